Context: an optimization exercise on an open-source flow, tuned for a short achievable clock period and few clock cycles. The choices shown serve that exercise and are no tape-out recipe.
RTL that was checked went through simulation tests only; none was proved equivalent to the original.
Runs are listed by start time; runs that overlapped did not see each other's results, and the first one shown may already differ from the original design.
Some runs may be left out. An edit can pass the tests and still lose a function that they never use.
The RTL of run 2 was laid out without a check of its function.
Power figures rest on the tool's default switching activity, not on a simulated workload.

[design.v]
module ALU (Control,Src1,Src2,Result,Zero);
	input[2:0] Control;
	input[31:0] Src1, Src2;
	output[31:0] Result;
		reg[31:0] Result;
	output Zero;
		wire Zero;
	assign Zero = ~|Result;
	always @(Control or Src1 or Src2)
	begin
		case(Control)
		3'b000:	Result = 32'd0;
		3'b010:	Result = Src1 + Src2;
		3'b011:	Result = Src1 - Src2;
		3'b100:	Result = Src1 & Src2;
		3'b101:		Result = Src1 | Src2;
		3'b110:	Result = Src1 < Src2;
		default:		Result = 32'd0;
		endcase
	end
endmodule
module ALUControl (ALU_Op,Function,Control);
	input[2:0] ALU_Op;
	input[5:0] Function;
	output[2:0] Control;
		reg[2:0] Control;
	always @(ALU_Op or Function)
	begin
		if(ALU_Op == 3'b001)
		begin
			case(Function)
			6'b100000:		Control = 3'b010;
			6'b100010:		Control = 3'b011;
			6'b100100:		Control = 3'b100;
			6'b100101:		Control = 3'b101;
			6'b101010:		Control = 3'b110;
			default: Control = 3'b000;
			endcase
		end
		else
			Control = ALU_Op;
	end
endmodule
module ControlUnit (Op,WriteReg,MemToReg,Branch,ReadMem,WriteMem,DstReg,ALUSrc,ALU_Op);
	input[5:0] Op;
	output WriteReg, MemToReg;
	output Branch, ReadMem, WriteMem;
	output DstReg, ALUSrc;
	output[2:0] ALU_Op;
		reg WriteReg, MemToReg;
		reg Branch, ReadMem, WriteMem;
		reg DstReg, ALUSrc;
		reg[2:0] ALU_Op;
	always @(Op)
	begin
		case(Op)
		6'b000000:	{WriteReg,MemToReg,Branch,ReadMem,WriteMem,DstReg,ALUSrc,ALU_Op} = {7'b1000010,3'b001};
		6'b000100:			{WriteReg,MemToReg,Branch,ReadMem,WriteMem,DstReg,ALUSrc,ALU_Op} = {7'b0010010,3'b011};
		6'b001000:		{WriteReg,MemToReg,Branch,ReadMem,WriteMem,DstReg,ALUSrc,ALU_Op} = {7'b1000001,3'b010};
		6'b100011:			{WriteReg,MemToReg,Branch,ReadMem,WriteMem,DstReg,ALUSrc,ALU_Op} = {7'b1101001,3'b010};
		6'b101011:			{WriteReg,MemToReg,Branch,ReadMem,WriteMem,DstReg,ALUSrc,ALU_Op} = {7'b0000101,3'b010};
		default: 	{WriteReg,MemToReg,Branch,ReadMem,WriteMem,DstReg,ALUSrc,ALU_Op} = {7'b0000000,3'b000};
		endcase
	end
endmodule
module EX_Ctrl (clk,rst,En,Clr,WriteReg_i,MemToReg_i,Branch_i,ReadMem_i,WriteMem_i,WriteReg,MemToReg,Branch,ReadMem,WriteMem);
	input clk, rst;
	input En, Clr;
	input WriteReg_i, MemToReg_i;
	input Branch_i, ReadMem_i, WriteMem_i;
	output WriteReg, MemToReg;
	output Branch, ReadMem, WriteMem;
		reg WriteReg, MemToReg;
		reg Branch, ReadMem, WriteMem;
	always @(posedge clk or negedge rst)
	begin
		if(!rst)
		begin
			{WriteReg,MemToReg} <= 2'b00;
			{Branch,ReadMem,WriteMem} <= 3'b00;
		end
		else
		begin
			if(Clr)
			begin
				{WriteReg,MemToReg} <= 2'b00;
				{Branch,ReadMem,WriteMem} <= 3'b00;
			end
			else if(En)
			begin
				{WriteReg,MemToReg} <= {WriteReg_i,MemToReg_i};
				{Branch,ReadMem,WriteMem} <= {Branch_i,ReadMem_i,WriteMem_i};
			end
		end
	end
endmodule
module EX_Register (clk,rst,En,Clr,JumpAddr_i,Result_i,Zero_i,rData2_i,wAddr_i,JumpAddr,Result,Zero,rData2,wAddr);
	input clk, rst;
	input En, Clr;
	input[31:0] JumpAddr_i,Result_i;
	input Zero_i;
	input[31:0] rData2_i;
	input[4:0] wAddr_i;
	output[31:0] JumpAddr,Result;
	output Zero;
	output[31:0] rData2;
	output[4:0] wAddr;
		reg[31:0] JumpAddr,Result;
		reg Zero;
		reg[31:0] rData2;
		reg[4:0] wAddr;
	always @(posedge clk or negedge rst)
	begin
		if(!rst)
			{JumpAddr,Result,Zero,rData2,wAddr} <= {32'd0,32'd0,1'b0,32'd0,5'd0};
		else
			if(Clr)
				{JumpAddr,Result,Zero,rData2,wAddr} <= {32'd0,32'd0,1'b0,32'd0,5'd0};
			else if(En)
				{JumpAddr,Result,Zero,rData2,wAddr} <= {JumpAddr_i,Result_i,Zero_i,rData2_i,wAddr_i};
	end
endmodule
module EX_Stage (clk,rst,En,Clr,RefAddr,rData1,rData2_i,Offset,RtAddr,RdAddr,DstReg,ALUSrc,ALU_Op,JumpAddr,Result,Zero,rData2,wAddr);
	input clk, rst;
	input En, Clr;
	input[31:0] RefAddr;
	input[31:0] rData1, rData2_i;
	input[31:0] Offset;
	input[4:0] RtAddr, RdAddr;
	input DstReg, ALUSrc;
	input[2:0] ALU_Op;
	output[31:0] JumpAddr;
	output[31:0] Result;
	output Zero;
	output[31:0] rData2;
	output[4:0] wAddr;
		wire[31:0] JumpAddr;
		wire[31:0] Result;
		wire Zero;
		wire[31:0] rData2;
		wire[4:0] wAddr;
	wire[31:0] Src2;
	wire[2:0] Control;
	wire[31:0] JumpAddr_a;
	wire[31:0] Result_a;
	wire Zero_a;
	wire[4:0] wAddr_a;
	JumpAddressAdder JumpAddressAdder (
		.RefAddr(RefAddr),
		.Offset(Offset[29:0]),
		.JumpAddr(JumpAddr_a)
	);
	Mux32_2to1 SrcMux (
		.Sel(ALUSrc),
		.In0(rData2_i),
		.In1(Offset),
		.Out(Src2)
	);
	ALU ALU (
		.Control(Control),
		.Src1(rData1),
		.Src2(Src2),
		.Result(Result_a),
		.Zero(Zero_a)
	);
	ALUControl ALUControl (
		.ALU_Op(ALU_Op),
		.Function(Offset[5:0]),
		.Control(Control)
	);
	Mux5_1to2 Mux5_1to2 (
		.Sel(DstReg),
		.In0(RtAddr),
		.In1(RdAddr),
		.Out(wAddr_a)
	);
	EX_Register EX_Register (
		.clk(clk),
		.rst(rst),
		.En(En),
		.Clr(Clr),
		.JumpAddr_i(JumpAddr_a),
		.Result_i(Result_a),
		.Zero_i(Zero_a),
		.rData2_i(rData2_i),
		.wAddr_i(wAddr_a),
		.JumpAddr(JumpAddr),
		.Result(Result),
		.Zero(Zero),
		.rData2(rData2),
		.wAddr(wAddr)
	);
endmodule
module ForwardingUnit (ID_RsAddr,ID_RtAddr,EX_wAddr,MEM_wAddr,EX_WriteReg,MEM_WriteReg,Fwd1,Fwd2);
	input[4:0] ID_RsAddr, ID_RtAddr;
	input[4:0] EX_wAddr, MEM_wAddr;
	input EX_WriteReg, MEM_WriteReg;
	output[1:0] Fwd1, Fwd2;
		reg[1:0] Fwd1, Fwd2;
	always @(ID_RsAddr or EX_wAddr or MEM_wAddr or EX_WriteReg or MEM_WriteReg)
	begin
		if(EX_WriteReg & (|EX_wAddr) & (EX_wAddr==ID_RsAddr))
			Fwd1 = 2'b01;
		else if(MEM_WriteReg & (|MEM_wAddr) & (MEM_wAddr==ID_RsAddr))
			Fwd1 = 2'b10;
		else
			Fwd1 = 2'b00;
	end
	always @(ID_RtAddr or EX_wAddr or MEM_wAddr or EX_WriteReg or MEM_WriteReg)
	begin
		if(EX_WriteReg & (|EX_wAddr) & (EX_wAddr==ID_RtAddr))
			Fwd2 = 2'b01;
		else if(MEM_WriteReg & (|MEM_wAddr) & (MEM_wAddr==ID_RtAddr))
			Fwd2 = 2'b10;
		else
			Fwd2 = 2'b00;
	end
endmodule
module HazardControlUnit (Enable,LoadStall,SetBranch,nStall,Flush);
	input Enable, LoadStall, SetBranch;
	output[3:0] nStall, Flush;
		reg[3:0] nStall, Flush;
	always @(Enable or LoadStall or SetBranch)
	begin
		if(!Enable)
			{nStall,Flush} = {4'b0000,4'b0000};
		else if(LoadStall)
			{nStall,Flush} = {4'b0011,4'b0010};
		else if(SetBranch)
			{nStall,Flush} = {4'b1111,4'b0110};
		else
			{nStall,Flush} = {4'b1111,4'b0000};
	end
endmodule
module ID_Ctrl (clk,rst,En,Clr,WriteReg_i,MemToReg_i,Branch_i,ReadMem_i,WriteMem_i,DstReg_i,ALUSrc_i,ALU_Op_i,WriteReg,MemToReg,Branch,ReadMem,WriteMem,DstReg,ALUSrc,ALU_Op);
	input clk, rst;
	input En, Clr;
	input WriteReg_i, MemToReg_i;
	input Branch_i, ReadMem_i, WriteMem_i;
	input DstReg_i, ALUSrc_i;
	input[2:0] ALU_Op_i;
	output WriteReg, MemToReg;
	output Branch, ReadMem, WriteMem;
	output DstReg, ALUSrc;
	output[2:0] ALU_Op;
		reg WriteReg, MemToReg;
		reg Branch, ReadMem, WriteMem;
		reg DstReg, ALUSrc;
		reg[2:0] ALU_Op;
	always @(posedge clk or negedge rst)
	begin
		if(!rst)
		begin
			{WriteReg,MemToReg} <= 2'b00;
			{Branch,ReadMem,WriteMem} <= 3'b00;
			{DstReg,ALUSrc,ALU_Op} <= {2'b00,3'b000};
		end
		else
		begin
			if(Clr)
			begin
				{WriteReg,MemToReg} <= 2'b00;
				{Branch,ReadMem,WriteMem} <= 3'b00;
				{DstReg,ALUSrc,ALU_Op} <= {2'b00,3'b000};
			end
			else if(En)
			begin
				{WriteReg,MemToReg} <= {WriteReg_i,MemToReg_i};
				{Branch,ReadMem,WriteMem} <= {Branch_i,ReadMem_i,WriteMem_i};
				{DstReg,ALUSrc,ALU_Op} <= {DstReg_i,ALUSrc_i,ALU_Op_i};
			end
		end
	end
endmodule
module ID_Register (clk,rst,En,Clr,Upd,fData1,fData2,RefAddr_i,rData1_i,rData2_i,Offset_i,RsAddr_i,RtAddr_i,RdAddr_i,RefAddr,rData1,rData2,Offset,RsAddr,RtAddr,RdAddr);
	input clk, rst;
	input En,Clr;
	input Upd;
	input[31:0] fData1, fData2;
	input[31:0] RefAddr_i;
	input[31:0] rData1_i, rData2_i;
	input[31:0] Offset_i;
	input[4:0] RsAddr_i, RtAddr_i, RdAddr_i;
	output[31:0] RefAddr;
	output[31:0] rData1, rData2;
	output[31:0] Offset;
	output[4:0] RsAddr, RtAddr, RdAddr;
		reg[31:0] RefAddr;
		reg[31:0] rData1, rData2;
		reg[31:0] Offset;
		reg[4:0] RsAddr, RtAddr, RdAddr;
	always @(posedge clk or negedge rst)
	begin
		if(!rst)
			{RefAddr,rData1,rData2,Offset,RsAddr,RtAddr,RdAddr} <= {32'd0,32'd0,32'd0,32'd0,5'd0,5'd0,5'd0};
		else
			if(Clr)
				{RefAddr,rData1,rData2,Offset,RsAddr,RtAddr,RdAddr} <= {32'd0,32'd0,32'd0,32'd0,5'd0,5'd0,5'd0};
			else if(En)
				{RefAddr,rData1,rData2,Offset,RsAddr,RtAddr,RdAddr} <= {RefAddr_i,rData1_i,rData2_i,Offset_i,RsAddr_i,RtAddr_i,RdAddr_i};
			else if(Upd)
				{rData1,rData2} <= {fData1,fData2};
	end
endmodule
module ID_Stage (clk,rst,En,Clr,Upd,fData1,fData2,RefAddr_i,Instr,WriteReg,wAddr,wData,RefAddr,rData1,rData2,Offset,RsAddr,RtAddr,RdAddr);
	input clk, rst;
	input En, Clr;
	input Upd;
	input[31:0] fData1, fData2;
	input[31:0] RefAddr_i;
	input[25:0] Instr;
	input WriteReg;
	input[4:0] wAddr;
	input[31:0] wData;
	output[31:0] RefAddr;
	output[31:0] rData1, rData2;
	output[31:0] Offset;
	output[4:0] RsAddr, RtAddr, RdAddr;
		wire[31:0] RefAddr;
		wire[31:0] rData1, rData2;
		wire[31:0] Offset;
		wire[4:0] RsAddr, RtAddr, RdAddr;
	wire[31:0] rData1_a, rData2_a;
	wire[31:0] Offset_a;
	RegisterFile RegisterFile (
		.clk(clk),
		.rst(rst),
		.WriteReg(WriteReg),
		.rAddr1(Instr[25:21]),
		.rAddr2(Instr[20:16]),
		.wAddr(wAddr),
		.wData(wData),
		.rData1(rData1_a),
		.rData2(rData2_a)
	);
	SignExtension SignExtension (
		.In(Instr[15:0]),
		.Out(Offset_a)
	);
	ID_Register ID_Register (
		.clk(clk),
		.rst(rst),
		.En(En),
		.Clr(Clr),
		.Upd(Upd),
		.fData1(fData1),
		.fData2(fData2),
		.RefAddr_i(RefAddr_i),
		.rData1_i(rData1_a),
		.rData2_i(rData2_a),
		.Offset_i(Offset_a),
		.RsAddr_i(Instr[25:21]),
		.RtAddr_i(Instr[20:16]),
		.RdAddr_i(Instr[15:11]),
		.RefAddr(RefAddr),
		.rData1(rData1),
		.rData2(rData2),
		.Offset(Offset),
		.RsAddr(RsAddr),
		.RtAddr(RtAddr),
		.RdAddr(RdAddr)
	);
endmodule
module IF_Register (clk,rst,En,Clr,RefAddr_i,Instr_i,RefAddr,Instr);
	input clk, rst;
	input En, Clr;
	input[31:0] RefAddr_i, Instr_i;
	output[31:0] RefAddr, Instr;
		reg[31:0] RefAddr, Instr;
	always @(posedge clk or negedge rst)
	begin
		if(!rst)
			{RefAddr,Instr} <= {32'd0,32'd0};
		else
			if(Clr)
				{RefAddr,Instr} <= {32'd0,32'd0};
			else if(En)
				{RefAddr,Instr} <= {RefAddr_i,Instr_i};
	end
endmodule
module IF_Stage (clk,rst,En,Clr,PCSrc,JumpAddr,Instr_i,iAddr,RefAddr,Instr);
	input clk, rst;
	input En, Clr;
	input PCSrc;
	input[31:0] JumpAddr, Instr_i;
	output[31:0] iAddr;
	output[31:0] RefAddr, Instr;
		wire[31:0] iAddr;
		wire[31:0] RefAddr, Instr;
	wire[31:0] PC, RefAddr_a;
	PC_Register PC_Register (
		.clk(clk),
		.rst(rst),
		.En(En),
		.Clr(Clr),
		.PC_i(RefAddr_a),
		.PC(PC)
	);
	Mux32_2to1 AddressMux (
		.Sel(PCSrc),
		.In0(PC),
		.In1(JumpAddr),
		.Out(iAddr)
	);
	PCAddressAdder PCAddressAdder (
		.In(iAddr),
		.Out(RefAddr_a)
	);
	IF_Register IF_Register (
		.clk(clk),
		.rst(rst),
		.En(En),
		.Clr(Clr),
		.RefAddr_i(RefAddr_a),
		.Instr_i(Instr_i),
		.RefAddr(RefAddr),
		.Instr(Instr)
	);
endmodule
module JumpAddressAdder (RefAddr,Offset,JumpAddr);
	input[31:0] RefAddr;
	input[29:0] Offset;
	output[31:0] JumpAddr;
		wire[31:0] JumpAddr;
	assign JumpAddr = RefAddr + {Offset,2'b00};
endmodule
module MEM_Ctrl (clk,rst,En,Clr,WriteReg_i,MemToReg_i,WriteReg,MemToReg);
	input clk, rst;
	input En, Clr;
	input WriteReg_i, MemToReg_i;
	output WriteReg, MemToReg;
		reg WriteReg, MemToReg;
	always @(posedge clk or negedge rst)
	begin
		if(!rst)
			{WriteReg,MemToReg} <= 2'b00;
		else
			if(Clr)
				{WriteReg,MemToReg} <= 2'b00;
			else if(En)
				{WriteReg,MemToReg} <= {WriteReg_i,MemToReg_i};
	end
endmodule
module MEM_Register (clk,rst,En,Clr,rData_i,Result_i,wAddr_i,rData,Result,wAddr);
	input clk, rst;
	input En, Clr;
	input[31:0] rData_i, Result_i;
	input[4:0] wAddr_i;
	output[31:0] rData, Result;
	output[4:0] wAddr;
		reg[31:0] rData, Result;
		reg[4:0] wAddr;
	always @(posedge clk or negedge rst)
	begin
		if(!rst)
			{rData,Result,wAddr} <= {32'd0,32'd0,5'd0};
		else
			if(Clr)
				{rData,Result,wAddr} <= {32'd0,32'd0,5'd0};
			else if(En)
				{rData,Result,wAddr} <= {rData_i,Result_i,wAddr_i};
	end
endmodule
module MEM_Stage (clk,rst,En,Clr,rData_i,Result_i,wAddr_i,rData,Result,wAddr);
	input clk, rst;
	input En, Clr;
	input[31:0] rData_i, Result_i;
	input[4:0] wAddr_i;
	output[31:0] rData, Result;
	output[4:0] wAddr;
		wire[31:0] rData;
		wire[31:0] Result;
		wire[4:0] wAddr;
	MEM_Register MEM_Register (
		.clk(clk),
		.rst(rst),
		.En(En),
		.Clr(Clr),
		.rData_i(rData_i),
		.Result_i(Result_i),
		.wAddr_i(wAddr_i),
		.rData(rData),
		.Result(Result),
		.wAddr(wAddr)
	);
endmodule
module Mux32_2to1 (Sel,In0,In1,Out);
	input Sel;
	input[31:0] In0, In1;
	output[31:0] Out;
		reg[31:0] Out;
	always @(Sel or In0 or In1)
	begin
		if(Sel)
			Out = In1;
		else
			Out = In0;
	end
endmodule
module Mux32_3to1 (Sel,In0,In1,In2,Out);
	input[1:0] Sel;
	input[31:0] In0, In1, In2;
	output[31:0] Out;
		reg[31:0] Out;
	always @(Sel or In0 or In1 or In2)
	begin
		case(Sel)
		2'b00: Out = In0;
		2'b01: Out = In1;
		2'b10: Out = In2;
		default: Out = In0;
		endcase
	end
endmodule
module Mux5_1to2 (Sel,In0,In1,Out);
	input Sel;
	input[4:0] In0, In1;
	output[4:0] Out;
		wire[4:0] Out;
	assign Out = (Sel)?(In1):(In0);
endmodule
module PCAddressAdder (In,Out);
	input[31:0] In;
	output[31:0] Out;
		wire[31:0] Out;
	assign Out = In + 32'd4;
endmodule
module PC_Register (clk,rst,En,Clr,PC_i,PC);
	input clk, rst;
	input En, Clr;
	input[31:0] PC_i;
	output[31:0] PC;
		reg[31:0] PC;
	always @(posedge clk or negedge rst)
	begin
		if(!rst)
			PC <= 32'd0;
		else
			if(Clr)
				PC <= 32'd0;
			else if(En)
				PC <= PC_i;
	end
endmodule
module RegisterFile (clk,rst,WriteReg,rAddr1,rAddr2,wAddr,wData,rData1,rData2);
	input clk, rst;
	input WriteReg;
	input[4:0] rAddr1, rAddr2, wAddr;
	input[31:0] wData;
	output[31:0] rData1, rData2;
		wire[31:0] rData1, rData2;
	integer i;
	reg[31:0] Register[1:31];
	assign rData1 = (rAddr1==5'd0)?(32'd0):(Register[rAddr1]);
	assign rData2 = (rAddr2==5'd0)?(32'd0):(Register[rAddr2]);
	always @(negedge clk or negedge rst)
	begin
		if(!rst)
			for(i=1; i<32; i=i+1)
				Register[i] <= 32'd0;
		else
			if(WriteReg & (|wAddr))
				Register[wAddr] <= wData;
	end
endmodule
module SignExtension (In,Out);
	input[15:0] In;
	output[31:0] Out;
		wire[31:0] Out;
	assign Out = {{16{In[15]}},In};
endmodule
module StallDetection (ID_RsAddr,ID_RtAddr,ID_ALUSrc,ID_WriteMem,EX_wAddr,EX_ReadMem,LoadStall);
	input[4:0] ID_RsAddr, ID_RtAddr;
	input ID_ALUSrc, ID_WriteMem;
	input[4:0] EX_wAddr;
	input EX_ReadMem;
	output LoadStall;
		wire LoadStall;
	assign LoadStall = EX_ReadMem & ((ID_RsAddr==EX_wAddr) | ((~ID_ALUSrc|ID_WriteMem)&(ID_RtAddr==EX_wAddr)));
endmodule
module Datapath (clk,rst,Enable,Instr,rData,dWriteMem,dReadMem,iAddr,dAddr,wData);
	input clk, rst;
	input Enable;
	input[31:0] Instr, rData;
	output dWriteMem, dReadMem;
	output[31:0] iAddr, dAddr, wData;
		wire dWriteMem, dReadMem;
		wire[31:0] iAddr, dAddr, wData;
	wire[31:0] IF_RefAddr, IF_Instr;
	wire[31:0] ID_RefAddr, ID_rData1, ID_rData2, ID_Offset;
	wire[4:0] ID_RsAddr, ID_RtAddr, ID_RdAddr;
	wire[31:0] EX_JumpAddr, EX_Result;
	wire Zero;
	wire[31:0] EX_rData2;
	wire[4:0] EX_wAddr;
	wire[31:0] MEM_rData, MEM_Result;
	wire[4:0] MEM_wAddr;
	wire[31:0] MEM_wData;
	wire[1:0] Fwd1, Fwd2;
	wire[31:0] FWD_rData1, FWD_rData2;
	wire SetBranch;
	wire LoadStall;
	wire[3:0] nStall, Flush;
	wire WriteReg, MemToReg;
	wire Branch, ReadMem, WriteMem;
	wire DstReg, ALUSrc;
	wire[2:0] ALU_Op;
	wire ID_WriteReg, ID_MemToReg;
	wire ID_Branch, ID_ReadMem, ID_WriteMem;
	wire ID_DstReg, ID_ALUSrc;
	wire[2:0] ID_ALU_Op;
	wire EX_WriteReg, EX_MemToReg;
	wire EX_Branch, EX_ReadMem, EX_WriteMem;
	wire MEM_WriteReg, MEM_MemToReg;
	IF_Stage IF_Stage (
		.clk(clk),
		.rst(rst),
		.En(nStall[3]),
		.Clr(Flush[3]),
		.PCSrc(SetBranch),
		.JumpAddr(EX_JumpAddr),
		.Instr_i(Instr),
		.iAddr(iAddr),
		.RefAddr(IF_RefAddr),
		.Instr(IF_Instr)
	);
	ID_Stage ID_Stage (
		.clk(clk),
		.rst(rst),
		.En(nStall[2]),
		.Clr(Flush[2]),
		.Upd(Enable & LoadStall),
		.fData1(FWD_rData1),
		.fData2(FWD_rData2),
		.RefAddr_i(IF_RefAddr),
		.Instr(IF_Instr[25:0]),
		.WriteReg(MEM_WriteReg),
		.wAddr(MEM_wAddr),
		.wData(MEM_wData),
		.RefAddr(ID_RefAddr),
		.rData1(ID_rData1),
		.rData2(ID_rData2),
		.Offset(ID_Offset),
		.RsAddr(ID_RsAddr),
		.RtAddr(ID_RtAddr),
		.RdAddr(ID_RdAddr)
	);
	EX_Stage EX_Stage (
		.clk(clk),
		.rst(rst),
		.En(nStall[1]),
		.Clr(Flush[1]),
		.RefAddr(ID_RefAddr),
		.rData1(FWD_rData1),
		.rData2_i(FWD_rData2),
		.Offset(ID_Offset),
		.RtAddr(ID_RtAddr),
		.RdAddr(ID_RdAddr),
		.DstReg(ID_DstReg),
		.ALUSrc(ID_ALUSrc),
		.ALU_Op(ID_ALU_Op),
		.JumpAddr(EX_JumpAddr),
		.Result(EX_Result),
		.Zero(Zero),
		.rData2(EX_rData2),
		.wAddr(EX_wAddr)
	);
	assign dAddr = EX_Result;
	assign wData = EX_rData2;
	MEM_Stage MEM_Stage (
		.clk(clk),
		.rst(rst),
		.En(nStall[0]),
		.Clr(Flush[0]),
		.rData_i(rData),
		.Result_i(EX_Result),
		.wAddr_i(EX_wAddr),
		.rData(MEM_rData),
		.Result(MEM_Result),
		.wAddr(MEM_wAddr)
	);
	Mux32_2to1 Mux32_2to1 (
		.Sel(MEM_MemToReg),
		.In0(MEM_Result),
		.In1(MEM_rData),
		.Out(MEM_wData)
	);
	Mux32_3to1 FwdMux1 (
		.Sel(Fwd1),
		.In0(ID_rData1),
		.In1(EX_Result),
		.In2(MEM_wData),
		.Out(FWD_rData1)
	);
	 Mux32_3to1 FwdMux2 (
		.Sel(Fwd2),
		.In0(ID_rData2),
		.In1(EX_Result),
		.In2(MEM_wData),
		.Out(FWD_rData2)
	);
	ForwardingUnit ForwardingUnit (
		.ID_RsAddr(ID_RsAddr),
		.ID_RtAddr(ID_RtAddr),
		.EX_wAddr(EX_wAddr),
		.MEM_wAddr(MEM_wAddr),
		.EX_WriteReg(EX_WriteReg),
		.MEM_WriteReg(MEM_WriteReg),
		.Fwd1(Fwd1),
		.Fwd2(Fwd2)
	);
	assign SetBranch = EX_Branch & Zero;
	StallDetection StallDetection (
		.ID_RsAddr(ID_RsAddr),
		.ID_RtAddr(ID_RtAddr),
		.ID_ALUSrc(ID_ALUSrc),
		.ID_WriteMem(ID_WriteMem),
		.EX_wAddr(EX_wAddr),
		.EX_ReadMem(EX_ReadMem),
		.LoadStall(LoadStall)
	);
	HazardControlUnit HazardControlUnit (
		.Enable(Enable),
		.LoadStall(LoadStall),
		.SetBranch(SetBranch),
		.nStall(nStall),
		.Flush(Flush)
	);
	ControlUnit ControlUnit (
		.Op(IF_Instr[31:26]),
		.WriteReg(WriteReg),
		.MemToReg(MemToReg),
		.Branch(Branch),
		.ReadMem(ReadMem),
		.WriteMem(WriteMem),
		.DstReg(DstReg),
		.ALUSrc(ALUSrc),
		.ALU_Op(ALU_Op)
	);
	ID_Ctrl ID_Ctrl (
		.clk(clk),
		.rst(rst),
		.En(nStall[2]),
		.Clr(Flush[2]),
		.WriteReg_i(WriteReg),
		.MemToReg_i(MemToReg),
		.Branch_i(Branch),
		.ReadMem_i(ReadMem),
		.WriteMem_i(WriteMem),
		.DstReg_i(DstReg),
		.ALUSrc_i(ALUSrc),
		.ALU_Op_i(ALU_Op),
		.WriteReg(ID_WriteReg),
		.MemToReg(ID_MemToReg),
		.Branch(ID_Branch),
		.ReadMem(ID_ReadMem),
		.WriteMem(ID_WriteMem),
		.DstReg(ID_DstReg),
		.ALUSrc(ID_ALUSrc),
		.ALU_Op(ID_ALU_Op)
	);
	EX_Ctrl EX_Ctrl (
		.clk(clk),
		.rst(rst),
		.En(nStall[1]),
		.Clr(Flush[1]),
		.WriteReg_i(ID_WriteReg),
		.MemToReg_i(ID_MemToReg),
		.Branch_i(ID_Branch),
		.ReadMem_i(ID_ReadMem),
		.WriteMem_i(ID_WriteMem),
		.WriteReg(EX_WriteReg),
		.MemToReg(EX_MemToReg),
		.Branch(EX_Branch),
		.ReadMem(EX_ReadMem),
		.WriteMem(EX_WriteMem)
	);
	assign dReadMem = EX_ReadMem;
	assign dWriteMem = EX_WriteMem;
	MEM_Ctrl MEM_Ctrl (
		.clk(clk),
		.rst(rst),
		.En(nStall[0]),
		.Clr(Flush[0]),
		.WriteReg_i(EX_WriteReg),
		.MemToReg_i(EX_MemToReg),
		.WriteReg(MEM_WriteReg),
		.MemToReg(MEM_MemToReg)
	);
endmodule
[run.sh]
#!/bin/bash
# synth_recipe.tcl (not shown) runs the flow's synth.tcl, then flattens the netlist and writes it again
# the make line also repeats each setting of config.mk as NAME=value (left out here)
make -C /OpenROAD-flow-scripts/flow DESIGN_CONFIG=/design/flow/config.mk WORK_HOME=/design/flow/orfs CLKGATE_MAP_FILE= SYNTH_SCRIPT=/design/flow/synth_recipe.tcl finish
[config.mk]
export PLATFORM = sky130hd
export DESIGN_NAME = Datapath
export DESIGN_NICKNAME = Datapath
export VERILOG_FILES = /design/flow/design.v
export SDC_FILE = /design/flow/constraint.sdc
export NUM_CORES = 4
export LEC_CHECK = 0
export CAP_MARGIN = 20
export CORE_MARGIN = 2
export CORE_UTILIZATION = 40
export PLACE_DENSITY = 0.6
export SLEW_MARGIN = 20
[constraint.sdc]
create_clock -name core_clock -period 8.0 [get_ports {clk}]
set_input_delay 1.6000 -clock core_clock [delete_from_list [all_inputs] [get_ports {clk}]]
set_output_delay 1.6000 -clock core_clock [all_outputs]
set_load 0.01 [all_outputs]
==> results of run 1 <==
[Yosys cell counts (9+ instances only)]
cell       number
dfrtp_1       370
nand2_1       868
buf_1          31
o21ai_0       581
a221oi_1      253
o31ai_1        17
mux2_2         86
dfrtn_1       992
mux2i_1        42
nand3_1       157
nor3_1        127
a211oi_1       55
nor4_1         18
a22oi_1       345
nor2_1        857
a31oi_1        11
inv_1         121
ha_1          128
a21o_1         28
a22o_1        319
o22ai_1        13
a21boi_0       13
clkbuf_1      621
a21oi_1       926
o21bai_1       15
and2_1          9
a221o_1        12
nand2b_1       21
xnor2_1        59
and3_1          9
nand4_1       144
xor2_1         18
o221ai_1       10
o2bb2ai_1      98
o21a_1         36
o211ai_1       15
a222oi_1       66
nor2b_1        14
buf_2          23
[power breakdown]
| part | switching, mW | internal [mW] | total, mW |
|---|---|---|---|
| sequential | 1.10 | 7.99 | 9.10 |
| combinational | 3.35 | 1.68 | 5.03 |
| clock | 3.11 | 4.16 | 7.27 |
[registers in the layout, indices dropped and copies added, names as in the netlist, 2 cells and up]
register                        count
EX_Stage.EX_Register.JumpAddr      32
EX_Stage.EX_Register.Result        32
EX_Stage.EX_Register.rData2        32
EX_Stage.EX_Register.wAddr          5
ID_Ctrl.ALU_Op                      2
ID_Stage.ID_Register.Offset        12
ID_Stage.ID_Register.RdAddr         4
ID_Stage.ID_Register.RefAddr       32
ID_Stage.ID_Register.RsAddr         5
ID_Stage.ID_Register.RtAddr         5
ID_Stage.ID_Register.rData1        32
ID_Stage.ID_Register.rData2        32
ID_Stage.RegisterFile.Register    992
IF_Stage.IF_Register.Instr         32
IF_Stage.PC_Register.PC            32
MEM_Stage.MEM_Register.Result      32
MEM_Stage.MEM_Register.rData       32
MEM_Stage.MEM_Register.wAddr        5
[worst max path at each step]
stage | start | end | depth (start not counted)
floorplan | MEM_Stage.MEM_Register.wAddr[3]$_DFFE_PN0P_ | ID_Stage.RegisterFile.Register[13][0]$_DFFE_NN0P_ | 5
CTS | MEM_Stage.MEM_Register.wAddr[3]$_DFFE_PN0P_ | EX_Stage.EX_Register.Zero$_DFFE_PN0P_ | 20
finish | MEM_Stage.MEM_Register.wAddr[3]$_DFFE_PN0P_ | EX_Stage.EX_Register.Zero$_DFFE_PN0P_ | 20
global placement | MEM_Stage.MEM_Register.wAddr[3]$_DFFE_PN0P_ | EX_Stage.EX_Register.Zero$_DFFE_PN0P_ | 20
detailed placement | MEM_Stage.MEM_Register.wAddr[3]$_DFFE_PN0P_ | EX_Stage.EX_Register.Zero$_DFFE_PN0P_ | 20
global route | MEM_Stage.MEM_Register.wAddr[3]$_DFFE_PN0P_ | EX_Stage.EX_Register.Zero$_DFFE_PN0P_ | 20
[cell families after synthesis]
kind of cell	count (synthesis)	synth area share (%)
mux	128	1.991
xor+xnor	77	0.9666
buf+inv	806	4.437
fa+ha+maj	131	2.382
flops	1362	48.85
compound gates	2900	27.49
simple gates	2278	13.88
[layout by cell type (no fill, tap or decap), types with 226 or more instances in the layout]
cell type,netlist,routed
buf_4,5,226
a22o_1,319,318
nor2_1,857,780
a221oi_1,253,253
a21oi_1,926,925
dfrtp_1,370,367
a22oi_1,345,344
o21ai_0,581,581
dfrtn_1,992,992
nand2_1,868,853
[cell type report]
cell class                      instances  area share, %
Sequential cell                      1362          42.47
Antenna cell                           12        0.03741
Timing Repair Buffer                  424          5.060
Tap cell                             2325          3.624
Multi-Input combinational cell       5514          41.91
Clock inverter                         43         0.7326
Inverter                              123         0.5814
Clock buffer                          224          5.582
[routing by layer]
layer  track usage [%]  up-vias  routed length (µm)
met5            0.1882        -                 155
met4             20.41       18               24050
met3             14.64     1567               47220
met2             51.31     5151              135100
met1             46.98    32648              126100
li1                  -    28000                   -
[worst reg2reg max path: cells and delay by family (launching register included)]
family | cells | cell delay [ns]
compound gates | 10 | 3.40
simple gates | 6 | 1.78
fa+ha+maj | 2 | 0.72
flops | 1 | 0.53
mux | 1 | 0.39
buf+inv | 1 | 0.27
[metrics by stage]
stage,instance area [µm²],power [mW]
6_report,80270,21.40
5_1_grt,80240,22.15
4_1_cts,80050,21.17
3_5_place_dp,74990,13.96
3_3_place_gp,74990,13.88
2_1_floorplan,69770,11.65
==> impl_metrics.env, run 1 <==
export IMPL_period_needed_ns=7.108
export IMPL_postCtsSetupBuffers=0
export IMPL_async_flop_share_pct=100.0
export IMPL_antenna_found_initial=13
export IMPL_synth_nets=7880
export IMPL_drc=0
export IMPL_finalNonFillerCells=10027
export IMPL_die_w_um=421.6
export IMPL_clk_path_buf_depth=3
export IMPL_postCtsHoldBufs=0
export IMPL_syn_area_per_cell_um2=9.082
export IMPL_via_count=67384
export IMPL_status="no timing/DRC/antenna violations"
export IMPL_path_cells="or2_2 > o41ai_1 > nor4_2 > buf_4 > o21ai_0 > o21ai_0 > mux2_2 > ha_1 > fa_1 > o21bai_1 > nand3_1 > a211oi_2 > o31ai_4 > a2111oi_0 > or3_1 > a21oi_1 > a2111oi_0 > nand4_1 > nor4_2 > a32o_1"
export IMPL_grt_max_degree=191
export IMPL_yosys_warnings=17
export IMPL_fin_nets=7773
export IMPL_clkSinkCount=1362
export IMPL_drive_gt1_share_pct=9.961
export IMPL_slowest_delay_ns=0.63
export IMPL_initial_core_util_pct=40.18
export IMPL_io_pins=165
export IMPL_r2r_start="MEM_Stage.MEM_Register.wAddr[3]$_DFFE_PN0P_"
export IMPL_timing_rr_end="EX_Stage.EX_Register.Zero$_DFFE_PN0P_"
export IMPL_finClkSkew_ns=0.1123
export IMPL_regArea_um2=34090
export IMPL_start_kind="flip-flop"
export IMPL_core_um2=173600
export IMPL_post_dp_hpwl_um=198800
export IMPL_place_inst=9741
export IMPL_syn_inst=7682
export IMPL_whs_path_depth=2
export IMPL_drv_slew=0
export IMPL_wire_per_inst_um=33.17
export IMPL_syn_to_final_growth_pct=15.05
export IMPL_hold_slack_ns=0.4547
export IMPL_drv_cap=0
export IMPL_rows=153
export IMPL_r2r_cells=20
export IMPL_fill_cells=16385
export IMPL_ir_worst_vdd_mv=0.2404
export IMPL_min_period_over_period_pct=88.85
export IMPL_slew_headroom_pct=10.22
export IMPL_min_from="ID_Stage.RegisterFile.Register[1][23]$_DFFE_NN0P_"
export IMPL_critical_path_top_delay_family="compound AO/OA/AOI/OAI gates"
export IMPL_required_ns=8.77
export IMPL_max_freq_mhz=140.7
export IMPL_rsz0062_at_grt="no"
export IMPL_critPathMaxFanout=31
export IMPL_crit_type="flip-flop to flip-flop"
export IMPL_worstMarginPinSlew_ns=1.344
export IMPL_antenna_left=0
export IMPL_hold_violations=0
export IMPL_grt_usage_pct=36.32
export IMPL_cts_root_buf="clkbuf_16"
export IMPL_setup_tns_ns=0
export IMPL_synth_enable_flop_cells=0
export IMPL_endpoint_kind="flip-flop"
export IMPL_ys_ff_latch=1362
export IMPL_grt_pass1_vias=63922
export IMPL_hp_class="flip-flop to flip-flop"
export IMPL_fin_ws_ns=0.8923
export IMPL_cts_inserted_buffers=150
export IMPL_drtIter0Drc=10480
export IMPL_cts_htree_levels=4
export IMPL_p_leak_nw=34.42
export IMPL_port_buffers=164
export IMPL_multi_input_area_um2=33640
export IMPL_ctsResizeCount=0
export IMPL_cts_tree="done"
export IMPL_setup_viol=0
export IMPL_synth_area_leader_cell="dfrtn_1"
export IMPL_die_height_um=421.6
export IMPL_crit_buf_inv=1
export IMPL_place_ws_ns=0.9716
export IMPL_post_synth_top_area_fraction_pct=35.58
export IMPL_viasPerCell=6.720
export IMPL_synth_area_um2=69770
export IMPL_globalplace_congestion=0.9721
export IMPL_first_pass_iters=11
export IMPL_clk_latency_ns=0.83
export IMPL_dieArea_um2=177800
export IMPL_p_per_area_nw_per_um2=266.6
export IMPL_grt_pass1_wl_um=472500
export IMPL_whs_endpoint="ID_Stage.RegisterFile.Register[1][23]$_DFFE_NN0P_"
export IMPL_synth_flop_cell="dfrtn_1"
export IMPL_drt_wl_total_um=332600
export IMPL_overflow=0
export IMPL_synth_distinct_cells=86
export IMPL_cts_clk_slew_worst_paths_ns=0.07
export IMPL_fin_util_pct=46.23
export IMPL_crit_slowest_cell="o41ai_1"
export IMPL_rrSetupSlack_ns=0.89
export IMPL_seq_area_frac_synth_pct=48.85
export IMPL_critPathArrivalTime_ns=7.88
export IMPL_synth_area_leaders="dfrtn_1, dfrtp_1, a21oi_1"
Testbench counts, summed over its fixed seeds: cycles 14,326.
==> inputs of run 2 (changes only) <==
==> design.v (replaced) <==
module Datapath (clk,rst,Enable,Instr,rData,dWriteMem,dReadMem,iAddr,dAddr,wData);
	input clk, rst;
	input Enable;
	input[31:0] Instr, rData;
	output dWriteMem, dReadMem;
	output[31:0] iAddr, dAddr, wData;
	reg[31:0] pc, pc4;	 
	reg[31:0] e_a, e_b, e_sd, e_pc, e_target;
	reg[4:0]  e_dest;
	reg       e_valid, e_wen, e_load, e_store, e_beq;
	reg       e_add, e_sub, e_and, e_or, e_slt;
	reg[31:0] m_res, m_sd;
	reg[4:0]  m_dest;
	reg       m_wen, m_load, m_store;
	reg[31:0] rf[1:31];
	assign dAddr = m_res;
	assign wData = m_sd;
	assign dReadMem = m_load;
	assign dWriteMem = m_store;
	wire hold = (m_load | m_store) & ~Enable;
	wire[31:0] m_val = m_load ? rData : m_res;
	wire m_commit = m_wen & ~hold;
	integer i;
	always @(posedge clk or negedge rst)
	begin
		if(!rst)
			for(i=1; i<32; i=i+1)
				rf[i] <= 32'd0;
		else if(m_commit)
			rf[m_dest] <= m_val;
	end
	wire[31:0] e_sum = e_a + e_b;
	wire[31:0] e_diff = e_a - e_b;
	wire e_ltu = e_a < e_b;
	wire[31:0] e_res = ({32{e_add}} & e_sum) | ({32{e_sub}} & e_diff) |
	                   ({32{e_and}} & (e_a & e_b)) | ({32{e_or}} & (e_a | e_b)) |
	                   {31'd0, e_slt & e_ltu};
	wire redirect = e_beq & (e_a == e_b);
	assign iAddr = pc;
	wire[31:0] pc8 = pc4 + 32'd4;
	wire[5:0] op = Instr[31:26];
	wire[4:0] rs = Instr[25:21];
	wire[4:0] rt = Instr[20:16];
	wire[4:0] rd = Instr[15:11];
	wire[5:0] fn = Instr[5:0];
	wire[31:0] imm = {{16{Instr[15]}}, Instr[15:0]};
	wire is_r   = (op == 6'h00);
	wire is_beq = (op == 6'h04);
	wire is_addi = (op == 6'h08);
	wire is_lw  = (op == 6'h23);
	wire is_sw  = (op == 6'h2b);
	wire same   = (rs == rt);
	wire taken_f = is_beq & same;		 
	wire cond_beq = is_beq & ~same;	 
	wire uses_rs = is_r | cond_beq | is_addi | is_lw | is_sw;
	wire uses_rt = is_r | cond_beq | is_sw;
	wire itype = is_addi | is_lw | is_sw;
	wire[4:0] dest = is_r ? rd : rt;
	wire wen = ((is_r & (rd != 5'd0)) | ((is_addi | is_lw) & (rt != 5'd0)));
	wire[31:0] target = pc4 + {imm[29:0], 2'b00};
	wire[31:0] target4 = pc8 + {imm[29:0], 2'b00};
	wire luse = e_load & e_wen & ((uses_rs & (e_dest == rs)) | (uses_rt & (e_dest == rt)));
	wire fe_a = e_wen & (e_dest == rs);
	wire fm_a = m_wen & (m_dest == rs);
	wire fe_b = e_wen & (e_dest == rt);
	wire fm_b = m_wen & (m_dest == rt);
	wire[31:0] rf_a = (rs == 5'd0) ? 32'd0 : rf[rs];
	wire[31:0] rf_b = (rt == 5'd0) ? 32'd0 : rf[rt];
	wire[31:0] op_a = fe_a ? e_res : (fm_a ? m_val : rf_a);
	wire[31:0] op_b = fe_b ? e_res : (fm_b ? m_val : rf_b);
	wire squash = hold | redirect | luse;
	always @(posedge clk)
	begin
		e_a <= op_a;
		e_b <= itype ? imm : op_b;
		e_sd <= op_b;
		e_pc <= pc;
		e_target <= target;
		e_dest <= dest;
		if(!hold)
		begin
			m_res <= e_res;
			m_sd <= e_sd;
			m_dest <= e_dest;
		end
	end
	always @(posedge clk or negedge rst)
	begin
		if(!rst)
		begin
			pc <= 32'd0;
			pc4 <= 32'd4;
			{e_valid, e_wen, e_load, e_store, e_beq} <= 5'd0;
			{e_add, e_sub, e_and, e_or, e_slt} <= 5'd0;
			{m_wen, m_load, m_store} <= 3'd0;
		end
		else
		begin
			if(hold)
			begin
				if(e_valid)	 
					{pc, pc4} <= {e_pc, e_pc + 32'd4};
			end
			else if(redirect)
				{pc, pc4} <= {e_target, e_target + 32'd4};
			else if(luse)
				{pc, pc4} <= {pc, pc4};
			else if(taken_f)
				{pc, pc4} <= {target, target4};
			else
				{pc, pc4} <= {pc4, pc8};
			if(!hold)
				{m_wen, m_load, m_store} <= {e_wen, e_load, e_store};
			if(squash)
			begin
				{e_valid, e_wen, e_load, e_store, e_beq} <= 5'd0;
				{e_add, e_sub, e_and, e_or, e_slt} <= 5'd0;
			end
			else
			begin
				e_valid <= 1'b1;
				e_wen <= wen;
				e_load <= is_lw;
				e_store <= is_sw;
				e_beq <= cond_beq;
				e_add <= itype | (is_r & (fn == 6'h20));
				e_sub <= is_r & (fn == 6'h22);
				e_and <= is_r & (fn == 6'h24);
				e_or  <= is_r & (fn == 6'h25);
				e_slt <= is_r & (fn == 6'h2a);
			end
		end
	end
endmodule
--- a/config.mk
+++ b/config.mk
@@ -10,3 +10,4 @@
 export CORE_UTILIZATION = 40
 export PLACE_DENSITY = 0.6
+export SETUP_SLACK_MARGIN = 5
 export SLEW_MARGIN = 20
==> impl_metrics.env, run 2 <==
export IMPL_status="no timing/DRC/antenna violations"
export IMPL_synth_flop_cell="dfrtp_1"
export IMPL_post_dp_hpwl_um=211600
export IMPL_endpoint_kind="flip-flop"
export IMPL_cts_clk_slew_worst_paths_ns=0.06
export IMPL_seqPwrFrac_pct=37.4
export IMPL_cts_htree_levels=4
export IMPL_synth_common_cells="nor2_1, a21oi_1, dfrtp_1"
export IMPL_synth_distinct_cells=95
export IMPL_ir_worst_vdd_mv=0.2692
export IMPL_p_int_mw=14.42
export IMPL_final_cell_mix="dfrtp_1, a21oi_1, nor2_1"
export IMPL_die_w_um=415.1
export IMPL_regArea_um2=32190
export IMPL_wl_met2_um=150900
export IMPL_drv_cap=0
export IMPL_cts_inserted_buffers=146
export IMPL_antenna_left=0
export IMPL_start_kind="input pin"
export IMPL_grt_max_degree=162
export IMPL_synth_area_leaders="dfrtp_1, a21oi_1, a22oi_1"
export IMPL_rsz0062_at_grt="yes"
export IMPL_multi_input_area_um2=39520
export IMPL_synth_area_um2=67600
export IMPL_cts_root_buf="clkbuf_16"
export IMPL_syn_area_per_cell_um2=8.876
export IMPL_fin_util_pct=55.91
export IMPL_seq_area_frac_synth_pct=47.53
export IMPL_max_freq_mhz=262.1
export IMPL_crit_buf_inv=4
export IMPL_rows=150
export IMPL_drt_wl_total_um=397900
export IMPL_finalNonFillerCells=10711
export IMPL_clkSinkCount=1303
export IMPL_topRoutingLayerUsed="met5"
export IMPL_first_pass_iters=23
export IMPL_drtIter0Drc=16979
export IMPL_combinationalPowerShare_pct=29.0
export IMPL_crit_type="input pin to flip-flop"
export IMPL_antenna_found_initial=23
export IMPL_clk_path_buf_depth=3
export IMPL_via_count=76425
export IMPL_synth_enable_flop_cells=69
export IMPL_fill_cells=14090
export IMPL_yosys_warnings=2
export IMPL_regMostFlops="rf"
export IMPL_grt_usage_pct=43.52
export IMPL_dieArea_um2=172300
export IMPL_synth_nets=7852
export IMPL_drc=0
export IMPL_async_flop_share_pct=82.04
export IMPL_cts_tree="done"
export IMPL_yosysMostFrequentCell="nor2_1"
export IMPL_hold_violations=0
export IMPL_hold_slack_ns=0.3876
export IMPL_wl_met1_um=136500
export IMPL_power_frac_clock_pct=33.6
export IMPL_p_leak_nw=40.07
export IMPL_min_period_over_period_pct=47.69
export IMPL_grt_pass1_wl_um=536000
export IMPL_largest_register_ffs=992
export IMPL_drv_slew=0
export IMPL_critPathMaxFanout=5
export IMPL_fin_nets=8594
export IMPL_worstMarginPinSlew_ns=1.221
export IMPL_period_needed_ns=3.815
export IMPL_finClkSkew_ns=0.07914
export IMPL_syn_to_final_growth_pct=38.62
export IMPL_slowest_delay_ns=0.84
export IMPL_critPathArrivalTime_ns=4.50
export IMPL_globalplace_congestion=0.9971
export IMPL_io_pins=165
export IMPL_post_synth_top_area_fraction_pct=39.54
export IMPL_wire_per_inst_um=37.15
export IMPL_place_inst=9563
export IMPL_critical_path_top_delay_family="simple AND/OR/NAND/NOR gates"
export IMPL_clk_latency_ns=0.90
export IMPL_core_um2=167600
export IMPL_ys_ff_latch=1303
export IMPL_initial_core_util_pct=40.33
export IMPL_hp_class="flip-flop to flip-flop"
export IMPL_postCtsHoldBufs=0
export IMPL_port_buffers=164
export IMPL_setup_tns_ns=0
export IMPL_required_ns=8.68
export IMPL_wl_met3_um=66730
export IMPL_die_height_um=415.1
export IMPL_power_switching_mw=7.675
export IMPL_path_cells="buf_12 > buf_12 > buf_4 > buf_4 > and3_1 > a31oi_1 > nor2_1 > a221oi_1 > nand4_1 > nor3_4 > nor2_4 > nor3_2 > a21oi_2"
export IMPL_drive_gt1_share_pct=28.91
export IMPL_crit_slowest_cell="nor3_4"
export IMPL_sw_frac_of_total_pct=34.73
export IMPL_setup_viol=0
export IMPL_p_per_area_nw_per_um2=235.8
export IMPL_p_total_mw=22.10
export IMPL_grt_pass1_vias=69490
export IMPL_mostFrequentLayoutCell="dfrtp_1"
export IMPL_slew_headroom_pct=18.59
export IMPL_viasPerCell=7.135
export IMPL_syn_inst=7616
export IMPL_synth_area_leader_cell="dfrtp_1"
export IMPL_overflow=0
## run 2: metal layers
metal | global-route usage (%) | vias to the layer above
met5 | 3.779 | -
met4 | 31.77 | 57
met3 | 24.49 | 2712
met2 | 57.42 | 7560
met1 | 52.04 | 36580
li1 | - | 29516
## run 2: through the flow
stage	instance area, µm²	worst slack (ns)
2_1_floorplan	70020	4.143
3_3_place_gp	73280	2.062
3_5_place_dp	73450	1.974
4_1_cts	88730	4.446
5_1_grt	93650	4.206
6_report	93710	4.185
## run 2: path summary, 6_finish.rpt
check | depth (start not counted) | end | slack (ns) | startpoint
min in group asynchronous | 1 | rf[7][19]$_DFFE_PN0P_ | 0.78 | rst
max in group asynchronous | 3 | rf[1][30]$_DFFE_PN0P_ | 5.33 | rst
hold reg to reg | 0 | e_pc[18]$_DFF_P_ | 0.39 | pc[18]$_DFFE_PN0P_
setup / recovery | 13 | e_sd[31]$_DFF_P_ | 4.18 | Instr[16]
hold / removal | 0 | e_pc[18]$_DFF_P_ | 0.39 | pc[18]$_DFFE_PN0P_
setup reg to reg | 16 | pc4[31]$_DFFE_PN0P_ | 4.34 | pc4[2]$_DFFE_PN1P_
## run 2: what timing repair did
| action | 4_1_cts | 5_1_grt |
|---|---|---|
| gates resized for setup | 1563 | 544 |
| pin swaps | 412 | 365 |
| setup endpoints to repair | 1359 | 1037 |
| setup buffers | 530 | 245 |
| gates cloned | 50 | 19 |
## run 2: area by class of cell
class | instances | area share, %
antenna | 29 | 0.07744
clock buffer | 203 | 4.496
clock inverter | 65 | 1.047
inverter | 166 | 0.6983
multi-input combinational | 5535 | 42.17
sequential | 1303 | 34.36
tap | 2204 | 2.943
timing repair buffer | 1204 | 14.19
timing repair inverter | 2 | 0.01869
## run 2: kinds of logic after synthesis
logic type / after synthesis / synth area share, %
fa+ha+maj: 169 / 3.172
compound gates: 2874 / 27.44
buf+inv: 804 / 4.570
mux: 60 / 0.9180
xor+xnor: 152 / 1.969
simple gates: 2254 / 14.41
flops: 1303 / 47.53
## run 2: power by group through the flow
stage,clock network [mW],logic (mW),registers (mW)
after CTS,7.38,5.38,8.17
after global routing,7.67,6.72,8.29
after detailed placement,0,4.32,8.30
final,7.43,6.41,8.26
after floorplan,0,2.86,8.02
after global placement,0,4.26,8.30
==> inputs of run 3 (changes only) <==
--- a/design.v
+++ b/design.v
@@ -30,7 +30,9 @@
 			rf[m_dest] <= m_val;
 	end
-	wire[31:0] e_sum = e_a + e_b;
-	wire[31:0] e_diff = e_a - e_b;
-	wire e_ltu = e_a < e_b;
+	wire[31:0] e_sum, e_diff;
+	wire e_co, e_nb;
+	KSAdd #(32, 5) AddAdder (.a(e_a), .b(e_b), .cin(1'b0), .s(e_sum), .co(e_co));
+	KSAdd #(32, 5) SubAdder (.a(e_a), .b(~e_b), .cin(1'b1), .s(e_diff), .co(e_nb));
+	wire e_ltu = ~e_nb;	 
 	wire[31:0] e_res = ({32{e_add}} & e_sum) | ({32{e_sub}} & e_diff) |
 	                   ({32{e_and}} & (e_a & e_b)) | ({32{e_or}} & (e_a | e_b)) |
@@ -58,6 +60,10 @@
 	wire[4:0] dest = is_r ? rd : rt;
 	wire wen = ((is_r & (rd != 5'd0)) | ((is_addi | is_lw) & (rt != 5'd0)));
-	wire[31:0] target = pc4 + {imm[29:0], 2'b00};
-	wire[31:0] target4 = pc8 + {imm[29:0], 2'b00};
+	wire[29:0] target_w, target4_w;
+	wire target_co, target4_co;
+	KSAdd #(30, 5) TargetAdder (.a(pc4[31:2]), .b(imm[29:0]), .cin(1'b0), .s(target_w), .co(target_co));
+	KSAdd #(30, 5) Target4Adder (.a(pc8[31:2]), .b(imm[29:0]), .cin(1'b0), .s(target4_w), .co(target4_co));
+	wire[31:0] target = {target_w, pc4[1:0]};
+	wire[31:0] target4 = {target4_w, pc8[1:0]};
 	wire luse = e_load & e_wen & ((uses_rs & (e_dest == rs)) | (uses_rt & (e_dest == rt)));
 	wire fe_a = e_wen & (e_dest == rs);
@@ -133,2 +139,33 @@
 	end
 endmodule
+module KSAdd (a, b, cin, s, co);
+	parameter W = 32;
+	parameter L = 5;	 
+	input[W-1:0] a, b;
+	input cin;
+	output[W-1:0] s;
+	output co;
+	reg[W-1:0] g[0:L];
+	reg[W-1:0] p[0:L];
+	integer i, k;
+	always @*
+	begin
+		g[0] = a & b;
+		p[0] = a ^ b;
+		g[0][0] = (a[0] & b[0]) | ((a[0] ^ b[0]) & cin);
+		for(k=0; k<L; k=k+1)
+			for(i=0; i<W; i=i+1)
+				if(i >= (1 << k))
+				begin
+					g[k+1][i] = g[k][i] | (p[k][i] & g[k][i-(1<<k)]);
+					p[k+1][i] = p[k][i] & p[k][i-(1<<k)];
+				end
+				else
+				begin
+					g[k+1][i] = g[k][i];
+					p[k+1][i] = p[k][i];
+				end
+	end
+	assign s = (a ^ b) ^ {g[L][W-2:0], cin};
+	assign co = g[L][W-1];
+endmodule
==> impl_metrics.env, run 3 <==
export IMPL_status="no timing/DRC/antenna violations"
export IMPL_max_freq_mhz=244.7
export IMPL_overflow=0
export IMPL_port_buffers=164
export IMPL_synth_flop_cell="dfrtp_1"
export IMPL_endpoint_kind="flip-flop"
export IMPL_drv_slew=0
export IMPL_wire_per_inst_um=37.63
export IMPL_yosysMostFrequentCell="nor2_1"
export IMPL_die_w_um=415.5
export IMPL_regArea_um2=32220
export IMPL_multi_input_area_um2=39930
export IMPL_first_pass_iters=13
export IMPL_required_ns=8.72
export IMPL_start_kind="input pin"
export IMPL_setup_viol=0
export IMPL_fin_nets=8631
export IMPL_yosys_warnings=8
export IMPL_viasPerCell=7.095
export IMPL_period_needed_ns=4.086
export IMPL_p_leak_nw=40.44
export IMPL_final_cell_mix="dfrtp_1, a21oi_1, nor2_1"
export IMPL_antenna_found_initial=36
export IMPL_finClkSkew_ns=0.04750
export IMPL_core_um2=168700
export IMPL_mostFrequentLayoutCell="dfrtp_1"
export IMPL_ir_worst_vdd_mv=0.2494
export IMPL_drc=0
export IMPL_globalplace_congestion=1.001
export IMPL_worstMarginPinSlew_ns=1.243
export IMPL_initial_core_util_pct=40.15
export IMPL_critPathMaxFanout=7
export IMPL_synth_area_leader_cell="dfrtp_1"
export IMPL_cts_inserted_buffers=143
export IMPL_via_count=76272
export IMPL_syn_area_per_cell_um2=8.917
export IMPL_clk_path_buf_depth=3
export IMPL_seq_area_frac_synth_pct=47.42
export IMPL_synth_enable_flop_cells=69
export IMPL_min_period_over_period_pct=51.08
export IMPL_post_dp_hpwl_um=211500
export IMPL_hp_class="flip-flop to flip-flop"
export IMPL_drive_gt1_share_pct=29.91
export IMPL_drtIter0Drc=16363
export IMPL_rows=151
export IMPL_critPathArrivalTime_ns=4.81
export IMPL_grt_usage_pct=43.95
export IMPL_clk_latency_ns=0.85
export IMPL_cts_root_buf="clkbuf_16"
export IMPL_setup_tns_ns=0
export IMPL_drv_cap=0
export IMPL_rsz0062_at_grt="yes"
export IMPL_grt_pass1_wl_um=537200
export IMPL_crit_type="input pin to flip-flop"
export IMPL_grt_max_degree=149
export IMPL_regMostFlops="rf"
export IMPL_post_synth_top_area_fraction_pct=39.45
export IMPL_synth_area_leaders="dfrtp_1, a21oi_1, a22oi_1"
export IMPL_p_total_mw=21.20
export IMPL_dieArea_um2=172700
export IMPL_synth_nets=7832
export IMPL_syn_to_final_growth_pct=39.09
export IMPL_slew_headroom_pct=16.52
export IMPL_cts_htree_levels=4
export IMPL_io_pins=165
export IMPL_hold_violations=0
export IMPL_ys_ff_latch=1303
export IMPL_fill_cells=14214
export IMPL_synth_area_um2=67740
export IMPL_synth_distinct_cells=101
export IMPL_cts_clk_slew_worst_paths_ns=0.06
export IMPL_cts_tree="done"
export IMPL_drt_wl_total_um=404500
export IMPL_clkSinkCount=1303
export IMPL_die_height_um=415.5
export IMPL_antenna_left=0
export IMPL_synth_common_cells="nor2_1, a21oi_1, dfrtp_1"
export IMPL_largest_register_ffs=992
export IMPL_syn_inst=7597
export IMPL_p_per_area_nw_per_um2=225.0
export IMPL_grt_pass1_vias=68284
export IMPL_async_flop_share_pct=82.04
run 3: cell count changes in the layout (fill, tap and decap cells not counted), moves of 14 or more:
cell      change
a221oi_1     -14
o21ai_0      +18
buf_4        +73
o21ai_2      +16
inv_1        -20
a22oi_1      -19
a21oi_1      -14
nor2_1       -29
a21oi_4      -17
nand3_1      -14
run 3: cell type report:
type                    instances  area share, %
multi-input cells            5534          42.38
repair inverters                2        0.01859
clock inverters                55         0.8100
inverters                     148         0.6268
well taps                    2218          2.945
repair buffers               1264          14.48
flip-flops and latches       1303          34.19
diodes                         22        0.05843
clock buffers                 204          4.493
run 3: per-stage QoR:
stage / util, % / worst slack, ns / area [µm²] / hold WS (ns) / cells
2_1_floorplan: - / 4.189 / 70850 / 0.3678 / 7597
3_3_place_gp: 43.69 / 2.123 / 73720 / 0.3788 / 9534
3_5_place_dp: 43.81 / 2.136 / 73910 / 0.3771 / 9542
4_1_cts: 52.33 / 4.511 / 88280 / 0.3901 / 10379
5_1_grt: 55.83 / 3.975 / 94190 / 0.3949 / 10734
6_report: 55.85 / 3.914 / 94230 / 0.3727 / 10750
run 3: cell families (layout without fill, tap and decap cells):
group,Yosys count,count (layout),share of synthesized area [%]
AO/OA/AOI/OAI,2827,2832,26.92
AND/OR/NAND/NOR,2254,2275,14.56
flip-flops,1303,1303,47.42
buffers and inverters,790,1673,4.466
XOR/XNOR,178,178,2.301
adder cells (fa/ha/maj),168,168,3.147
multiplexers,77,81,1.177
other,0,22,0
run 3: critical path: stages:
cell and delay, ns:
buf_12 0.08, buf_12 0.15, or2_4 0.19, buf_6 0.11
buf_6 0.11, buf_4 0.27, nor2_4 0.17, a22oi_1 0.26
nand4_1 0.21, nor4_4 0.97, o32ai_2 0.18, nand2_1 0.13
o21ai_2 0.07, mux2_4 0.27
run 3: worst paths after layout:
path                               startpoint                     end  slack, ns  cells after the start
setup / recovery                    Instr[17]         e_b[10]$_DFF_P_       3.91                     14
hold / removal             pc[30]$_DFFE_PN0P_        e_pc[30]$_DFF_P_       0.37                      0
setup reg to reg           pc4[4]$_DFFE_PN0P_     pc4[30]$_DFFE_PN0P_       4.36                     15
hold reg to reg            pc[30]$_DFFE_PN0P_        e_pc[30]$_DFF_P_       0.37                      0
max in group asynchronous                 rst     pc4[13]$_DFFE_PN0P_       5.24                      3
min in group asynchronous                 rst  rf[18][20]$_DFFE_PN0P_       0.73                      1
run 3: per-layer routing:
| layer | vias up | global-route usage, % | wire, µm | part of all wire, % |
|---|---|---|---|---|
| met2 | 7300 | 58.68 | 155200 | 38 |
| met3 | 2705 | 23.94 | 66390 | 16 |
| met1 | 36629 | 52.31 | 138900 | 34 |
| met4 | 54 | 33.06 | 42860 | 11 |
| met5 | - | 1.334 | 1133 | 0.28 |
| li1 | 29584 | - | - | - |
run 3: power by group:
part	internal (mW)	leakage, nW	switching, mW
clock	4.16	2.45	3.04
sequential	7.37	16.8	0.926
combinational	2.50	21.2	3.21
run 3: repair_timing:
action	in CTS	in global routing
pin swaps	373	450
endpoints found under the setup margin	1300	530
setup buffers	521	330
hold buffers	0	0
hold endpoints to repair	0	0
resized for setup	1466	596
cloned	57	17
Testbench counts for the RTL of run 3, summed over its fixed seeds: cycles 12,115.
==> inputs of run 4 (changes only) <==
--- a/design.v
+++ b/design.v
@@ -5,5 +5,7 @@
 	output dWriteMem, dReadMem;
 	output[31:0] iAddr, dAddr, wData;
-	reg[31:0] pc, pc4;	 
+	reg[31:0] pc;
+	reg       d_valid;
+	reg[31:0] d_instr, d_pc, d_target;
 	reg[31:0] e_a, e_b, e_sd, e_pc, e_target;
 	reg[4:0]  e_dest;
@@ -39,12 +41,10 @@
 	                   {31'd0, e_slt & e_ltu};
 	wire redirect = e_beq & (e_a == e_b);
-	assign iAddr = pc;
-	wire[31:0] pc8 = pc4 + 32'd4;
-	wire[5:0] op = Instr[31:26];
-	wire[4:0] rs = Instr[25:21];
-	wire[4:0] rt = Instr[20:16];
-	wire[4:0] rd = Instr[15:11];
-	wire[5:0] fn = Instr[5:0];
-	wire[31:0] imm = {{16{Instr[15]}}, Instr[15:0]};
+	wire[5:0] op = d_instr[31:26];
+	wire[4:0] rs = d_instr[25:21];
+	wire[4:0] rt = d_instr[20:16];
+	wire[4:0] rd = d_instr[15:11];
+	wire[5:0] fn = d_instr[5:0];
+	wire[31:0] imm = {{16{d_instr[15]}}, d_instr[15:0]};
 	wire is_r   = (op == 6'h00);
 	wire is_beq = (op == 6'h04);
@@ -52,7 +52,5 @@
 	wire is_lw  = (op == 6'h23);
 	wire is_sw  = (op == 6'h2b);
-	wire same   = (rs == rt);
-	wire taken_f = is_beq & same;		 
-	wire cond_beq = is_beq & ~same;	 
+	wire cond_beq = is_beq & (rs != rt);	 
 	wire uses_rs = is_r | cond_beq | is_addi | is_lw | is_sw;
 	wire uses_rt = is_r | cond_beq | is_sw;
@@ -60,11 +58,5 @@
 	wire[4:0] dest = is_r ? rd : rt;
 	wire wen = ((is_r & (rd != 5'd0)) | ((is_addi | is_lw) & (rt != 5'd0)));
-	wire[29:0] target_w, target4_w;
-	wire target_co, target4_co;
-	KSAdd #(30, 5) TargetAdder (.a(pc4[31:2]), .b(imm[29:0]), .cin(1'b0), .s(target_w), .co(target_co));
-	KSAdd #(30, 5) Target4Adder (.a(pc8[31:2]), .b(imm[29:0]), .cin(1'b0), .s(target4_w), .co(target4_co));
-	wire[31:0] target = {target_w, pc4[1:0]};
-	wire[31:0] target4 = {target4_w, pc8[1:0]};
-	wire luse = e_load & e_wen & ((uses_rs & (e_dest == rs)) | (uses_rt & (e_dest == rt)));
+	wire luse = d_valid & e_load & e_wen & ((uses_rs & (e_dest == rs)) | (uses_rt & (e_dest == rt)));
 	wire fe_a = e_wen & (e_dest == rs);
 	wire fm_a = m_wen & (m_dest == rs);
@@ -73,14 +65,44 @@
 	wire[31:0] rf_a = (rs == 5'd0) ? 32'd0 : rf[rs];
 	wire[31:0] rf_b = (rt == 5'd0) ? 32'd0 : rf[rt];
-	wire[31:0] op_a = fe_a ? e_res : (fm_a ? m_val : rf_a);
 	wire[31:0] op_b = fe_b ? e_res : (fm_b ? m_val : rf_b);
-	wire squash = hold | redirect | luse;
+	wire a_e = fe_a;
+	wire a_m = ~fe_a & fm_a;
+	wire a_r = ~fe_a & ~fm_a;
+	wire b_i = itype;
+	wire b_e = ~itype & fe_b;
+	wire b_m = ~itype & ~fe_b & fm_b;
+	wire b_r = ~itype & ~fe_b & ~fm_b;
+	wire[31:0] e_and_r = e_a & e_b;
+	wire[31:0] e_or_r = e_a | e_b;
+	wire[31:0] next_a = ({32{a_e & e_add}} & e_sum) | ({32{a_e & e_sub}} & e_diff) |
+	                    ({32{a_e & e_and}} & e_and_r) | ({32{a_e & e_or}} & e_or_r) |
+	                    {31'd0, a_e & e_slt & e_ltu} |
+	                    ({32{a_m}} & m_val) | ({32{a_r}} & rf_a);
+	wire[31:0] next_b = ({32{b_e & e_add}} & e_sum) | ({32{b_e & e_sub}} & e_diff) |
+	                    ({32{b_e & e_and}} & e_and_r) | ({32{b_e & e_or}} & e_or_r) |
+	                    {31'd0, b_e & e_slt & e_ltu} |
+	                    ({32{b_m}} & m_val) | ({32{b_r}} & rf_b) | ({32{b_i}} & imm);
+	assign iAddr = pc;
+	wire[31:0] pc4 = pc + 32'd4;
+	wire taken_f = (Instr[31:26] == 6'h04) & (Instr[25:21] == Instr[20:16]);	 
+	wire[31:0] f_imm = {{16{Instr[15]}}, Instr[15:0]};
+	wire[29:0] target_w;
+	wire target_co;
+	KSAdd #(30, 5) TargetAdder (.a(pc[31:2]), .b(f_imm[29:0]), .cin(1'b1), .s(target_w), .co(target_co));
+	wire[31:0] target = {target_w, pc[1:0]};
+	wire[31:0] restart = e_valid ? e_pc : d_pc;
 	always @(posedge clk)
 	begin
-		e_a <= op_a;
-		e_b <= itype ? imm : op_b;
+		if(!luse)
+		begin
+			d_instr <= Instr;
+			d_pc <= pc;
+			d_target <= target;
+		end
+		e_a <= next_a;
+		e_b <= next_b;
 		e_sd <= op_b;
-		e_pc <= pc;
-		e_target <= target;
+		e_pc <= d_pc;
+		e_target <= d_target;
 		e_dest <= dest;
 		if(!hold)
@@ -96,5 +118,5 @@
 		begin
 			pc <= 32'd0;
-			pc4 <= 32'd4;
+			d_valid <= 1'b0;
 			{e_valid, e_wen, e_load, e_store, e_beq} <= 5'd0;
 			{e_add, e_sub, e_and, e_or, e_slt} <= 5'd0;
@@ -105,18 +127,22 @@
 			if(hold)
 			begin
-				if(e_valid)	 
-					{pc, pc4} <= {e_pc, e_pc + 32'd4};
+				if(e_valid | d_valid)	 
+					pc <= restart;
 			end
 			else if(redirect)
-				{pc, pc4} <= {e_target, e_target + 32'd4};
+				pc <= e_target;
 			else if(luse)
-				{pc, pc4} <= {pc, pc4};
+				pc <= pc;
 			else if(taken_f)
-				{pc, pc4} <= {target, target4};
+				pc <= target;
 			else
-				{pc, pc4} <= {pc4, pc8};
+				pc <= pc4;
+			if(hold | redirect)
+				d_valid <= 1'b0;
+			else if(!luse)
+				d_valid <= 1'b1;
 			if(!hold)
 				{m_wen, m_load, m_store} <= {e_wen, e_load, e_store};
-			if(squash)
+			if(hold | redirect | luse | ~d_valid)
 			begin
 				{e_valid, e_wen, e_load, e_store, e_beq} <= 5'd0;
==> impl_metrics.env, run 4 <==
export IMPL_syn_inst=7248
export IMPL_ir_worst_vdd_mv=0.2399
export IMPL_synth_flop_cell="dfrtp_1"
export IMPL_finalNonFillerCells=10227
export IMPL_start_kind="flip-flop"
export IMPL_fin_ws_ns=4.585
export IMPL_drtIter0Drc=14460
export IMPL_r2r_start="d_instr[20]$_DFFE_PN_"
export IMPL_finClkSkew_ns=0.04866
export IMPL_clk_path_buf_depth=3
export IMPL_cts_htree_levels=4
export IMPL_critPathMaxFanout=6
export IMPL_path_cells="buf_12 > or3b_4 > buf_6 > buf_12 > nor2_4 > buf_6 > buf_12 > a21oi_1 > nand4_1 > nor4_4 > or3_4 > o211ai_1 > o21a_1"
export IMPL_place_inst=9181
export IMPL_worst_path_stages=13
export IMPL_ys_ff_latch=1364
export IMPL_place_ws_ns=2.704
export IMPL_crit_type="flip-flop to flip-flop"
export IMPL_post_dp_hpwl_um=196200
export IMPL_die_height_um=414.2
export IMPL_globalplace_congestion=0.9794
export IMPL_post_synth_top_area_fraction_pct=38.59
export IMPL_async_flop_share_pct=76.10
export IMPL_worstMarginPinSlew_ns=1.185
export IMPL_fin_nets=8050
export IMPL_regMostFlops="rf"
export IMPL_core_um2=167200
export IMPL_drt_wl_total_um=383200
export IMPL_clkSinkCount=1364
export IMPL_yosys_warnings=8
export IMPL_setup_tns_ns=0
export IMPL_critPathArrivalTime_ns=4.12
export IMPL_antenna_found_initial=28
export IMPL_overflow=0
export IMPL_slew_headroom_pct=19.46
export IMPL_synth_area_um2=67300
export IMPL_die_w_um=414.2
export IMPL_p_per_area_nw_per_um2=229.8
export IMPL_largest_register_ffs=992
export IMPL_port_buffers=164
export IMPL_synth_enable_flop_cells=163
export IMPL_drive_gt1_share_pct=26.04
export IMPL_setup_viol=0
export IMPL_rrSetupSlack_ns=4.59
export IMPL_r2r_cells=13
export IMPL_critical_path_top_delay_family="simple AND/OR/NAND/NOR gates"
export IMPL_cts_inserted_buffers=150
export IMPL_p_total_mw=20.71
export IMPL_first_pass_iters=15
export IMPL_cp_endpoint="e_sd[15]$_DFF_P_"
export IMPL_clk_latency_ns=0.83
export IMPL_postCtsHoldBufs=0
export IMPL_hp_class="flip-flop to flip-flop"
export IMPL_required_ns=8.70
export IMPL_cts_clk_slew_worst_paths_ns=0.06
export IMPL_via_count=72604
export IMPL_p_leak_nw=37.62
export IMPL_synth_distinct_cells=96
export IMPL_synth_common_cells="dfrtp_1, nand2_1, o21ai_0"
export IMPL_synth_area_leaders="dfrtp_1, a22oi_1, edfxtp_1"
export IMPL_crit_slowest_cell="nor4_4"
export IMPL_place_area_um2=72160
export IMPL_so_faults="antenna rules"
export IMPL_drv_cap=0
export IMPL_grt_max_degree=182
export IMPL_final_cell_mix="dfrtp_1, nand2_1, o21ai_0"
export IMPL_cpMostUsedCell="buf_12"
export IMPL_hold_violations=0
export IMPL_viasPerCell=7.099
export IMPL_final_area_um2=90140
export IMPL_crit_buf_inv=5
export IMPL_slowest_delay_ns=0.75
export IMPL_cts_tree="done"
export IMPL_rows=150
export IMPL_syn_to_final_growth_pct=33.93
export IMPL_grt_usage_pct=41.70
export IMPL_timing_rr_end="e_sd[15]$_DFF_P_"
export IMPL_yosysMostFrequentCell="dfrtp_1"
export IMPL_mostFrequentLayoutCell="dfrtp_1"
export IMPL_grt_pass1_vias=65498
export IMPL_grt_pass1_wl_um=509700
export IMPL_dieArea_um2=171600
export IMPL_drc=0
export IMPL_max_freq_mhz=292.8
export IMPL_min_period_over_period_pct=42.68
export IMPL_antenna_left=1
export IMPL_initial_core_util_pct=40.25
export IMPL_io_pins=165
export IMPL_status="failed layout checks"
export IMPL_cts_root_buf="clkbuf_16"
export IMPL_rsz0062_at_grt="yes"
export IMPL_wire_per_inst_um=37.47
export IMPL_synth_area_leader_cell="dfrtp_1"
export IMPL_cp_startpoint="d_instr[20]$_DFFE_PN_"
export IMPL_drv_slew=0
export IMPL_seq_area_frac_synth_pct=50.72
export IMPL_synth_nets=7445
export IMPL_syn_area_per_cell_um2=9.286
export IMPL_period_needed_ns=3.415
export IMPL_endpoint_kind="flip-flop"
-- run 4: through the flow --
step                      util, %  hold slack, ns
after floorplan                 -          0.3233
after global placement      43.09          0.3241
after detailed placement    43.15          0.3269
after CTS                   51.00          0.3315
after global routing        53.83          0.3480
final                       53.90          0.3340
-- run 4: report_power, final --
group / internal [mW] / switching [mW]
registers: 7.80 / 0.547
logic: 2.16 / 3.06
clock network: 4.04 / 3.10
-- run 4: area by class of cell --
cell class | count | area, µm²
antenna | 52 | 130.1
clock buffer | 221 | 4357
clock inverter | 49 | 541.8
fill | 14329 | 77090
inverter | 136 | 561.8
multi-input combinational | 5143 | 35780
sequential | 1364 | 34240
tap | 2204 | 2758
timing repair buffer | 1056 | 11750
timing repair inverter | 2 | 17.52
-- run 4: worst min-delay path by stage --
| stage | slack, ns | to | start | depth (start not counted) |
|---|---|---|---|---|
| after floorplan | 0.32 | e_target[10]$_DFF_P_ | d_target[10]$_DFFE_PN_ | 0 |
| after global placement | 0.32 | e_target[24]$_DFF_P_ | d_target[24]$_DFFE_PN_ | 0 |
| after detailed placement | 0.33 | e_target[26]$_DFF_P_ | d_target[26]$_DFFE_PN_ | 0 |
| after CTS | 0.33 | e_target[15]$_DFF_P_ | d_target[15]$_DFFE_PN_ | 0 |
| after global routing | 0.35 | e_target[8]$_DFF_P_ | d_target[8]$_DFFE_PN_ | 0 |
| final | 0.33 | e_target[31]$_DFF_P_ | d_target[31]$_DFFE_PN_ | 0 |
-- run 4: what timing repair did --
action,in CTS,in global routing
endpoints found under the setup margin,1380,466
pin swaps,280,311
gates resized for setup,1287,475
hold endpoints to repair,0,0
cloned,45,19
buffers inserted,432,226
-- run 4: cells by family (layout without fill, tap and decap cells) --
family | count (synthesis) | in the layout | share of synthesized area, %
multiplexers | 96 | 98 | 1.491
AND/OR/NAND/NOR | 2096 | 2106 | 13.82
XOR/XNOR | 83 | 83 | 1.080
other | 0 | 52 | 0
flip-flops | 1364 | 1364 | 50.72
AO/OA/AOI/OAI | 2723 | 2726 | 26.07
adder cells (fa/ha/maj) | 130 | 130 | 2.450
buffers and inverters | 756 | 1464 | 4.373
-- run 4: worst reg2reg max path: cells and delay by family (launching register included) --
family	cells	cell delay [ns]
compound gates	3	0.51
buf+inv	5	0.73
flops	1	0.47
simple gates	5	1.57
-- run 4: routing by layer --
metal | share of wire [%] | wire length [µm] | vias up | GRT usage [%]
li1 | - | - | 27995 | -
met1 | 34 | 131700 | 34756 | 50.87
met2 | 38 | 146800 | 7289 | 56.01
met3 | 17 | 63610 | 2526 | 21.43
met4 | 10 | 39890 | 38 | 29.84
met5 | 0.32 | 1221 | - | 0.9169
Testbench counts for the RTL of run 4, summed over its fixed seeds: cycles 12,417.
==> inputs of run 5 (changes only) <==
--- a/design.v
+++ b/design.v
@@ -86,9 +86,12 @@
 	wire[31:0] pc4 = pc + 32'd4;
 	wire taken_f = (Instr[31:26] == 6'h04) & (Instr[25:21] == Instr[20:16]);	 
-	wire[31:0] f_imm = {{16{Instr[15]}}, Instr[15:0]};
-	wire[29:0] target_w;
-	wire target_co;
-	KSAdd #(30, 5) TargetAdder (.a(pc[31:2]), .b(f_imm[29:0]), .cin(1'b1), .s(target_w), .co(target_co));
-	wire[31:0] target = {target_w, pc[1:0]};
+	wire[15:0] t_lo;
+	wire t_c;
+	KSAdd #(16, 4) TargetAdder (.a(pc[17:2]), .b(Instr[15:0]), .cin(1'b1), .s(t_lo), .co(t_c));
+	wire[13:0] hi = pc[31:18];
+	wire[13:0] hi_inc = hi + 14'd1;
+	wire[13:0] hi_dec = hi - 14'd1;
+	wire[13:0] t_hi = Instr[15] ? (t_c ? hi : hi_dec) : (t_c ? hi_inc : hi);
+	wire[31:0] target = {t_hi, t_lo, pc[1:0]};
 	wire[31:0] restart = e_valid ? e_pc : d_pc;
 	always @(posedge clk)
==> impl_metrics.env, run 5 <==
export IMPL_status="no timing/DRC/antenna violations"
export IMPL_critPathMaxFanout=21
export IMPL_core_um2=166800
export IMPL_p_leak_nw=37.61
export IMPL_max_freq_mhz=279.3
export IMPL_synth_enable_flop_cells=163
export IMPL_min_period_over_period_pct=44.76
export IMPL_grt_pass1_vias=65751
export IMPL_fill_cells=14298
export IMPL_first_pass_iters=17
export IMPL_clkSinkCount=1364
export IMPL_setup_tns_ns=0
export IMPL_cts_clk_slew_worst_paths_ns=0.06
export IMPL_start_kind="flip-flop"
export IMPL_grt_max_degree=181
export IMPL_overflow=0
export IMPL_final_cell_mix="dfrtp_1, a21oi_1, nor2_1"
export IMPL_cts_inserted_buffers=149
export IMPL_postCtsHoldBufs=0
export IMPL_slew_headroom_pct=21.41
export IMPL_synth_area_leader_cell="dfrtp_1"
export IMPL_worstMarginPinSlew_ns=1.154
export IMPL_multi_input_area_um2=35190
export IMPL_via_count=73950
export IMPL_met1_usage_pct=52.21
export IMPL_seq_area_frac_synth_pct=50.89
export IMPL_cpMostUsedCell="buf_4"
export IMPL_grtUsageMet3_pct=23.63
export IMPL_post_synth_top_area_fraction_pct=38.73
export IMPL_cts_root_buf="clkbuf_16"
export IMPL_globalplace_congestion=0.9927
export IMPL_mostFrequentLayoutCell="dfrtp_1"
export IMPL_finClkSkew_ns=0.05360
export IMPL_drv_slew=0
export IMPL_post_dp_hpwl_um=196000
export IMPL_synth_common_cells="nor2_1, dfrtp_1, a21oi_1"
export IMPL_clk_path_buf_depth=3
export IMPL_drt_wl_total_um=387100
export IMPL_required_ns=8.72
export IMPL_crit_buf_inv=6
export IMPL_p_per_area_nw_per_um2=228.8
export IMPL_initial_core_util_pct=40.20
export IMPL_grt_busiest_layer="met2"
export IMPL_syn_area_per_cell_um2=9.302
export IMPL_grt_util_met2_pct=55.60
export IMPL_port_buffers=164
export IMPL_rows=150
export IMPL_drc=0
export IMPL_synth_distinct_cells=106
export IMPL_yosys_warnings=8
export IMPL_syn_to_final_growth_pct=32.38
export IMPL_die_w_um=413.5
export IMPL_wire_per_inst_um=38.37
export IMPL_die_height_um=413.5
export IMPL_regMostFlops="rf"
export IMPL_endpoint_kind="flip-flop"
export IMPL_slowest_delay_ns=0.63
export IMPL_crit_slowest_cell="nor4_4"
export IMPL_synth_nets=7396
export IMPL_setup_viol=0
export IMPL_grt_usage_pct=42.73
export IMPL_path_cells="buf_4 > buf_6 > buf_12 > buf_4 > nand2b_4 > buf_4 > nor2_4 > buf_6 > a22o_1 > a221oi_1 > nand3_1 > nor4_4 > nor3_1 > o22a_4 > a21o_1"
export IMPL_synth_area_leaders="dfrtp_1, a21oi_1, edfxtp_1"
export IMPL_cts_tree="done"
export IMPL_antenna_left=0
export IMPL_drv_cap=0
export IMPL_antenna_found_initial=26
export IMPL_critical_path_top_delay_family="simple AND/OR/NAND/NOR gates"
export IMPL_syn_inst=7210
export IMPL_critPathArrivalTime_ns=4.30
export IMPL_fin_nets=7889
export IMPL_clk_latency_ns=0.86
export IMPL_ys_ff_latch=1364
export IMPL_drive_gt1_share_pct=24.73
export IMPL_yosysMostFrequentCell="nor2_1"
export IMPL_crit_type="flip-flop to flip-flop"
export IMPL_dieArea_um2=171000
export IMPL_grt_pass1_wl_um=513200
export IMPL_async_flop_share_pct=76.10
export IMPL_p_total_mw=20.32
export IMPL_synth_area_um2=67070
export IMPL_largest_register_ffs=992
export IMPL_hp_class="flip-flop to flip-flop"
export IMPL_regArea_um2=34200
export IMPL_period_needed_ns=3.581
export IMPL_viasPerCell=7.330
export IMPL_io_pins=165
export IMPL_ir_worst_vdd_mv=0.3040
export IMPL_rsz0062_at_grt="yes"
export IMPL_drtIter0Drc=17363
export IMPL_synth_flop_cell="dfrtp_1"
export IMPL_hold_violations=0
export IMPL_cts_htree_levels=4
[run 5: cell count changes in the layout (fill, tap and decap cells not counted), moves of 15 or more]
cell,delta
nor2_1,+449
nand2_1,-448
o21ai_0,-414
a21oi_1,+412
a22oi_1,-235
buf_4,-108
a221oi_1,+103
a22o_1,+92
a31oi_1,+18
a222oi_1,+16
a22oi_2,+16
nor3_2,+16
buf_16,+15
ha_4,-15
[run 5: logic make-up (layout without fill, tap and decap cells)]
logic type                 after synthesis  after routing  synth area share [%]
AOI/OAI and AO/OA                     2668           2668                 26.02
xor gates and xnor gates                83             83                 1.084
adders and majority gates              120            120                 2.269
buffers and inverters                  770           1360                 4.423
DFF                                   1364           1364                 50.89
muxes                                   87             87                 1.339
other                                    0             63                     0
and+or+nand+nor                       2118           2140                 13.97
[run 5: metrics by stage]
stage                     utilization, %  area (µm²)  setup slack, ns  hold WS (ns)  instances
after global routing               53.14       88660            4.413        0.3211      10038
after CTS                          50.69       84570            4.440        0.3159       9829
after detailed placement           43.12       71940            2.671        0.3289       9135
after floorplan                        -       67490            3.898        0.3233       7210
final                              53.21       88780            4.419        0.3211      10089
after global placement             43.06       71840            2.739        0.3252       9131
[run 5: layer usage]
layer  wire length [µm]  share of wire (%)
met1             132200                 34
met2             143700                 37
met3              67290                 17
met4              42290                 11
met5               1586               0.41
[run 5: path summary, 6_finish.rpt]
path                            slack [ns]                     end  depth (start not counted)              startpoint
min in group asynchronous             0.84    rf[1][7]$_DFFE_PN0P_                          1                     rst
worst max-delay path                  4.42         e_b[26]$_DFF_P_                         15   d_instr[16]$_DFFE_PN_
max in group asynchronous             5.41  rf[19][16]$_DFFE_PN0P_                          3                     rst
worst min register to register        0.32    e_target[11]$_DFF_P_                          0  d_target[11]$_DFFE_PN_
worst max register to register        4.42         e_b[26]$_DFF_P_                         15   d_instr[16]$_DFFE_PN_
worst min-delay path                  0.32    e_target[11]$_DFF_P_                          0  d_target[11]$_DFFE_PN_
[run 5: what timing repair did]
item                                    4_1_cts  5_1_grt
pin swaps                                   221      247
setup buffers                               383      176
resized for setup                          1265      464
cloned                                       41       18
endpoints found under the setup margin     1365     1177
[run 5: cell type report]
class / count / area share [%]
multi-input combinational: 5098 / 39.63
sequential: 1364 / 38.52
timing repair buffer: 948 / 12.20
clock buffer: 212 / 4.876
tap: 2204 / 3.106
clock inverter: 58 / 0.8061
inverter: 139 / 0.6567
antenna: 63 / 0.1776
timing repair inverter: 3 / 0.02678
[run 5: where the power goes]
group | leakage [nW] | internal, mW | switching [mW]
logic | 17.8 | 1.84 | 2.72
clock network | 2.49 | 4.12 | 3.16
registers | 17.4 | 7.87 | 0.616
Testbench counts for the RTL of run 5, summed over its fixed seeds: cycles 12,417.
==> inputs of run 6 (changes only) <==
--- a/design.v
+++ b/design.v
@@ -86,12 +86,9 @@
 	wire[31:0] pc4 = pc + 32'd4;
 	wire taken_f = (Instr[31:26] == 6'h04) & (Instr[25:21] == Instr[20:16]);	 
-	wire[15:0] t_lo;
-	wire t_c;
-	KSAdd #(16, 4) TargetAdder (.a(pc[17:2]), .b(Instr[15:0]), .cin(1'b1), .s(t_lo), .co(t_c));
-	wire[13:0] hi = pc[31:18];
-	wire[13:0] hi_inc = hi + 14'd1;
-	wire[13:0] hi_dec = hi - 14'd1;
-	wire[13:0] t_hi = Instr[15] ? (t_c ? hi : hi_dec) : (t_c ? hi_inc : hi);
-	wire[31:0] target = {t_hi, t_lo, pc[1:0]};
+	wire[31:0] f_imm = {{16{Instr[15]}}, Instr[15:0]};
+	wire[29:0] target_w;
+	wire target_co;
+	KSAdd #(30, 5) TargetAdder (.a(pc[31:2]), .b(f_imm[29:0]), .cin(1'b1), .s(target_w), .co(target_co));
+	wire[31:0] target = {target_w, pc[1:0]};
 	wire[31:0] restart = e_valid ? e_pc : d_pc;
 	always @(posedge clk)
--- a/config.mk
+++ b/config.mk
@@ -7,4 +7,5 @@
 export LEC_CHECK = 0
 export CAP_MARGIN = 20
+export CELL_PAD_IN_SITES_DETAIL_PLACEMENT = 1
 export CORE_MARGIN = 2
 export CORE_UTILIZATION = 40
==> impl_metrics.env, run 6 <==
export IMPL_status="stopped before the end"
export IMPL_lastStage="global routing"
export IMPL_error="[ERROR GRT-0228] Horizontal edge usage exceeds the maximum allowed. (26, 9) usage=65535 limit=3200"
export IMPL_postCtsHoldBufs=0
export IMPL_post_dp_hpwl_um=208900
export IMPL_syn_inst=7248
export IMPL_die_w_um=414.2
export IMPL_rows=150
export IMPL_cts_htree_levels=4
export IMPL_synth_nets=7445
export IMPL_synth_common_cells="dfrtp_1, nand2_1, o21ai_0"
export IMPL_yosys_warnings=8
export IMPL_place_ws_ns=2.604
export IMPL_synth_area_leaders="dfrtp_1, a22oi_1, edfxtp_1"
export IMPL_yosysMostFrequentCell="dfrtp_1"
export IMPL_grt_max_degree=182
export IMPL_place_area_um2=72160
export IMPL_post_synth_top_area_fraction_pct=38.59
export IMPL_cts_inserted_buffers=150
export IMPL_worstEndpointType="register input"
export IMPL_initial_core_util_pct=40.25
export IMPL_synth_distinct_cells=96
export IMPL_port_buffers=164
export IMPL_syn_area_per_cell_um2=9.286
export IMPL_synth_enable_flop_cells=163
export IMPL_die_height_um=414.2
export IMPL_synth_area_um2=67300
export IMPL_synth_area_leader_cell="dfrtp_1"
export IMPL_io_pins=165
export IMPL_synth_flop_cell="dfrtp_1"
export IMPL_place_inst=9181
export IMPL_ys_ff_latch=1364
export IMPL_async_flop_share_pct=76.10
export IMPL_seq_area_frac_synth_pct=50.72
export IMPL_clkSinkCount=1364
export IMPL_globalplace_congestion=0.9794
export IMPL_antenna_found_initial=97
export IMPL_crit_endpoint="e_sd[15]$_DFF_P_/D"
export IMPL_cts_root_buf="clkbuf_16"
export IMPL_clk_path_buf_depth=3
-- run 6: changes by cell type after synthesis, moves of 16 or more --
cell      previous run  this run
a21oi_1           1021       622
nor2_1            1056       604
a222oi_1            54        38
a221oi_1           178        85
buf_2               43        69
o21ai_0            318       765
nor3_1             118        85
o21ai_1             25         6
a22oi_1            511       730
clkbuf_1           544       504
nand2_1            445       904
a22o_1             161        71
-- run 6: metrics by stage --
| stage | utilization (%) | hold WS, ns |
|---|---|---|
| CTS | 51.45 | 0.3391 |
| detailed placement | 43.15 | 0.3288 |
| global placement | 43.09 | 0.3241 |
| floorplan | - | 0.3233 |
-- run 6: cell families after synthesis --
group | synth area share, %
adder cells (fa/ha/maj) | 2.450
AND/OR/NAND/NOR | 13.82
AO/OA/AOI/OAI | 26.07
flip-flops | 50.72
buffers and inverters | 4.373
multiplexers | 1.491
XOR/XNOR | 1.080
-- run 6: power by group through the flow --
stage	sequential (mW)	combinational [mW]	clock, mW
3_5_place_dp	8.54	3.60	0
3_3_place_gp	8.49	3.45	0
2_1_floorplan	8.31	2.14	0
4_1_cts	8.33	4.74	7.32
-- run 6: worst max-delay path by stage --
stage | end | slack [ns] | cells after the start
2_1_floorplan | pc[29]$_DFFE_PN0P_ | 4.21 | 10
3_3_place_gp | rf[27][29]$_DFFE_PN0P_ | 2.80 | 9
3_5_place_dp | rf[27][24]$_DFFE_PN0P_ | 2.60 | 8
4_1_cts | pc[29]$_DFFE_PN0P_ | 4.54 | 11
-- run 6: repair_timing --
item	in CTS
cloned	52
resized for setup	1363
setup endpoints to repair	1382
setup buffers	444
pin swaps	311
hold endpoints to repair	0
Testbench counts for the RTL of run 6, summed over its fixed seeds: cycles 12,417.

==> re-timing with driven ports <==
The results above use ideal ports. As a check the final layouts listed here were re-extracted and re-timed, cells and wires unchanged.
Step 1: set_driving_cell puts a clkbuf_16 on clk and a buf_2 on each other input, an assumption about the parent block.
Step 2 times the ports against the registers' clock, not the clock port: input delays grow and output delays shrink by t, the midpoint of the rising clock arrivals with the driver on.
a / b / c = ideal / step 1 / step 2; a / b = the first two.
| run | t (ns) | slack for setup (ns) | clock arrival spread, ns |
|---|---|---|---|
| run 2 | 0.946 | 4.185 / 4.084 / 3.139 | 0.081 / 0.081 |
| run 3 | 0.931 | 3.914 / 3.937 / 3.006 | 0.061 / 0.060 |
| run 4 | 0.906 | 4.585 / 4.585 / 3.792 | 0.076 / 0.075 |
| run 5 | 0.921 | 4.419 / 4.419 / 3.616 | 0.065 / 0.065 |
For run 2, which loses most, drivers alone change the setup slack by -0.101 ns; drivers and shift together by -1.046 ns.
